This design comes from an exercise in tuning for small area on the open sky130 flow, not from production work. Where RTL was checked, it was by simulation tests only, not by an equivalence proof against the original. The runs stand in the order in which they began. Some may have run side by side, so a run need not build on the results above it, and the first need not be the original design. The series may have gaps, and a smaller design here may also do less where the tests do not look. Function not checked in runs 4 to 8: the RTL went through the layout flow alone. No activity file was given, so power comes from the tool's default toggle rates.

--- constraint.sdc ---
create_clock -name core_clock -period 20.0 [get_ports {CLOCK_50}]
set_input_delay 4.0000 -clock core_clock [delete_from_list [all_inputs] [get_ports {CLOCK_50}]]
set_output_delay 4.0000 -clock core_clock [all_outputs]
set_load 0.01 [all_outputs]
--- design.v ---
module decode_2t4 (
    input en,
    input wire[1:0] a,
    output reg[3:0] b
);
always @(*) begin
    if(en==0) b <= 4'd0;
    else begin
        case (a)
            2'd0 : b <= 4'b0001;
            2'd1 : b <= 4'b0010;
            2'd2 : b <= 4'b0100;
            2'd3 : b <= 4'b1000;
        endcase
    end
end
endmodule
module decode_3t8 (
    input en,
    input wire[2:0] a,
    output reg[7:0] b
);
always @(*) begin
    if(en==0) b <= 8'd0;
    else begin
    case (a)
        3'd0 : b <= 8'b0000_0001;
        3'd1 : b <= 8'b0000_0010;
        3'd2 : b <= 8'b0000_0100;
        3'd3 : b <= 8'b0000_1000;
        3'd4 : b <= 8'b0001_0000;
        3'd5 : b <= 8'b0010_0000;
        3'd6 : b <= 8'b0100_0000;
        3'd7 : b <= 8'b1000_0000;
    endcase
    end
end
endmodule
module button_state (
    input key,             
    input CLOCK_50,
    input rst,             
    output reg[1:0] state
);
reg en;
reg[15:0] count;     
always @(posedge CLOCK_50) begin
    if(rst)
        en <= 0;
    else if(key == 0)
        en <= 1;
    else en <= 0;
end
always @(posedge CLOCK_50) begin
    if(rst) begin
        count <= 0;
        state <= 2'b00;
    end
    else if(!en) begin
        if(count > 16'd12207) begin      
            state <= 2'b10;
            count <= 0;
        end
        else if(count > 16'd244) begin    
            state <= 2'b01;
            count <= 0;
        end
        else begin
            count <= 0;
            state <= 2'b00;
        end 
    end
    else begin
        count <= count + 1;
        state <= 2'b00;
    end
end
endmodule
module control (
    input CLOCK_50,              
    input rst,                   
    input wire[6:0] keys,        
    output reg[7:0] leds,        
    output reg[3:0] enable       
);
wire[1:0] key0_state;
button_state button_u0(
    .CLOCK_50(CLOCK_50),
    .rst(rst),
    .key(keys[0]),
    .state(key0_state)
);
wire[1:0] key1_state;
button_state button_u1(
    .CLOCK_50(CLOCK_50),
    .rst(rst),
    .key(keys[1]),
    .state(key1_state)
);
wire[1:0] key2_state;
button_state button_u2(
    .CLOCK_50(CLOCK_50),
    .rst(rst),
    .key(keys[2]),
    .state(key2_state)
);
reg[1:0] which;  
wire[3:0] which_en;
decode_2t4 decode_2t4_u1(
    .en(1'b1),
    .a(which),
    .b(which_en)
);
always @(posedge CLOCK_50) begin
    if(rst) begin
        which <= 2'd0;
        enable <= 4'd0;
        end
    else if(key0_state[1]) begin      
        enable <= 4'd0;
        end
    else if(enable == 4'd0) begin
            if(key0_state[0]) begin  
                which <= which - 1;
            end
            else if(key1_state[0]) begin  
                which <= which + 1;
            end
            else if(key2_state[0]) begin  
                enable <= which_en;
            end
        end
    else enable <= enable;
end
reg[13:0] count;  
always @(posedge CLOCK_50) begin
    if(rst) count <= 0;
    else count <= count + 1;
end
always @(*) begin
    leds[7:4] <= 4'd0;       
    if(enable==4'd0) begin
        leds[3:0] <= which_en & {count[12],count[12],count[12],count[12]};
    end
    else leds[3:0] <= which_en;
end
endmodule
module utility_1 (
    input en,
    input wire[6:0] keys,
    output reg[4:0] row,
    output reg[6:0] column
);
always @(*) begin
    if(en)  begin
        column <= 7'b1111111;
        row <= {keys[0],keys[1],keys[2],keys[3],keys[4]};
    end
    else begin
        column <= 0;
        row <= 0;
    end
end
endmodule
module scanlight (
    input en,
    input CLOCK_50,
    input rst,       
    output reg[4:0] row,
    output reg[6:0] column
);
reg[13:0] count; 
wire[7:0] wire_column;
always @(*) begin
    column <= wire_column[6:0];
end
decode_3t8 decode_3t8_column(
    .en(en),
    .a(count[13:11]),
    .b(wire_column)
);
reg[3:0] count_row;  
wire[13:0] count_next = (en == 0) ? 14'd0 : count + 14'd1;
always @(posedge CLOCK_50) begin
    if(rst)
        count_row <= 4'd0;
    else if(count[13] && !count_next[13]) begin
        if(count_row > 4'd4)
            count_row <= 4'd0;
        else count_row <= count_row + 1;
    end
end
wire[7:0] wire_row;
decode_3t8 decode_3t8_row(
    .en(en),
    .a(count_row),
    .b(wire_row)
);
always @(*) begin
    row <= wire_row[4:0];
end
always @(posedge CLOCK_50) begin
    if(rst)
        count <= 0;
    else
        count <= count_next;
end
endmodule
module descan (
    input wire[2:0] num_row,
    input wire[2:0] num_column,
    output reg[34:0] ens
);
always @(*) begin
    if(num_row == 3'd0 && num_column == 3'd0)
        ens <= 35'b0000000_0000000_0000000_0000000_0000001;
    else if(num_row == 3'd0 && num_column == 3'd1)
        ens <= 35'b0000000_0000000_0000000_0000000_0000010;
    else if(num_row == 3'd0 && num_column == 3'd2)
        ens <= 35'b0000000_0000000_0000000_0000000_0000100;
    else if(num_row == 3'd0 && num_column == 3'd3)
        ens <= 35'b0000000_0000000_0000000_0000000_0001000;
    else if(num_row == 3'd0 && num_column == 3'd4)
        ens <= 35'b0000000_0000000_0000000_0000000_0010000;
    else if(num_row == 3'd0 && num_column == 3'd5)
        ens <= 35'b0000000_0000000_0000000_0000000_0100000;
    else if(num_row == 3'd0 && num_column == 3'd6)
        ens <= 35'b0000000_0000000_0000000_0000000_1000000;
    else if(num_row == 3'd1 && num_column == 3'd0)
        ens <= 35'b0000000_0000000_0000000_0000001_0000000;
    else if(num_row == 3'd1 && num_column == 3'd1)
        ens <= 35'b0000000_0000000_0000000_0000010_0000000;
    else if(num_row == 3'd1 && num_column == 3'd2)
        ens <= 35'b0000000_0000000_0000000_0000100_0000000;
    else if(num_row == 3'd1 && num_column == 3'd3)
        ens <= 35'b0000000_0000000_0000000_0001000_0000000;
    else if(num_row == 3'd1 && num_column == 3'd4)
        ens <= 35'b0000000_0000000_0000000_0010000_0000000;
    else if(num_row == 3'd1 && num_column == 3'd5)
        ens <= 35'b0000000_0000000_0000000_0100000_0000000;
    else if(num_row == 3'd1 && num_column == 3'd6)
        ens <= 35'b0000000_0000000_0000000_1000000_0000000;
    else if(num_row == 3'd2 && num_column == 3'd0)
        ens <= 35'b0000000_0000000_0000001_0000000_0000000;
    else if(num_row == 3'd2 && num_column == 3'd1)
        ens <= 35'b0000000_0000000_0000010_0000000_0000000;
    else if(num_row == 3'd2 && num_column == 3'd2)
        ens <= 35'b0000000_0000000_0000100_0000000_0000000;
    else if(num_row == 3'd2 && num_column == 3'd3)
        ens <= 35'b0000000_0000000_0001000_0000000_0000000;
    else if(num_row == 3'd2 && num_column == 3'd4)
        ens <= 35'b0000000_0000000_0010000_0000000_0000000;
    else if(num_row == 3'd2 && num_column == 3'd5)
        ens <= 35'b0000000_0000000_0100000_0000000_0000000;
    else if(num_row == 3'd2 && num_column == 3'd6)
        ens <= 35'b0000000_0000000_1000000_0000000_0000000;
    else if(num_row == 3'd3 && num_column == 3'd0)
        ens <= 35'b0000000_0000001_0000000_0000000_0000000;
    else if(num_row == 3'd3 && num_column == 3'd1)
        ens <= 35'b0000000_0000010_0000000_0000000_0000000;
    else if(num_row == 3'd3 && num_column == 3'd2)
        ens <= 35'b0000000_0000100_0000000_0000000_0000000;
    else if(num_row == 3'd3 && num_column == 3'd3)
        ens <= 35'b0000000_0001000_0000000_0000000_0000000;
    else if(num_row == 3'd3 && num_column == 3'd4)
        ens <= 35'b0000000_0010000_0000000_0000000_0000000;
    else if(num_row == 3'd3 && num_column == 3'd5)
        ens <= 35'b0000000_0100000_0000000_0000000_0000000;
    else if(num_row == 3'd3 && num_column == 3'd6)
        ens <= 35'b0000000_1000000_0000000_0000000_0000000;
    else if(num_row == 3'd4 && num_column == 3'd0)
        ens <= 35'b0000001_0000000_0000000_0000000_0000000;
    else if(num_row == 3'd4 && num_column == 3'd1)
        ens <= 35'b0000010_0000000_0000000_0000000_0000000;
    else if(num_row == 3'd4 && num_column == 3'd2)
        ens <= 35'b0000100_0000000_0000000_0000000_0000000;
    else if(num_row == 3'd4 && num_column == 3'd3)
        ens <= 35'b0001000_0000000_0000000_0000000_0000000;
    else if(num_row == 3'd4 && num_column == 3'd4)
        ens <= 35'b0010000_0000000_0000000_0000000_0000000;
    else if(num_row == 3'd4 && num_column == 3'd5)
        ens <= 35'b0100000_0000000_0000000_0000000_0000000;
    else if(num_row == 3'd4 && num_column == 3'd6)
        ens <= 35'b1000000_0000000_0000000_0000000_0000000;
    else ens <= 0;
end
endmodule
module scan_en (
    input CLOCK_50,
    input rst,       
    input wire[34:0] ens,
    output reg[4:0] row,
    output reg[6:0] column
);
reg[13:0] freq;   
wire[13:0] freq_next = freq + 14'd1;
always @(posedge CLOCK_50) begin
    if(rst) freq <= 0;
    else freq <= freq_next;
end
reg[5:0] count_35;   
always @(posedge CLOCK_50) begin
    if(rst)
        count_35 <= 0;
    else if(!freq[2] && freq_next[2]) begin
        if(count_35 > 6'd33)
            count_35 <= 0;
        else count_35 <= count_35 + 1;
    end
end
always @(*) begin
    case (count_35)
        6'd0 : begin
            row     <= {1'b0,1'b0,1'b0,1'b0,ens[0]};
            column  <= {1'b0,1'b0,1'b0,1'b0,1'b0,1'b0,ens[0]};
        end
        6'd1 : begin
            row     <= {1'b0,1'b0,1'b0,1'b0,ens[1]};
            column  <= {1'b0,1'b0,1'b0,1'b0,1'b0,ens[1],1'b0};
        end
        6'd2 : begin
            row     <= {1'b0,1'b0,1'b0,1'b0,ens[2]};
            column  <= {1'b0,1'b0,1'b0,1'b0,ens[2],1'b0,1'b0};
        end
        6'd3 : begin
            row     <= {1'b0,1'b0,1'b0,1'b0,ens[3]};
            column  <= {1'b0,1'b0,1'b0,ens[3],1'b0,1'b0,1'b0};
        end
        6'd4 : begin
            row     <= {1'b0,1'b0,1'b0,1'b0,ens[4]};
            column  <= {1'b0,1'b0,ens[4],1'b0,1'b0,1'b0,1'b0};
        end
        6'd5 : begin
            row     <= {1'b0,1'b0,1'b0,1'b0,ens[5]};
            column  <= {1'b0,ens[5],1'b0,1'b0,1'b0,1'b0,1'b0};
        end
        6'd6 : begin
            row     <= {1'b0,1'b0,1'b0,1'b0,ens[6]};
            column  <= {ens[6],1'b0,1'b0,1'b0,1'b0,1'b0,1'b0};
        end
        6'd7 : begin
            row     <= {1'b0,1'b0,1'b0,ens[7],1'b0};
            column  <= {1'b0,1'b0,1'b0,1'b0,1'b0,1'b0,ens[7]};
        end
        6'd8 : begin
            row     <= {1'b0,1'b0,1'b0,ens[8],1'b0};
            column  <= {1'b0,1'b0,1'b0,1'b0,1'b0,ens[8],1'b0};
        end
        6'd9 : begin
            row     <= {1'b0,1'b0,1'b0,ens[9],1'b0};
            column  <= {1'b0,1'b0,1'b0,1'b0,ens[9],1'b0,1'b0};
        end
        6'd10 : begin
            row     <= {1'b0,1'b0,1'b0,ens[10],1'b0};
            column  <= {1'b0,1'b0,1'b0,ens[10],1'b0,1'b0,1'b0};
        end
        6'd11 : begin
            row     <= {1'b0,1'b0,1'b0,ens[11],1'b0};
            column  <= {1'b0,1'b0,ens[11],1'b0,1'b0,1'b0,1'b0};
        end
        6'd12 : begin
            row     <= {1'b0,1'b0,1'b0,ens[12],1'b0};
            column  <= {1'b0,ens[12],1'b0,1'b0,1'b0,1'b0,1'b0};
        end
        6'd13 : begin
            row     <= {1'b0,1'b0,1'b0,ens[13],1'b0};
            column  <= {ens[13],1'b0,1'b0,1'b0,1'b0,1'b0,1'b0};
        end
        6'd14 : begin
            row     <= {1'b0,1'b0,ens[14],1'b0,1'b0};
            column  <= {1'b0,1'b0,1'b0,1'b0,1'b0,1'b0,ens[14]};
        end
        6'd15 : begin
            row     <= {1'b0,1'b0,ens[15],1'b0,1'b0};
            column  <= {1'b0,1'b0,1'b0,1'b0,1'b0,ens[15],1'b0};
        end
        6'd16 : begin
            row     <= {1'b0,1'b0,ens[16],1'b0,1'b0};
            column  <= {1'b0,1'b0,1'b0,1'b0,ens[16],1'b0,1'b0};
        end
        6'd17 : begin
            row     <= {1'b0,1'b0,ens[17],1'b0,1'b0};
            column  <= {1'b0,1'b0,1'b0,ens[17],1'b0,1'b0,1'b0};
        end
        6'd18 : begin
            row     <= {1'b0,1'b0,ens[18],1'b0,1'b0};
            column  <= {1'b0,1'b0,ens[18],1'b0,1'b0,1'b0,1'b0};
        end
        6'd19 : begin
            row     <= {1'b0,1'b0,ens[19],1'b0,1'b0};
            column  <= {1'b0,ens[19],1'b0,1'b0,1'b0,1'b0,1'b0};
        end
        6'd20 : begin
            row     <= {1'b0,1'b0,ens[20],1'b0,1'b0};
            column  <= {ens[20],1'b0,1'b0,1'b0,1'b0,1'b0,1'b0};
        end
        6'd21 : begin
            row     <= {1'b0,ens[21],1'b0,1'b0,1'b0};
            column  <= {1'b0,1'b0,1'b0,1'b0,1'b0,1'b0,ens[21]};
        end
        6'd22 : begin
            row     <= {1'b0,ens[22],1'b0,1'b0,1'b0};
            column  <= {1'b0,1'b0,1'b0,1'b0,1'b0,ens[22],1'b0};
        end
        6'd23 : begin
            row     <= {1'b0,ens[23],1'b0,1'b0,1'b0};
            column  <= {1'b0,1'b0,1'b0,1'b0,ens[23],1'b0,1'b0};
        end
        6'd24 : begin
            row     <= {1'b0,ens[24],1'b0,1'b0,1'b0};
            column  <= {1'b0,1'b0,1'b0,ens[24],1'b0,1'b0,1'b0};
        end
        6'd25 : begin
            row     <= {1'b0,ens[25],1'b0,1'b0,1'b0};
            column  <= {1'b0,1'b0,ens[25],1'b0,1'b0,1'b0,1'b0};
        end
        6'd26 : begin
            row     <= {1'b0,ens[26],1'b0,1'b0,1'b0};
            column  <= {1'b0,ens[26],1'b0,1'b0,1'b0,1'b0,1'b0};
        end
        6'd27 : begin
            row     <= {1'b0,ens[27],1'b0,1'b0,1'b0};
            column  <= {ens[27],1'b0,1'b0,1'b0,1'b0,1'b0,1'b0};
        end
        6'd28 : begin
            row     <= {ens[28],1'b0,1'b0,1'b0,1'b0};
            column  <= {1'b0,1'b0,1'b0,1'b0,1'b0,1'b0,ens[28]};
        end
        6'd29 : begin
            row     <= {ens[29],1'b0,1'b0,1'b0,1'b0};
            column  <= {1'b0,1'b0,1'b0,1'b0,1'b0,ens[29],1'b0};
        end
        6'd30 : begin
            row     <= {ens[30],1'b0,1'b0,1'b0,1'b0};
            column  <= {1'b0,1'b0,1'b0,1'b0,ens[30],1'b0,1'b0};
        end
        6'd31 : begin
            row     <= {ens[31],1'b0,1'b0,1'b0,1'b0};
            column  <= {1'b0,1'b0,1'b0,ens[31],1'b0,1'b0,1'b0};
        end
        6'd32 : begin
            row     <= {ens[32],1'b0,1'b0,1'b0,1'b0};
            column  <= {1'b0,1'b0,ens[32],1'b0,1'b0,1'b0,1'b0};
        end
        6'd33 : begin
            row     <= {ens[33],1'b0,1'b0,1'b0,1'b0};
            column  <= {1'b0,ens[33],1'b0,1'b0,1'b0,1'b0,1'b0};
        end
        6'd34 : begin
            row     <= {ens[34],1'b0,1'b0,1'b0,1'b0};
            column  <= {ens[34],1'b0,1'b0,1'b0,1'b0,1'b0,1'b0};
        end
        default : begin      
            row     <= 5'd0;
            column  <= 7'd0;
        end
    endcase
end
endmodule
module display_pic (
    input en,
    input CLOCK_50,
    input rst,       
    input edit,
    input wire[34:0] ens_storage,
    input wire[34:0] ens_cursor,
    output reg[4:0] row,
    output reg[6:0] column
);
wire[4:0] row_wire;
wire[6:0] column_wire;
reg[34:0] input_wire;
always @(*) begin
    row <= row_wire;
    column <= column_wire;
end
scan_en scan_en_u1(
    .CLOCK_50(CLOCK_50),
    .rst(rst),
    .ens(input_wire),
    .row(row_wire),
    .column(column_wire)
);
reg[13:0] count;     
always @(posedge CLOCK_50) begin
    if(rst) count <= 0;
    else count <= count + 1;
end
always @(*) begin
    if(!en) begin
        input_wire <= 0;
    end
    else if(!edit) begin
        input_wire <= ens_storage;
    end
    else begin
        input_wire <= ens_storage | (ens_cursor & {35{count[12]}});
    end
end
endmodule
module select_state (
    input en,            
    input CLOCK_50,
    input rst,           
    input wire[4:1] keys,
    output reg edit,
    output reg[34:0] ens_cursor,
    output reg place
);
wire[1:0] key1_state;
button_state picture_key1(
    .key(keys[1]),
    .CLOCK_50(CLOCK_50),
    .rst(rst),
    .state(key1_state)
);
wire[1:0] key2_state;
button_state picture_key2(
    .key(keys[2]),
    .CLOCK_50(CLOCK_50),
    .rst(rst),
    .state(key2_state)
);
wire[1:0] key3_state;
button_state picture_key3(
    .key(keys[3]),
    .CLOCK_50(CLOCK_50),
    .rst(rst),
    .state(key3_state)
);
wire[1:0] key4_state;
button_state picture_key4(
    .key(keys[4]),
    .CLOCK_50(CLOCK_50),
    .rst(rst),
    .state(key4_state)
);
always @(posedge CLOCK_50) begin
    if(rst) begin
        edit <= 0;
    end
    else if(!en) begin
        edit <= 0;
    end
    else begin
        if(key1_state[1])
            edit <= ~edit;
    end
end
reg[2:0] cursor_c; 
reg[2:0] cursor_r; 
wire[34:0] ens_cursor_wire;
always @(*) begin
    ens_cursor <= ens_cursor_wire;
end
descan descan_u1(
    .num_row(cursor_r),
    .num_column(cursor_c),
    .ens(ens_cursor_wire)
);
reg shift;
always @(posedge CLOCK_50) begin
    if(rst)
        shift <= 0;
    else if(en&&edit&&key1_state[0])
        shift <= ~shift;
end
always @(posedge CLOCK_50) begin
    if(rst) begin
        cursor_r <= 0;
        cursor_c <= 0;
    end
    else if(en&&edit&&shift&&key3_state[0]&&(cursor_r > 3'd3)) begin
        cursor_r <= 0;
    end
    else if(en&&edit&&(!shift)&&key3_state[0]&&(cursor_c == 3'd6)) begin
        cursor_c <= 0;
    end
    else if(en&&edit&&shift&&key2_state[0]&&(cursor_r == 0)) begin
        cursor_r <= 3'd4;
    end
    else if(en&&edit&&(!shift)&&key2_state[0]&&(cursor_c == 0)) begin
        cursor_c <= 3'd6;
    end
    else if(en&&edit&&shift&&key3_state[0]) begin
        cursor_r <= cursor_r + 1;
    end
    else if(en&&edit&&shift&&key2_state[0]) begin
        cursor_r <= cursor_r - 1;
    end
    else if(en&&edit&&(!shift)&&key3_state[0]) begin
        cursor_c <= cursor_c + 1;
    end
    else if(en&&edit&&(!shift)&&key2_state[0]) begin
        cursor_c <= cursor_c - 1;
    end
    else if(en&&edit) begin
        cursor_r <= cursor_r;
        cursor_c <= cursor_c;
    end
    else begin
        cursor_r <= 0;
        cursor_c <= 0;
    end
end
always @(posedge CLOCK_50) begin
    if(rst) begin
        place <= 0;
    end
    else if(en&&edit&&key4_state[0]) begin
        place <= 1;
    end
    else place <= 0;
end
endmodule
module picture_plus (
    input en,
    input CLOCK_50,
    input rst,       
    input wire[4:1] key,  
    output reg led_edit,
    output reg[4:0] row,
    output reg[6:0] column
);
reg[34:0] ens_storage;
wire edit;
wire[34:0] ens_cursor;
wire place;
select_state select_state_u1(
    .en(en),
    .CLOCK_50(CLOCK_50),
    .rst(rst),
    .keys(key),
    .edit(edit),
    .place(place),
    .ens_cursor(ens_cursor)
);
wire[4:0] row_wire;
wire[6:0] column_wire;
always @(*) begin
    row <= row_wire;
    column <= column_wire;
end
display_pic display_pic_u1(
    .en(en),
    .CLOCK_50(CLOCK_50),
    .rst(rst),
    .edit(edit),
    .ens_storage(ens_storage),
    .ens_cursor(ens_cursor),
    .row(row_wire),
    .column(column_wire)
);
always @(posedge CLOCK_50) begin
    if(rst)
        ens_storage <= 35'd0;
    else if(en&&edit&&place) begin
        if(ens_storage==(ens_storage|ens_cursor))
            ens_storage <= ens_storage - ens_cursor;
        else ens_storage <= ens_storage + ens_cursor;
    end
    else ens_storage <= ens_storage;
end
reg[13:0] countToLed;    
always @(posedge CLOCK_50) begin
    if(rst)
        countToLed <= 0;
    else if(en&&edit) 
        countToLed <= countToLed + 1;
    else countToLed <= 0;
end
always @(*) begin
    if(en&&edit)
        led_edit <= countToLed[12];
    else led_edit <= 0;
end
endmodule
module gif (
    input en,
    input CLOCK_50,
    input rst,       
    input wire[6:1] keys,
    output reg[7:4] leds,        
    output reg[4:0] row,
    output reg[6:0] column
);
reg[2:0] choice;
always @(*) begin
    if(en) leds[6:4] <= choice;
    else leds[6:4] <= 0;
end
wire[7:0] pic_en;
decode_3t8 decode_3t8_gifu1(
    .en(en),
    .a(choice),
    .b(pic_en)
);
wire[7:0] led_edit;
wire[4:0] row_wire_0,row_wire_1,row_wire_2,row_wire_3,row_wire_4,row_wire_5,row_wire_6,row_wire_7;
wire[6:0] column_wire_0,column_wire_1,column_wire_2,column_wire_3,column_wire_4,column_wire_5,column_wire_6,column_wire_7;
always @(*) begin
    leds[7] <= | led_edit;
    row <= row_wire_0|row_wire_1|row_wire_2|row_wire_3|row_wire_4|row_wire_5|row_wire_6|row_wire_7;
    column <= column_wire_0|column_wire_1|column_wire_2|column_wire_3|column_wire_4|column_wire_5|column_wire_6|column_wire_7;
end
picture_plus gif_pic_0(
    .en(pic_en[0]),
    .CLOCK_50(CLOCK_50),
    .rst(rst),
    .key(keys[4:1]),
    .led_edit(led_edit[0]),
    .row(row_wire_0),
    .column(column_wire_0)
);
picture_plus gif_pic_1(
    .en(pic_en[1]),
    .CLOCK_50(CLOCK_50),
    .rst(rst),
    .key(keys[4:1]),
    .led_edit(led_edit[1]),
    .row(row_wire_1),
    .column(column_wire_1)
);
picture_plus gif_pic_2(
    .en(pic_en[2]),
    .CLOCK_50(CLOCK_50),
    .rst(rst),
    .key(keys[4:1]),
    .led_edit(led_edit[2]),
    .row(row_wire_2),
    .column(column_wire_2)
);
picture_plus gif_pic_3(
    .en(pic_en[3]),
    .CLOCK_50(CLOCK_50),
    .rst(rst),
    .key(keys[4:1]),
    .led_edit(led_edit[3]),
    .row(row_wire_3),
    .column(column_wire_3)
);
picture_plus gif_pic_4(
    .en(pic_en[4]),
    .CLOCK_50(CLOCK_50),
    .rst(rst),
    .key(keys[4:1]),
    .led_edit(led_edit[4]),
    .row(row_wire_4),
    .column(column_wire_4)
);
picture_plus gif_pic_5(
    .en(pic_en[5]),
    .CLOCK_50(CLOCK_50),
    .rst(rst),
    .key(keys[4:1]),
    .led_edit(led_edit[5]),
    .row(row_wire_5),
    .column(column_wire_5)
);
picture_plus gif_pic_6(
    .en(pic_en[6]),
    .CLOCK_50(CLOCK_50),
    .rst(rst),
    .key(keys[4:1]),
    .led_edit(led_edit[6]),
    .row(row_wire_6),
    .column(column_wire_6)
);
picture_plus gif_pic_7(
    .en(pic_en[7]),
    .CLOCK_50(CLOCK_50),
    .rst(rst),
    .key(keys[4:1]),
    .led_edit(led_edit[7]),
    .row(row_wire_7),
    .column(column_wire_7)
);
wire[1:0] k5_state,k6_state;
button_state gif_button_k5(
    .key(keys[5]),
    .CLOCK_50(CLOCK_50),
    .rst(rst),
    .state(k5_state)
);
button_state gif_button_k6(
    .key(keys[6]),
    .CLOCK_50(CLOCK_50),
    .rst(rst),
    .state(k6_state)
);
reg[13:0] count_gif;     
reg run; 
reg add,sub,clr;
reg drive;
always @(*) begin
    if(run) begin
        drive <= count_gif[10];
    end
    else drive <= add || sub || clr;
end
wire[13:0] count_gif_next = run ? count_gif + 14'd1 : 14'd0;
reg run_next, add_next, sub_next, clr_next;
always @(*) begin
    run_next = run;
    add_next = add;
    sub_next = sub;
    clr_next = clr;
    if(en&&k5_state[1]) begin    
        clr_next = 1;
        run_next = 0;
    end
    else if(en&&k6_state[1]) begin   
        run_next = 1;
    end
    else if(!run&&en&&k6_state[0]) begin  
        add_next = 1;
        sub_next = 0;
        clr_next = 0;
    end
    else if(!run&&en&&k5_state[0]) begin  
        add_next = 0;
        sub_next = 1;
        clr_next = 0;
    end
    else if(run&&en) begin
        run_next = 1;
        add_next = 0;
        sub_next = 0;
        clr_next = 0;
    end
    else begin
        run_next = 0;
        add_next = 0;
        sub_next = 0;
        clr_next = 0;
    end
end
wire drive_next = run_next ? count_gif_next[10] : (add_next || sub_next || clr_next);
always @(posedge CLOCK_50) begin
    if(rst) begin
        count_gif <= 0;
        run <= 0;
        add <= 0;
        sub <= 0;
        clr <= 0;
    end
    else begin
        count_gif <= count_gif_next;
        run <= run_next;
        add <= add_next;
        sub <= sub_next;
        clr <= clr_next;
    end
end
always @(posedge CLOCK_50) begin
    if(rst) begin
        choice <= 0;
    end
    else if(!drive && drive_next) begin
        if(run_next) begin
            choice <= choice + 1;
        end
        else if(clr_next) begin
            choice <= 0;
        end
        else if(add_next) begin
            choice <= choice + 1;
        end
        else if(sub_next) begin
            choice <= choice - 1;
        end
    end
end
endmodule
module Round (
    input CLOCK_50,
    input rst,                   
    input wire[6:0] keys,
    output reg[7:0] leds,
    output reg[4:0] row,
    output reg[6:0] column
);
wire[7:0] led_wire;
wire[3:0] en_wire;
always @(*) begin
    leds <= {led7_pic||led_wire[7]||leds_gif[7],led_wire[6:4]|leds_gif[6:4],led_wire[3:0]};
end
control control_u(
    .CLOCK_50(CLOCK_50),
    .rst(rst),
    .keys(keys),
    .leds(led_wire),
    .enable(en_wire)
);
wire[4:0] row_wire;
wire[6:0] column_wire;
always @(*) begin
    if(en_wire[0]) begin
        row <= row_wire;
        column <= column_wire;
    end
    else if(en_wire[1]) begin
        row <= row_wire_scan;
        column <= column_wire_scan;
    end
    else if(en_wire[2]) begin
        row <= row_wire_pic;
        column <= column_wire_pic;
    end
    else if(en_wire[3]) begin
        row <= row_wire_gif;
        column <= column_wire_gif;
    end
    else begin
        row <= 5'd0;
        column <= 7'd0;
    end
end
utility_1 utility_1_1(
    .en(en_wire[0]),
    .keys(keys),
    .row(row_wire),
    .column(column_wire)
);
wire[4:0] row_wire_scan;
wire[6:0] column_wire_scan;
scanlight scanlight_uti(
    .en(en_wire[1]),
    .CLOCK_50(CLOCK_50),
    .rst(rst),
    .row(row_wire_scan),
    .column(column_wire_scan)
);
wire[4:0] row_wire_pic;
wire[6:0] column_wire_pic;
wire led7_pic;
picture_plus picture_uti(
    .en(en_wire[2]),
    .CLOCK_50(CLOCK_50),
    .rst(rst),
    .key(keys[4:1]),
    .led_edit(led7_pic),
    .row(row_wire_pic),
    .column(column_wire_pic)
);
wire[4:0] row_wire_gif;
wire[6:0] column_wire_gif;
wire[7:4] leds_gif;
gif gif_last(
    .en(en_wire[3]),
    .CLOCK_50(CLOCK_50),
    .rst(rst),
    .keys(keys[6:1]),
    .leds(leds_gif),
    .row(row_wire_gif),
    .column(column_wire_gif)
);
endmodule
--- run.sh ---
#!/bin/bash
# synth_recipe.tcl (not shown) runs the flow's synth.tcl, then flattens the netlist and writes it again
# the make line also repeats each setting of config.mk as NAME=value (left out here)
make -C /OpenROAD-flow-scripts/flow DESIGN_CONFIG=/design/flow/config.mk WORK_HOME=/design/flow/orfs CLKGATE_MAP_FILE= SYNTH_SCRIPT=/design/flow/synth_recipe.tcl finish
--- config.mk ---
export PLATFORM = sky130hd
export DESIGN_NAME = Round
export DESIGN_NICKNAME = Round
export VERILOG_FILES = /design/flow/design.v
export SDC_FILE = /design/flow/constraint.sdc
export NUM_CORES = 8
export LEC_CHECK = 0
export CAP_MARGIN = 20
export CORE_MARGIN = 2
export CORE_UTILIZATION = 40
export SLEW_MARGIN = 20
==> results.cfg, run 1 <==
[outcome]
status = no timing/DRC/antenna violations

[drt]
first_pass_iters = 8
routedWlPerCell_um = 20.7
drc = 0
drt_iter0_markers = 9012
vias = 92896
viasPerCell = 5.81
wl_mm = 331
antenna_left = 0

[timing]
finalSetupViolations = 0
setup_tns_ns = 0
finalHoldViolations = 0
post-route-min-period_ns = 11.22
fin_crit_sh = 0.561
relSlewSlack = 0.189
maxSlewViolCount = 0
grt_setup_unrepaired = no
max_freq_mhz = 89.1
worst_slew_pin_slew_ns = 1.19
skew_ns = 0.103

[clock_network]
worstSkewPairLatency_ns = 0.88
cts-hold-fix-buffers = 0
path_clk_slew_ns = 0.06
cts_root_buffer = clkbuf_16
cts-htree-levels = 4
cts.repair.resized = 0
cts.sinks = 1495
postCtsSetupBuffers = 0
clk_path_buf_depth = 3
cts_buffers = 175
cts_tree = built

[die]
ios = 29
coreArea_sq_mm = 0.241
core.rowCount = 180
die_area_sq_mm = 0.246
start_util = 0.403
dieWidth_um = 496
die_h_um = 496

[worst_setup_path]
cp_top_family = simple AND/OR/NAND/NOR gates
crit_slowest_cell = dfxtp_1
critPathArrivalTime_ns = 7.22
critPathLaunch = gif_last.gif_pic_6.select_state_u1.cursor_c[2]$_SDFFE_PP0P_
cp-end-kind = output port
required_ns = 16.00
crit_chain = inv_1, ha_1, or4_1, a22oi_1, nand2_1, nor2_1, and3_1, a21oi_1, nor3_1, a2111oi_0, o311ai_0, nor2_1, o21ai_0, clkdlybuf4s50_1
r2r_start = gif_last.gif_pic_2.select_state_u1.cursor_r[0]$_SDFFE_PP0P_
worstPathBufferInverterCount = 2
crit_type = register to output port
crit_fanout = 32
critPathLaunchType = register
path_common_cell = nor2_1
cp_slowest_stage_delay_ns = 0.98

[final_layout]
final_layout_size_suffix_gt1_frac = 0.0420
nets = 13273
fill_cells = 24431
stdcell_count = 15997
area_growth_pct = 9.56
postLayoutCellArea_sq_mm = 0.106

[grt]
antenna_found_initial = 21
grt_max_degree = 106
grt_remaining_overflow = 0
grt_pass1_vias = 84661
grt_usage = 0.259
grt_pass1_wl_mm = 508

[logic_synthesis]
synth_area_per_cell_sq_um = 7.52
yosysSeqAreaShare = 0.309
synth_nets = 13518
async_flop_share = 0
synth-seq-cells = 1495
ys_types = 106
synth_area_sq_mm = 0.0970
synthFlopType = dfxtp_1
ys_warn_count = 14
synth_cells = 12903
synth-edff-count = 0

[placement]
hpwl_mm = 250
gp_congestion = 1.07
placed_cell_area_sq_mm = 0.100
io_buffers = 28
placedCellCount = 15666

[flow_run]
drv_cap = 0

[worst_hold_path]
hp-class = register to register
[layout by cell type (no fill, tap or decap), types with 29 or more instances in the layout]
cell / instances
a21oi_1: 1197
nor2b_1: 164
o21ai_0: 566
a2111oi_0: 38
clkbuf_8: 35
o211ai_1: 104
dfxtp_1: 1494
a31oi_1: 111
nor2_1: 1650
o21bai_1: 55
or3_1: 303
xnor2_1: 406
a22oi_1: 39
or2_2: 64
o22ai_1: 69
or4_1: 74
and4_1: 31
nand3b_1: 41
a211oi_1: 107
o221ai_1: 32
nand2b_1: 159
o31ai_1: 42
nor3_1: 430
inv_1: 477
and3_1: 225
a21boi_0: 44
ha_1: 597
nor4_1: 134
buf_4: 102
nand2_1: 1338
xor2_1: 518
o2111ai_1: 30
nand3_1: 610
clkbuf_16: 176
o21a_1: 80
a21o_1: 147
nor3b_1: 55
and2_1: 133
nor4b_1: 29
nand4_1: 206
[routing by layer]
metal,up-vias,track usage,share of wire
met2,3071,0.395,0.42
met4,14,0.118,0.051
met5,-,0,0.00041
met3,713,0.0440,0.072
met1,43634,0.356,0.45
li1,45464,-,-
[layout make-up]
cell class,instances,area [sq um],share of cell area
clock inverters,76,1240,0.0117
inverters,481,1810,0.0170
multi-input cells,10374,63200,0.595
repair buffers,131,1060,0.0100
diodes,16,40.0,0.000377
flip-flops and latches,1495,29900,0.282
well taps,3185,3990,0.0375
clock buffers,239,4990,0.0470
[sequential cells by signal, summed over array words and instances, names as in the netlist, 35 cells and up, named ones only]
signal and cells:
gif_last.gif_pic_5.ens_storage 35, gif_last.gif_pic_0.ens_storage 35, picture_uti.ens_storage 35, gif_last.gif_pic_6.ens_storage 35
gif_last.gif_pic_2.ens_storage 35, gif_last.gif_pic_3.ens_storage 35, gif_last.gif_pic_4.ens_storage 35, gif_last.gif_pic_1.ens_storage 35
gif_last.gif_pic_7.ens_storage 35
[synthesized netlist by cell type, types with 135 or more instances]
cell type,count,area share
a21o_1,147,0.011
a21oi_1,1197,0.062
and3_1,226,0.015
clkbuf_1,484,0.019
dfxtp_1,1495,0.31
ha_1,597,0.077
inv_1,478,0.019
nand2_1,1342,0.052
nand2b_1,159,0.010
nand3_1,610,0.031
nand4_1,206,0.013
nor2_1,1650,0.064
nor2b_1,165,0.011
nor3_1,432,0.022
nor4_1,135,0.0087
o21ai_0,566,0.029
or3_1,303,0.020
xnor2_1,406,0.037
xor2_1,518,0.047
[cell families after synthesis]
logic type,synth area share
AO/OA/AOI/OAI,0.195
XOR/XNOR,0.0835
adder cells (fa/ha/maj),0.0789
buffers and inverters,0.0405
flip-flops,0.309
multiplexers,0.00372
AND/OR/NAND/NOR,0.290
[final timing paths]
check / end / slack, ns / cells past startpoint
max reg2reg: gif_last.gif_pic_2.ens_storage[34]$_SDFFE_PP0P_ / 11.22 / 23
max: column[3] / 8.78 / 14
min: register / 0.41 / 1
min reg2reg: register / 0.41 / 1
[per-stage QoR]
step / hold WS [ns] / setup slack (ns) / util
2_1_floorplan: 0.390 / 11.69 / -
3_3_place_gp: 0.399 / 9.86 / 0.415
3_5_place_dp: 0.404 / 9.88 / 0.415
4_1_cts: 0.414 / 8.90 / 0.441
5_1_grt: 0.429 / 8.50 / 0.441
6_report: 0.412 / 8.78 / 0.441
[worst reg2reg max path, cell delays in order, from the launching register on]
cell and delay (ns):
dfxtp_1 0.36, inv_1 0.13, ha_1 0.46, nor2b_1 0.84, a22oi_1 0.41, nand4_1 0.39, o22ai_1 0.13, nor4_1 0.56
o211ai_1 0.21, nor4_1 0.53, nand2_1 0.71, a21oi_1 0.58, ha_1 0.36, o21ai_0 0.20, nor2_1 0.10, o21ai_0 0.48
o211ai_1 0.40, a2111oi_0 0.69, o31a_1 0.27, o31ai_1 0.12, a31oi_1 0.20, o21ba_2 0.19, mux4_2 0.31, o2111ai_2 0.07
Power of run 1 is not shown: the default activity estimate is doubtful for this run.
==> run 2: changes to the inputs <==
==> design.v (replaced) <==
module button_state (
    input key,             
    input CLOCK_50,
    input rst,             
    output reg[1:0] state
);
reg en;
reg[15:0] count;     
always @(posedge CLOCK_50) begin
    if(rst)
        en <= 0;
    else if(key == 0)
        en <= 1;
    else en <= 0;
end
always @(posedge CLOCK_50) begin
    if(rst) begin
        count <= 0;
        state <= 2'b00;
    end
    else if(!en) begin
        if(count > 16'd12207) begin      
            state <= 2'b10;
            count <= 0;
        end
        else if(count > 16'd244) begin    
            state <= 2'b01;
            count <= 0;
        end
        else begin
            count <= 0;
            state <= 2'b00;
        end 
    end
    else begin
        count <= count + 1;
        state <= 2'b00;
    end
end
endmodule
module Round (
    input CLOCK_50,
    input rst,
    input wire[6:0] keys,
    output reg[7:0] leds,
    output reg[4:0] row,
    output reg[6:0] column
);
wire clk = CLOCK_50;
wire[1:0] s0, s1, s2, s3, s4, s5, s6;
button_state b0(.key(keys[0]), .CLOCK_50(clk), .rst(rst), .state(s0));
button_state b1(.key(keys[1]), .CLOCK_50(clk), .rst(rst), .state(s1));
button_state b2(.key(keys[2]), .CLOCK_50(clk), .rst(rst), .state(s2));
button_state b3(.key(keys[3]), .CLOCK_50(clk), .rst(rst), .state(s3));
button_state b4(.key(keys[4]), .CLOCK_50(clk), .rst(rst), .state(s4));
button_state b5(.key(keys[5]), .CLOCK_50(clk), .rst(rst), .state(s5));
button_state b6(.key(keys[6]), .CLOCK_50(clk), .rst(rst), .state(s6));
reg[12:0] G;
always @(posedge clk) G <= rst ? 13'd0 : G + 13'd1;
reg[1:0] which;
reg act;
always @(posedge clk) begin
    if(rst) begin which <= 0; act <= 0; end
    else if(s0[1]) act <= 0;
    else if(!act) begin
        if(s0[0]) which <= which - 1;
        else if(s1[0]) which <= which + 1;
        else if(s2[0]) act <= 1;
    end
end
wire[3:0] which_en = 4'b0001 << which;
wire en0 = act & (which == 2'd0);
wire en1 = act & (which == 2'd1);
wire en3 = act & (which == 2'd3);
wire A = act & which[1];           
reg[10:0] cg;
reg run, add, sub, clr;
reg[2:0] choice;
wire drive = run ? cg[10] : (add | sub | clr);
wire[10:0] cg_next = run ? cg + 11'd1 : 11'd0;
reg run_n, add_n, sub_n, clr_n;
always @(*) begin
    run_n = run; add_n = add; sub_n = sub; clr_n = clr;
    if(en3 & s5[1]) begin clr_n = 1; run_n = 0; end
    else if(en3 & s6[1]) run_n = 1;
    else if(!run & en3 & s6[0]) begin add_n = 1; sub_n = 0; clr_n = 0; end
    else if(!run & en3 & s5[0]) begin add_n = 0; sub_n = 1; clr_n = 0; end
    else if(run & en3) begin run_n = 1; add_n = 0; sub_n = 0; clr_n = 0; end
    else begin run_n = 0; add_n = 0; sub_n = 0; clr_n = 0; end
end
wire drive_n = run_n ? cg_next[10] : (add_n | sub_n | clr_n);
reg[2:0] choice_n;
always @(*) begin
    choice_n = choice;
    if(!drive & drive_n) begin
        if(run_n) choice_n = choice + 1;
        else if(clr_n) choice_n = 0;
        else if(add_n) choice_n = choice + 1;
        else if(sub_n) choice_n = choice - 1;
    end
end
always @(posedge clk) begin
    if(rst) begin
        cg <= 0; run <= 0; add <= 0; sub <= 0; clr <= 0; choice <= 0;
    end
    else begin
        cg <= cg_next; run <= run_n; add <= add_n; sub <= sub_n; clr <= clr_n;
        choice <= choice_n;
    end
end
wire same = (choice_n == choice);
reg E, P;
reg[2:0] cr, cc;
reg[8:0] sh;
wire[3:0] a = which[0] ? {1'b0, choice} : 4'd8;
wire sha = sh[a];
wire k2s = s2[0], k3s = s3[0];
always @(posedge clk) begin
    if(rst) begin E <= 0; P <= 0; end
    else begin
        E <= (A & same) ? (E ^ s1[1]) : 1'b0;
        P <= A & E & s4[0];
    end
end
always @(posedge clk) begin
    if(rst) sh <= 0;
    else if(A & E & s1[0]) sh[a] <= ~sh[a];
end
always @(posedge clk) begin
    if(rst) begin cr <= 0; cc <= 0; end
    else if(A & E) begin
        if(sha & k3s & (cr > 3'd3)) cr <= 0;
        else if(!sha & k3s & (cc == 3'd6)) cc <= 0;
        else if(sha & k2s & (cr == 3'd0)) cr <= 3'd4;
        else if(!sha & k2s & (cc == 3'd0)) cc <= 3'd6;
        else if(sha & k3s) cr <= cr + 1;
        else if(sha & k2s) cr <= cr - 1;
        else if(!sha & k3s) cc <= cc + 1;
        else if(!sha & k2s) cc <= cc - 1;
    end
    else begin cr <= 0; cc <= 0; end
end
reg[13:0] S;
wire[13:0] S_next = (en1 | (A & E)) ? S + 14'd1 : 14'd0;
always @(posedge clk) S <= rst ? 14'd0 : S_next;
reg[2:0] crow;
always @(posedge clk) begin
    if(rst) crow <= 0;
    else if((which == 2'd1) & S[13] & !S_next[13]) crow <= (crow > 3'd4) ? 3'd0 : crow + 3'd1;
end
reg[2:0] kr, kc;
always @(posedge clk) begin
    if(rst) begin kr <= 0; kc <= 0; end
    else if(G[2:0] == 3'd3) begin
        if(kc == 3'd6) begin
            kc <= 0;
            kr <= (kr == 3'd4) ? 3'd0 : kr + 3'd1;
        end
        else kc <= kc + 3'd1;
    end
end
wire[2:0] j = G[2:0] ^ 3'b100;
reg[279:0] R;
reg[34:0] M;
reg rdone;
reg pend, tm;
reg[2:0] tr, tc, tf;
wire tgl = A & E & P;
wire match_k = (tr == kr) & (tc == kc);
wire[3:0] tc3 = tc + 3'd3 + tf[2];
wire cy = tc3 >= 4'd7;
wire[2:0] tcx = cy ? tc3 - 4'd7 : tc3[2:0];
wire[3:0] tr2 = tr + 3'd2 + cy;
wire[2:0] trx = (tr2 >= 4'd5) ? tr2 - 4'd5 : tr2[2:0];
wire hit0 = pend & match_k & (j == tf);
wire hit140 = pend & (j == (tf ^ 3'b100)) & (trx == kr) & (tcx == kc);
wire hit = hit0 | hit140;
always @(posedge clk) begin
    if(rst) begin rdone <= 0; pend <= 0; end
    else begin
        rdone <= rdone | (G[7] & G[4]);
        if(tgl) pend <= 1;
        else if(hit) pend <= 0;
    end
end
always @(posedge clk) begin
    if(tgl) begin
        tr <= cr; tc <= cc;
        tf <= which[0] ? choice : 3'd0;
        tm <= !which[0];
    end
end
always @(posedge clk) begin
    R <= {rdone & (R[0] ^ (hit0 & !tm)), R[279:141], rdone & (R[140] ^ (hit140 & !tm)), R[139:1]};
    M <= {rdone & (M[0] ^ (hit & tm)), M[34:1]};
end
wire[14:0] rtap = {R[7:0], R[279:273]};
wire[3:0] ridx = {1'b0, choice} + {1'b0, ~j};
wire[7:0] mtap = {M[28], M[29], M[30], M[31], M[32], M[33], M[34], M[0]};
wire dot_v = which[0] ? rtap[ridx] : mtap[j];
wire corr = pend & match_k & (which[0] ? (!tm & (tf == choice)) : tm);
wire[5:0] pcur = cr * 7 + cc;
wire[5:0] k = kr * 7 + kc;
wire dot = A & ((dot_v ^ corr) | (E & (cr == kr) & (cc == kc) & G[12]));
wire[4:0] rowp = dot ? (5'b00001 << kr) : 5'd0;
wire[6:0] colp = dot ? (7'b0000001 << kc) : 7'd0;
always @(*) begin
    leds[7] = A & E & S[12];
    leds[6:4] = en3 ? choice : 3'd0;
    leds[3:0] = act ? which_en : (which_en & {4{G[12]}});
    if(en0) begin
        row = {keys[0], keys[1], keys[2], keys[3], keys[4]};
        column = 7'h7f;
    end
    else if(en1) begin
        row = (crow > 3'd4) ? 5'd0 : (5'b00001 << crow);
        column = (8'b00000001 << S[13:11]);
    end
    else begin
        row = rowp;
        column = colp;
    end
end
endmodule
==> results.cfg, run 2 <==
[outcome]
status = no timing/DRC/antenna violations

[final_layout]
regMostFlops = R
final_common_cell = dfxtp_1
diodes = 0
stdcell_count = 2243
nets = 1722
fill_cells = 3972
area_growth_pct = 14.1
final_cell_mix = dfxtp_1, nor2_1, nand2_1
final_layout_size_suffix_gt1_frac = 0.0572
reg_top3 = R (280), M (35)
largest_reg_flops = 280

[placement]
hpwl_mm = 18.7
io_buffers = 28
placedCellCount = 2155
gp_congestion = 0.833

[die]
coreArea_sq_mm = 0.0428
die_area_sq_mm = 0.0448
start_util = 0.403
ios = 29
die_h_um = 212
dieWidth_um = 212
core.rowCount = 76

[drt]
antenna_left = 0
viasPerCell = 4.87
drt_iter0_markers = 511
routedWlPerCell_um = 12.9
vias = 10918
wl_mm = 28.9
drc = 0
first_pass_iters = 5

[logic_synthesis]
synth_area_per_cell_sq_um = 10.7
yosys.area.top_type = dfxtp_1
synthAdderAreaFrac = 0.0390
netlist_top_cells_area = dfxtp_1, nor2_1, ha_1, xor2_1, xnor2_1
ys_warn_count = 2
synth_compound_area_frac = 0.0701
synthTopCellsByCount = dfxtp_1, nor2_1, nand2_1
synth-edff-count = 10
synth_xor_area_frac = 0.0665
synth-seq-cells = 531
synth_cells = 1617
async_flop_share = 0
synthFlopType = dfxtp_1
yosysMostFrequentCell = dfxtp_1
synth-simple-area-share = 0.164
muxShareOfSynthArea = 0.0154
synth_area_sq_mm = 0.0173
synth_nets = 1678
ys_types = 64
yosys.area.top_type_share = 0.604
synth_top_family_by_area = simple AND/OR/NAND/NOR gates
yosysSeqAreaShare = 0.622

[grt]
grt_pass1_wl_mm = 49.8
grt_usage = 0.132
grt_remaining_overflow = 0
antenna_found_initial = 0
grt_max_degree = 61
grt_pass1_vias = 10510

[worst_setup_path]
cp_top_family = buffers and inverters
crit_fanout = 3
crit_slowest_cell = clkdlybuf4s50_1
worstPathBufferInverterCount = 2
path_common_cell = clkdlybuf4s50_1
critPathLaunchType = input pin
crit_chain = clkdlybuf4s50_1, o211ai_1, o22ai_1, clkdlybuf4s50_1
crit_type = input pin to output port
required_ns = 16.00
cp-end-kind = output port
cp_slowest_stage_delay_ns = 0.58
critPathArrivalTime_ns = 5.43

[clock_network]
cts-hold-fix-buffers = 0
cts_buffers = 49
cts_root_buffer = clkbuf_16
path_clk_slew_ns = 0.06
clk_path_buf_depth = 3
cts_tree = built
cts.sinks = 531
worstSkewPairLatency_ns = 0.58
cts-htree-levels = 2
postCtsSetupBuffers = 0
cts.repair.resized = 0

[power]
p_leak_nw = 7.26
finalPower_w = 0.00199
power_per_cell_area_mw_per_mm2 = 101
max-vdd-ir-drop_mv = 0.0704

[worst_hold_path]
hp-class = register to register

[timing]
fin_crit_sh = 0.472
worst_slew_pin_slew_ns = 0.975
maxSlewViolCount = 0
max_freq_mhz = 106
skew_ns = 0.0152
grt_setup_unrepaired = no
setup_tns_ns = 0
finalSetupViolations = 0
relSlewSlack = 0.350
post-route-min-period_ns = 9.43
finalHoldViolations = 0

[flow_run]
drv_cap = 0
-- run 2: cell types whose count changed in the layout (fill, tap and decap cells not counted), moves of 407 or more --
cell	change
nor2_1	-1460
inv_1	-407
xor2_1	-449
dfxtp_1	-973
a21oi_1	-1126
nand3_1	-546
ha_1	-548
o21ai_0	-508
nand2_1	-1232
-- run 2: per-stage QoR --
stage	instance area (sq um)	hold slack (ns)	util	setup slack (ns)
global placement	18100	0.311	0.423	10.61
finish	19700	0.319	0.460	10.57
detailed placement	18100	0.312	0.423	10.58
global route	19700	0.327	0.460	10.49
CTS	19700	0.325	0.460	10.57
floorplan	17300	0.310	-	11.57
-- run 2: cell type report --
class	count	area, sq um	area share
tap	546	683	0.0347
timing repair buffer	30	290	0.0147
clock buffer	70	1440	0.0729
clock inverter	17	161	0.00820
sequential	531	10700	0.545
inverter	70	263	0.0133
multi-input combinational	979	6130	0.311
-- run 2: cell families (layout without fill, tap and decap cells) --
logic type / Yosys count / in the layout
xor gates and xnor gates: 131 / 131
and+or+nand+nor: 580 / 580
buffers and inverters: 107 / 187
muxes: 20 / 20
adders and majority gates: 52 / 52
AOI/OAI and AO/OA: 196 / 196
DFF: 531 / 531
-- run 2: final timing paths --
path | start | end | slack [ns] | cells past startpoint
max | keys[3] | row[1] | 10.57 | 4
max reg2reg | tf[2]$_SDFFCE_PN0P_ | M[34]$_DFF_P_ | 15.75 | 18
min reg2reg | M[13]$_DFF_P_ | M[12]$_DFF_P_ | 0.32 | 0
min | M[13]$_DFF_P_ | M[12]$_DFF_P_ | 0.32 | 0
-- run 2: routing by layer --
layer,wire [um],track usage
met5,0,0
met4,686,0.0425
met3,1130,0.0254
met2,12700,0.212
met1,14400,0.180
-- run 2: power breakdown --
part	leakage, nW	switching [W]	internal, W	total [W]
registers	4.27	0.00000388	0.00106	0.00107
logic	2.20	0.0000107	0.00000640	0.0000171
clock network	0.786	0.000388	0.000515	0.000903
==> run 3: changes to the inputs <==
--- a/config.mk
+++ b/config.mk
@@ -7,2 +7,3 @@
 export LEC_CHECK = 0
+export ABC_AREA = 1
 export CAP_MARGIN = 20
==> results.cfg, run 3 <==
[outcome]
status = no timing/DRC/antenna violations

[die]
die_h_um = 214
core.rowCount = 76
dieWidth_um = 214
ios = 29
die_area_sq_mm = 0.0457
coreArea_sq_mm = 0.0433
start_util = 0.407

[power]
max-vdd-ir-drop_mv = 0.0760
power_per_cell_area_mw_per_mm2 = 101
finalPower_w = 0.00206
p_leak_nw = 7.77

[timing]
holdWs_ns = 0.318
relSlewSlack = 0.616
skew_ns = 0.0328
max_freq_mhz = 104
finalSetupViolations = 0
fin_crit_sh = 0.481
setup_tns_ns = 0
grt_setup_unrepaired = no
post-route-min-period_ns = 9.63
finalHoldViolations = 0
worst_slew_pin_slew_ns = 0.562
maxSlewViolCount = 0

[worst_setup_path]
reg2reg_slack_ns = 16.28
critPathLaunchType = input pin
required_ns = 16.00
cp-end-kind = output port
crit_type = input pin to output port
critPathArrivalTime_ns = 5.63
crit_fanout = 2

[drt]
antenna_left = 0
viasPerCell = 4.69
drt_iter0_markers = 732
vias = 12254
drc = 0
wl_mm = 31.5
routedWlPerCell_um = 12.1
first_pass_iters = 5

[final_layout]
reg_top3 = R (280), M (35)
final_layout_size_suffix_gt1_frac = 0.0670
regArea_sq_mm = 0.0107
postLayoutCellArea_sq_mm = 0.0203
area_growth_pct = 15.1
fill_cells = 4039
final_common_cell = dfxtp_1
multiInputGateArea_sq_mm = 0.00589
largest_reg_flops = 280
regMostFlops = R
fin_util = 0.469
nets = 2051
diodes = 0
final_cell_mix = dfxtp_1, nand2_1, nor2_1

[flow_run]
drv_cap = 0

[logic_synthesis]
yosys.area.top_type_share = 0.592
yosysSeqAreaShare = 0.609
synth_nets = 1986
ys_types = 55
async_flop_share = 0
synth_area_per_cell_sq_um = 9.15
synthFlopType = dfxtp_1
ys_warn_count = 2
yosysMostFrequentCell = dfxtp_1
synthTopCellsByCount = dfxtp_1, nand2_1, nor2_1
synth_area_sq_mm = 0.0176
synth-edff-count = 10
synth-seq-cells = 531
synth_cells = 1925
netlist_top_cells_area = dfxtp_1, nand2_1, nor2_1, inv_1, a21oi_1
yosys.area.top_type = dfxtp_1

[grt]
grt_pass1_wl_mm = 53.5
grt_remaining_overflow = 0
grt_max_degree = 43
grt_pass1_vias = 11464
antenna_found_initial = 0
grt_usage = 0.143

[clock_network]
clk_path_buf_depth = 3
cts_tree = built
path_clk_slew_ns = 0.07
cts_buffers = 51
cts-htree-levels = 2
cts-hold-fix-buffers = 0
cts_root_buffer = clkbuf_16
worstSkewPairLatency_ns = 0.60
cts.sinks = 531
cts.repair.resized = 0
postCtsSetupBuffers = 0

[placement]
hpwl_mm = 21.4
placed_cell_area_sq_mm = 0.0186
io_buffers = 28
gp_congestion = 0.837

[worst_hold_path]
hp-class = register to register
[run 3: changes by cell type after synthesis, moves of 30 or more]
cell,previous run,this run
a21oi_1,71,129
and3_1,32,2
inv_1,70,230
nand2_1,106,301
nand3_1,64,98
nor2_1,190,237
or3_1,38,1
xnor2_1,62,10
xor2_1,69,17
[run 3: cells by family (layout without fill, tap and decap cells)]
kind of cell / count (synthesis) / after routing / share of synthesized area
AO/OA/AOI/OAI: 284 / 284 / 0.0906
XOR/XNOR: 27 / 27 / 0.0134
adder cells (fa/ha/maj): 52 / 52 / 0.0382
buffers and inverters: 260 / 365 / 0.0567
flip-flops: 531 / 531 / 0.609
AND/OR/NAND/NOR: 771 / 771 / 0.192
[run 3: layout make-up]
type	instances	share of cell area
well taps	585	0.0361
clock buffers	66	0.0683
repair buffers	30	0.0143
inverters	242	0.0450
clock inverters	27	0.0167
multi-input cells	1134	0.290
flip-flops and latches	531	0.529
[run 3: stage by stage]
stage	std cells	setup WS, ns
floorplan	1925	11.77
global placement	2522	10.37
detailed placement	2522	10.40
CTS	2615	10.39
global route	2615	10.39
finish	2615	10.37
[run 3: power by group]
group | leakage [nW] | switching, W | internal (W)
registers | 4.28 | 0.00000286 | 0.00106
logic | 2.65 | 0.0000164 | 0.00000775
clock network | 0.836 | 0.000406 | 0.000559
[run 3: path summary, 6_finish.rpt]
path,from,end,depth (start not counted)
setup / recovery,keys[1],row[3],4
hold / removal,R[91]$_DFF_P_,R[90]$_DFF_P_,0
setup reg to reg,tf[2]$_SDFFCE_PN0P_,R[139]$_DFF_P_,23
hold reg to reg,R[91]$_DFF_P_,R[90]$_DFF_P_,0
[run 3: metal layers]
metal,GRT usage,part of all wire,up-vias
met5,0,0,-
met4,0.0656,0.033,0
met3,0.0267,0.041,70
met2,0.226,0.43,222
met1,0.192,0.49,5577
li1,-,-,6385
[run 3: worst max-delay path: stages]
cell and delay [ns]:
clkdlybuf4s50_1 0.58, nor2_1 0.08, a21oi_1 0.34, clkdlybuf4s50_1 0.63
==> run 4: changes to the inputs <==
--- a/design.v
+++ b/design.v
@@ -4,36 +4,20 @@
     input rst,             
-    output reg[1:0] state
+    output reg[1:0] state  
 );
 reg en;
-reg[15:0] count;     
+reg[15:0] y;           
+reg fs, fl;            
+wire[15:0] x = y ^ 16'haaaa;
+wire z = (x[14:0] == 15'd0);
+wire fb = x[15] ^ x[13] ^ x[8] ^ x[0] ^ z;
+wire wrap = z & x[15];                   
+wire at244 = !y[1] & !y[3] & y[4] & y[6] & !y[15];
+wire at12207 = y[0] & y[1] & y[2] & !y[3] & y[4] & !y[5] & !y[6] & !y[7] & !y[12] & !y[13] & !y[15];
 always @(posedge CLOCK_50) begin
-    if(rst)
-        en <= 0;
-    else if(key == 0)
-        en <= 1;
-    else en <= 0;
-end
-always @(posedge CLOCK_50) begin
-    if(rst) begin
-        count <= 0;
-        state <= 2'b00;
-    end
-    else if(!en) begin
-        if(count > 16'd12207) begin      
-            state <= 2'b10;
-            count <= 0;
-        end
-        else if(count > 16'd244) begin    
-            state <= 2'b01;
-            count <= 0;
-        end
-        else begin
-            count <= 0;
-            state <= 2'b00;
-        end 
-    end
-    else begin
-        count <= count + 1;
-        state <= 2'b00;
-    end
+    en <= !rst & !key;
+    y <= en ? ({x[14:0], fb} ^ 16'haaaa) : 16'haaaa;
+    fs <= !rst & en & !wrap & (fs | at244);
+    fl <= !rst & en & !wrap & (fl | at12207);
+    if(rst) state <= 2'b00;
+    else state <= en ? 2'b00 : {fl, fs & !fl};
 end
--- a/config.mk
+++ b/config.mk
@@ -7,6 +7,8 @@
 export LEC_CHECK = 0
-export ABC_AREA = 1
 export CAP_MARGIN = 20
 export CORE_MARGIN = 2
-export CORE_UTILIZATION = 40
+export CORE_UTILIZATION = 60
+export CTS_BUF_LIST = sky130_fd_sc_hd__clkbuf_8 sky130_fd_sc_hd__clkbuf_16
+export CTS_CLUSTER_DIAMETER = 50
+export CTS_CLUSTER_SIZE = 20
 export SLEW_MARGIN = 20
==> results.cfg, run 4 <==
[timing]
grt_setup_unrepaired = no
worst_slew_pin_slew_ns = 1.04
holdWs_ns = 0.321
setup_tns_ns = 0
max_freq_mhz = 101
finalSetupViolations = 0
relSlewSlack = 0.294
finalHoldViolations = 0
post-route-min-period_ns = 9.86
postLayoutSetupSlackWorst_ns = 10.14
maxSlewViolCount = 0
skew_ns = 0.0275
fin_crit_sh = 0.493

[final_layout]
nets = 1513
postLayoutCellArea_sq_mm = 0.0183
diodes = 0
final_cell_mix = dfxtp_1, nand2_1, nor2_1
reg_top3 = R (280), M (35)
final_layout_size_suffix_gt1_frac = 0.0592
fill_cells = 2020
largest_reg_flops = 280
area_growth_pct = 11.5
regMostFlops = R
final_common_cell = dfxtp_1

[grt]
grt_pass1_wl_mm = 44.1
grt_remaining_overflow = 0
grt_usage = 0.188
grt_max_degree = 76
grt_pass1_vias = 8995
antenna_found_initial = 0

[clock_network]
cts_buffers = 41
clk_path_buf_depth = 3
cts-hold-fix-buffers = 0
cts_tree = built
worstSkewPairLatency_ns = 0.54
cts_root_buffer = clkbuf_16
cts.repair.resized = 0
cts.sinks = 545
postCtsSetupBuffers = 0
cts-htree-levels = 2
path_clk_slew_ns = 0.08

[power]
p_switching_w = 0.000388
p_leak_nw = 6.91
power.internal_w = 0.00155
finalPower_w = 0.00194
pwr-share-clk = 0.423
pwr-share-comb = 0.011
max-vdd-ir-drop_mv = 0.118
power_per_cell_area_mw_per_mm2 = 106
seq_power_share = 0.566
switching_share = 0.200

[placement]
pre_cts_ws_ns = 10.10
hpwl_mm = 16.4
placed_cell_area_sq_mm = 0.0169
io_buffers = 28
gp_congestion = 0.803

[logic_synthesis]
yosys.area.top_type_share = 0.653
synth-edff-count = 10
synthAdderAreaFrac = 0.0304
netlist_top_cells_area = dfxtp_1, nand2_1, ha_1, nor2b_1, nor2_1
synthTopCellsByCount = dfxtp_1, nand2_1, nor2_1
muxShareOfSynthArea = 0.0181
yosysMostFrequentCell = dfxtp_1
synth_area_per_cell_sq_um = 11.4
yosysSeqAreaShare = 0.671
synth_cells = 1439
synth_nets = 1486
yosys.area.top_type = dfxtp_1
ys_warn_count = 2
synth_xor_area_frac = 0.0422
async_flop_share = 0
synth_area_sq_mm = 0.0164
synth-seq-cells = 545
ys_types = 66
synth_top_family_by_area = simple AND/OR/NAND/NOR gates
synthFlopType = dfxtp_1
synth-simple-area-share = 0.155
synth_compound_area_frac = 0.0608

[worst_setup_path]
critPathArrivalTime_ns = 5.86
crit_fanout = 3
cp-end-kind = output port
crit_type = input pin to output port
critPathLaunchType = input pin
required_ns = 16.00

[die]
start_util = 0.610
die_h_um = 169
die_area_sq_mm = 0.0287
core.rowCount = 60
dieWidth_um = 169
ios = 29
coreArea_sq_mm = 0.0269

[flow_run]
drv_cap = 0

[drt]
vias = 9399
wl_met3_um = 894
wl_mm = 26.1
viasPerCell = 5.14
antenna_left = 0
routedWlPerCell_um = 14.3
dr_wl_met2_mm = 11.0
drt_iter0_markers = 485
top_layer_used = met4
first_pass_iters = 5
drc = 0
met1Wirelength_mm = 13.4

[outcome]
status = no timing/DRC/antenna violations

[worst_hold_path]
hp-class = register to register
-- run 4: cell count changes in the layout (fill, tap and decap cells not counted), sizes merged, moves of 15 or more --
cell	delta
a21oi	-92
clkbuf	-17
clkinv	-16
inv	-182
nand2	-178
nand3	-59
nor2	-132
nor2b	+69
nor3	-32
o21ai	-39
xnor2	+37
xor2	+15
-- run 4: cell families after synthesis --
kind of cell / count (synthesis)
AND/OR/NAND/NOR: 501
XOR/XNOR: 79
multiplexers: 21
AO/OA/AOI/OAI: 159
adder cells (fa/ha/maj): 38
buffers and inverters: 96
flip-flops: 545
-- run 4: critical path, cell delays in order --
cell and delay (ns):
clkdlybuf4s50_1 0.50, o21ai_0 0.09, o41ai_1 0.59, clkdlybuf4s50_1 0.67
-- run 4: final timing paths --
path	cells after the start	endpoint	startpoint	slack, ns
worst max-delay path	4	row[1]	keys[3]	10.14
worst min-delay path	0	R[146]$_DFF_P_	R[147]$_DFF_P_	0.32
worst max register to register	19	R[139]$_DFF_P_	tf[2]$_SDFFCE_PN0P_	15.80
worst min register to register	0	R[146]$_DFF_P_	R[147]$_DFF_P_	0.32
-- run 4: cell type report --
type / count / area (sq um) / area share
well taps: 341 / 427 / 0.0233
inverters: 50 / 188 / 0.0103
clock buffers: 49 / 1200 / 0.0658
clock inverters: 15 / 159 / 0.00868
multi-input cells: 798 / 5020 / 0.274
repair buffers: 30 / 290 / 0.0159
flip-flops and latches: 545 / 11000 / 0.602
-- run 4: power groups by stage --
stage,sequential [W],combinational (W),clock (W)
after floorplan,0.00112,0.0000201,0
after global placement,0.00112,0.0000208,0
after detailed placement,0.00112,0.0000211,0
after CTS,0.00110,0.0000212,0.000837
after global routing,0.00110,0.0000234,0.000877
final,0.00110,0.0000211,0.000818
-- run 4: stage by stage --
step | cells | util
floorplan | 1439 | -
global placement | 1764 | 0.630
detailed placement | 1764 | 0.630
CTS | 1828 | 0.681
global route | 1828 | 0.681
finish | 1828 | 0.681
-- run 4: metal layers --
metal / vias up / global-route usage
met1: 4347 / 0.275
met2: 132 / 0.286
li1: 4868 / -
met3: 52 / 0.0275
met5: - / 0
met4: 0 / 0.0650
==> run 5: changes to the inputs <==
--- a/config.mk
+++ b/config.mk
@@ -10,5 +10,2 @@
 export CORE_UTILIZATION = 60
-export CTS_BUF_LIST = sky130_fd_sc_hd__clkbuf_8 sky130_fd_sc_hd__clkbuf_16
-export CTS_CLUSTER_DIAMETER = 50
-export CTS_CLUSTER_SIZE = 20
 export SLEW_MARGIN = 20
==> results.cfg, run 5 <==
[grt]
grt_pass1_vias = 9254
grt_busiest_layer = met2
grt_remaining_overflow = 0
gr-usage-met1 = 0.281
grt_max_degree = 76
grt_usage = 0.196
grtUsageMet3 = 0.0308
antenna_found_initial = 0
met2_usage = 0.306
grt_pass1_wl_mm = 46.0

[flow_run]
drv_cap = 0

[worst_setup_path]
cp_top_family = buffers and inverters
cp-end-kind = output port
path_common_cell = clkdlybuf4s50_1
cp_slowest_stage_delay_ns = 0.68
worstPathBufferInverterCount = 2
crit_type = input pin to output port
required_ns = 16.00
crit_chain = clkdlybuf4s50_1, o21ai_0, o41ai_1, clkdlybuf4s50_1
critPathLaunchType = input pin
crit_slowest_cell = clkdlybuf4s50_1
crit_fanout = 3
critPathArrivalTime_ns = 5.84

[clock_network]
worstSkewPairLatency_ns = 0.57
cts-hold-fix-buffers = 0
path_clk_slew_ns = 0.06
cts_buffers = 49
cts.repair.resized = 0
cts_root_buffer = clkbuf_16
cts-htree-levels = 2
clk_path_buf_depth = 3
cts_tree = built
cts.sinks = 545
postCtsSetupBuffers = 0

[timing]
setup_tns_ns = 0
relSlewSlack = 0.330
worst_slew_pin_slew_ns = 0.992
fin_crit_sh = 0.492
max_freq_mhz = 102
finalHoldViolations = 0
finalSetupViolations = 0
grt_setup_unrepaired = no
post-route-min-period_ns = 9.84
skew_ns = 0.0196
postLayoutSetupSlackWorst_ns = 10.16
maxSlewViolCount = 0

[final_layout]
regMostFlops = R
final_layout_size_suffix_gt1_frac = 0.0694
final_cell_mix = dfxtp_1, nand2_1, nor2_1
largest_reg_flops = 280
postLayoutCellArea_sq_mm = 0.0187
fill_cells = 1956
reg_top3 = R (280), M (35)
final_common_cell = dfxtp_1
area_growth_pct = 13.9
diodes = 0
nets = 1521

[logic_synthesis]
yosysMostFrequentCell = dfxtp_1
synth_xor_area_frac = 0.0422
synth-edff-count = 10
synth_compound_area_frac = 0.0608
async_flop_share = 0
ys_types = 66
synthTopCellsByCount = dfxtp_1, nand2_1, nor2_1
synthFlopType = dfxtp_1
netlist_top_cells_area = dfxtp_1, nand2_1, ha_1, nor2b_1, nor2_1
synth_nets = 1486
synth-simple-area-share = 0.155
synth_top_family_by_area = simple AND/OR/NAND/NOR gates
synthAdderAreaFrac = 0.0304
yosys.area.top_type_share = 0.653
synth_cells = 1439
yosysSeqAreaShare = 0.671
synth_area_per_cell_sq_um = 11.4
synth-seq-cells = 545
ys_warn_count = 2
muxShareOfSynthArea = 0.0181
synth_area_sq_mm = 0.0164
yosys.area.top_type = dfxtp_1

[drt]
first_pass_iters = 5
antenna_left = 0
drc = 0
wl_mm = 26.9
drt_iter0_markers = 435
viasPerCell = 5.15
routedWlPerCell_um = 14.5
vias = 9551

[die]
ios = 29
die_h_um = 169
dieWidth_um = 169
die_area_sq_mm = 0.0287
core.rowCount = 60
coreArea_sq_mm = 0.0269
start_util = 0.610

[power]
max-vdd-ir-drop_mv = 0.0956
p_leak_nw = 7.09
power_per_cell_area_mw_per_mm2 = 112
finalPower_w = 0.00209

[placement]
gp_congestion = 0.803
io_buffers = 28
placed_cell_area_sq_mm = 0.0169
hpwl_mm = 16.4
pre_cts_ws_ns = 10.10

[outcome]
status = no timing/DRC/antenna violations

[worst_hold_path]
hp-class = register to register
## run 5: cell counts after synthesis
No cell type changed its count.
## run 5: metal layers
layer	part of all wire	wire [um]	up-vias
li1	-	-	4904
met1	0.50	13500	4448
met3	0.038	1020	52
met4	0.020	552	0
met2	0.44	11900	147
met5	0	0	-
## run 5: final timing paths
check / slack (ns) / start / cells past startpoint / end
min reg2reg: 0.32 / R[146]$_DFF_P_ / 0 / R[145]$_DFF_P_
min: 0.32 / R[146]$_DFF_P_ / 0 / R[145]$_DFF_P_
max: 10.16 / keys[4] / 4 / row[0]
max reg2reg: 15.73 / tf[2]$_SDFFCE_PN0P_ / 19 / R[139]$_DFF_P_
## run 5: area by class of cell
cell class                      instances  area (sq um)  share of cell area
Timing Repair Buffer                   30           290              0.0155
Inverter                               50           188              0.0100
Clock inverter                         16           233              0.0125
Clock buffer                           74          1520              0.0811
Tap cell                              341           427              0.0228
Multi-Input combinational cell        798          5020               0.269
Sequential cell                       545         11000               0.589
## run 5: report_power, final
group / leakage [nW] / internal (W) / switching [W] / total (W)
combinational: 1.85 / 0.0000102 / 0.0000108 / 0.0000210
clock: 0.851 / 0.000570 / 0.000399 / 0.000969
sequential: 4.39 / 0.00109 / 0.00000622 / 0.00110
## run 5: cell families after synthesis
group                    count (synthesis)
AO/OA/AOI/OAI                          159
XOR/XNOR                                79
adder cells (fa/ha/maj)                 38
buffers and inverters                   96
flip-flops                             545
multiplexers                            21
AND/OR/NAND/NOR                        501
## run 5: per-stage QoR
| step | std cells | utilization | hold WS, ns |
|---|---|---|---|
| after CTS | 1854 | 0.695 | 0.316 |
| after global placement | 1764 | 0.630 | 0.311 |
| after floorplan | 1439 | - | 0.310 |
| after detailed placement | 1764 | 0.630 | 0.312 |
| final | 1854 | 0.695 | 0.322 |
| after global routing | 1854 | 0.695 | 0.320 |
## run 5: worst reg2reg max path, delay by kind of cell, from the launching register on
family                   cells  cell delay [ns]
AO/OA/AOI/OAI                3             0.53
adder cells (fa/ha/maj)      6             1.32
buffers and inverters        3             0.19
flip-flops                   1             0.41
multiplexers                 2             0.42
AND/OR/NAND/NOR              5             1.35
==> run 6: changes to the inputs <==
--- a/config.mk
+++ b/config.mk
@@ -10,2 +10,5 @@
 export CORE_UTILIZATION = 60
+export CTS_BUF_LIST = sky130_fd_sc_hd__clkbuf_16
+export CTS_CLUSTER_DIAMETER = 60
+export CTS_CLUSTER_SIZE = 30
 export SLEW_MARGIN = 20
==> results.cfg, run 6 <==
[timing]
relSlewSlack = 0.284
finalHoldViolations = 0
maxSlewViolCount = 0
post-route-min-period_ns = 9.83
skew_ns = 0.0195
worst_slew_pin_slew_ns = 1.06
max_freq_mhz = 102
grt_setup_unrepaired = no
setup_tns_ns = 0
finalSetupViolations = 0
fin_crit_sh = 0.492

[drt]
first_pass_iters = 5
routedWlPerCell_um = 13.9
viasPerCell = 5.14
antenna_left = 0
wl_mm = 25.3
vias = 9337
drc = 0
drt_iter0_markers = 450

[worst_setup_path]
cp_slowest_stage_delay_ns = 0.67
crit_chain = clkdlybuf4s50_1, o21ai_0, o41ai_1, clkdlybuf4s50_1
r2r_cells = 19
path_common_cell = clkdlybuf4s50_1
crit_type = input pin to output port
critPathLaunchType = input pin
crit_slowest_cell = clkdlybuf4s50_1
cp-end-kind = output port
required_ns = 16.00
crit_fanout = 3
critPathArrivalTime_ns = 5.83

[final_layout]
diodes = 0
multiInputGateArea_sq_mm = 0.00502
largest_reg_flops = 280
nets = 1502
final_cell_mix = dfxtp_1, nand2_1, nor2_1
stdcell_count = 1818
regArea_sq_mm = 0.0110
area_growth_pct = 9.66
regMostFlops = R
final_layout_size_suffix_gt1_frac = 0.0521
final_common_cell = dfxtp_1
fill_cells = 2070
reg_top3 = R (280), M (35)

[clock_network]
clk_path_buf_depth = 3
worstSkewPairLatency_ns = 0.59
postCtsSetupBuffers = 0
cts_tree = built
cts.repair.resized = 0
cts.sinks = 545
cts-htree-levels = 1
cts_buffers = 30
path_clk_slew_ns = 0.10
cts_root_buffer = clkbuf_16
cts-hold-fix-buffers = 0

[logic_synthesis]
synth_area_sq_mm = 0.0164
synth-edff-count = 10
netlist_top_cells_area = dfxtp_1, nand2_1, ha_1, nor2b_1, nor2_1
async_flop_share = 0
ys_warn_count = 2
synth-seq-cells = 545
yosys.area.top_type = dfxtp_1
ys_types = 66
yosysSeqAreaShare = 0.671
yosysMostFrequentCell = dfxtp_1
synth_nets = 1486
synthTopCellsByCount = dfxtp_1, nand2_1, nor2_1
synthFlopType = dfxtp_1
synth_area_per_cell_sq_um = 11.4
yosys.area.top_type_share = 0.653
synth_cells = 1439

[grt]
grt_usage = 0.182
grt_max_degree = 76
grt_pass1_wl_mm = 43.3
grt_remaining_overflow = 0
grt_pass1_vias = 8864
antenna_found_initial = 0

[outcome]
status = no timing/DRC/antenna violations

[worst_hold_path]
holdPathStages = 0
hp-class = register to register

[placement]
hpwl_mm = 16.4
gp_congestion = 0.803
io_buffers = 28
placedCellCount = 1764

[die]
dieWidth_um = 169
die_area_sq_mm = 0.0287
coreArea_sq_mm = 0.0269
die_h_um = 169
core.rowCount = 60
ios = 29
start_util = 0.610

[power]
max-vdd-ir-drop_mv = 0.117
power_per_cell_area_mw_per_mm2 = 100
p_leak_nw = 6.75

[flow_run]
drv_cap = 0
## run 6: worst paths after layout
path | from | end | slack (ns)
worst min register to register | R[157]$_DFF_P_ | R[156]$_DFF_P_ | 0.32
worst min-delay path | R[157]$_DFF_P_ | R[156]$_DFF_P_ | 0.32
worst max-delay path | keys[4] | row[0] | 10.17
worst max register to register | tf[2]$_SDFFCE_PN0P_ | R[139]$_DFF_P_ | 15.75
## run 6: logic make-up after synthesis
| logic type | count (synthesis) | synth area share |
|---|---|---|
| multiplexers | 21 | 0.0181 |
| AND/OR/NAND/NOR | 501 | 0.155 |
| AO/OA/AOI/OAI | 159 | 0.0608 |
| XOR/XNOR | 79 | 0.0422 |
| flip-flops | 545 | 0.671 |
| buffers and inverters | 96 | 0.0228 |
| adder cells (fa/ha/maj) | 38 | 0.0304 |
## run 6: area by class of cell
| type | count | area share |
|---|---|---|
| Clock buffer | 30 | 0.0417 |
| Clock inverter | 24 | 0.0169 |
| Inverter | 50 | 0.0104 |
| Multi-Input combinational cell | 798 | 0.279 |
| Sequential cell | 545 | 0.612 |
| Tap cell | 341 | 0.0237 |
| Timing Repair Buffer | 30 | 0.0161 |
## run 6: metal layers
metal | up-vias | routed length [um] | global-route usage
li1 | 4846 | - | -
met1 | 4324 | 13300 | 0.272
met4 | 0 | 616 | 0.0468
met5 | - | 0 | 0
met2 | 122 | 10600 | 0.278
met3 | 45 | 845 | 0.0268
## run 6: stage by stage
step | power [W] | hold WS (ns) | setup WS (ns) | area (sq um) | utilization
5_1_grt | 0.00187 | 0.324 | 10.11 | 18000 | 0.669
6_report | 0.00180 | 0.323 | 10.17 | 18000 | 0.669
4_1_cts | 0.00182 | 0.326 | 10.10 | 18000 | 0.669
2_1_floorplan | 0.00114 | 0.310 | 11.50 | 16400 | -
3_5_place_dp | 0.00114 | 0.312 | 10.10 | 16900 | 0.630
3_3_place_gp | 0.00114 | 0.311 | 10.09 | 16900 | 0.630
## run 6: critical path, delay by kind of cell
family          cells  cell delay (ns)
compound gates      2             0.64
buf+inv             2             1.18
## run 6: report_power, final
group,internal [W],switching [W],leakage [nW]
Clock,0.000303,0.000382,0.509
Sequential,0.00109,0.00000623,4.39
Combinational,0.0000102,0.0000109,1.85
Total,0.00140,0.000399,6.75
==> run 7: changes to the inputs <==
--- a/config.mk
+++ b/config.mk
@@ -9,6 +9,3 @@
 export CORE_MARGIN = 2
-export CORE_UTILIZATION = 60
-export CTS_BUF_LIST = sky130_fd_sc_hd__clkbuf_16
-export CTS_CLUSTER_DIAMETER = 60
-export CTS_CLUSTER_SIZE = 30
+export CORE_UTILIZATION = 40
 export SLEW_MARGIN = 20
==> results.cfg, run 7 <==
[grt]
grt_usage = 0.125
grt_pass1_wl_mm = 43.9
antenna_found_initial = 0
grt_max_degree = 45
grt_pass1_vias = 9297
grt_remaining_overflow = 0

[die]
die_h_um = 207
die_area_sq_mm = 0.0426
start_util = 0.404
dieWidth_um = 207
core.rowCount = 74
ios = 29
coreArea_sq_mm = 0.0406

[final_layout]
reg_top3 = R (280), M (35)
area_growth_pct = 15.7
final_common_cell = dfxtp_1
regMostFlops = R
fin_util = 0.467
final_layout_size_suffix_gt1_frac = 0.0730
diodes = 0
largest_reg_flops = 280
final_cell_mix = dfxtp_1, nand2_1, nor2_1
nets = 1524
postLayoutCellArea_sq_mm = 0.0190

[timing]
setup_tns_ns = 0
post-route-min-period_ns = 9.51
worst_slew_pin_slew_ns = 1.05
finalSetupViolations = 0
relSlewSlack = 0.294
finalHoldViolations = 0
fin_crit_sh = 0.476
max_freq_mhz = 105
grt_setup_unrepaired = no
skew_ns = 0.0211
maxSlewViolCount = 0

[power]
p_leak_nw = 7.13
switching_share = 0.198
power.internal_w = 0.00170
pwr-share-comb = 0.010
max-vdd-ir-drop_mv = 0.0793
power_per_cell_area_mw_per_mm2 = 112
seq_power_share = 0.518
p_switching_w = 0.000418
pwr-share-clk = 0.472

[logic_synthesis]
ys_types = 66
yosys.area.top_type = dfxtp_1
synthFlopType = dfxtp_1
yosysMostFrequentCell = dfxtp_1
synthTopCellsByCount = dfxtp_1, nand2_1, nor2_1
synth_area_per_cell_sq_um = 11.4
async_flop_share = 0
synth_cells = 1439
synth_nets = 1486
yosys.area.top_type_share = 0.653
synth-edff-count = 10
synth_area_sq_mm = 0.0164
synth-seq-cells = 545
ys_warn_count = 2
yosysSeqAreaShare = 0.671
netlist_top_cells_area = dfxtp_1, nand2_1, ha_1, nor2b_1, nor2_1

[worst_setup_path]
crit_fanout = 3
crit_type = input pin to output port
reg2reg_slack_ns = 15.90
critPathArrivalTime_ns = 5.51
critPathLaunchType = input pin
cp_top_family = buffers and inverters
crit_slowest_cell = clkdlybuf4s50_1
crit_chain = clkdlybuf4s50_1, o21ai_0, o41ai_1, clkdlybuf4s50_1
required_ns = 16.00
cp_slowest_stage_delay_ns = 0.60
worstPathBufferInverterCount = 2
path_common_cell = clkdlybuf4s50_1
cp-end-kind = output port

[drt]
viasPerCell = 4.68
routedWlPerCell_um = 12.5
drt_iter0_markers = 480
drc = 0
vias = 9601
first_pass_iters = 5
antenna_left = 0
wl_mm = 25.7

[clock_network]
cts_tree = built
cts_root_buffer = clkbuf_16
clk_path_buf_depth = 3
cts.sinks = 545
cts-hold-fix-buffers = 0
postCtsSetupBuffers = 0
worstSkewPairLatency_ns = 0.58
path_clk_slew_ns = 0.06
cts.repair.resized = 0
cts-htree-levels = 2
cts_buffers = 52

[placement]
hpwl_mm = 16.7
gp_congestion = 0.778
io_buffers = 28
placed_cell_area_sq_mm = 0.0172

[outcome]
status = no timing/DRC/antenna violations

[worst_hold_path]
hp-class = register to register

[flow_run]
drv_cap = 0
==> run 7: cell counts after synthesis <==
No cell type changed its count.
==> run 7: final timing paths <==
kind,from,end,cells after the start
worst max register to register,tf[2]$_SDFFCE_PN0P_,R[139]$_DFF_P_,19
worst max-delay path,keys[4],row[0],4
worst min register to register,R[246]$_DFF_P_,R[245]$_DFF_P_,0
worst min-delay path,R[246]$_DFF_P_,R[245]$_DFF_P_,0
==> run 7: worst reg2reg max path: cells and delay by family, from the launching register on <==
family,cells,cell delay (ns)
AO/OA/AOI/OAI,3,0.52
buffers and inverters,3,0.19
multiplexers,2,0.40
AND/OR/NAND/NOR,5,1.14
adder cells (fa/ha/maj),6,1.33
flip-flops,1,0.41
==> run 7: per-stage QoR <==
stage | total power [W] | hold slack, ns | std cells | worst slack [ns]
floorplan | 0.00114 | 0.310 | 1439 | 11.50
global placement | 0.00114 | 0.310 | 1955 | 10.55
detailed placement | 0.00114 | 0.312 | 1955 | 10.50
CTS | 0.00214 | 0.325 | 2052 | 10.50
global route | 0.00220 | 0.328 | 2052 | 10.37
finish | 0.00212 | 0.322 | 2052 | 10.49
==> run 7: area by class of cell <==
cell class	instances	area (sq um)
Multi-Input combinational cell	798	5020
Inverter	50	188
Sequential cell	545	11000
Clock buffer	76	1520
Timing Repair Buffer	30	290
Tap cell	532	666
Clock inverter	21	292
Fill cell	3654	21700
==> run 7: layer usage <==
| layer | wire length [um] | GRT usage |
|---|---|---|
| met3 | 942 | 0.0271 |
| met1 | 12800 | 0.170 |
| met2 | 11500 | 0.195 |
| met4 | 577 | 0.0464 |
| met5 | 0 | 0 |
==> run 7: kinds of logic (layout without fill, tap and decap cells) <==
logic type,count (synthesis),after routing,synth area share
adders and majority gates,38,38,0.0304
xor gates and xnor gates,79,79,0.0422
and+or+nand+nor,501,501,0.155
muxes,21,21,0.0181
DFF,545,545,0.671
AOI/OAI and AO/OA,159,159,0.0608
buffers and inverters,96,177,0.0228
==> run 7: power by group through the flow <==
stage / Sequential [W] / Combinational (W) / Clock [W]
6_report: 0.00110 / 0.0000212 / 0.000998
5_1_grt: 0.00110 / 0.0000236 / 0.00107
4_1_cts: 0.00110 / 0.0000215 / 0.00103
3_5_place_dp: 0.00112 / 0.0000213 / 0
3_3_place_gp: 0.00112 / 0.0000211 / 0
2_1_floorplan: 0.00112 / 0.0000201 / 0
==> run 8: changes to the inputs <==
--- a/design.v
+++ b/design.v
@@ -149,14 +149,13 @@
 reg rdone;
-reg pend, tm;
-reg[2:0] tr, tc, tf;
+reg pend;
+reg[2:0] tr, tc;
+reg[3:0] ts;                   
 wire tgl = A & E & P;
-wire match_k = (tr == kr) & (tc == kc);
-wire[3:0] tc3 = tc + 3'd3 + tf[2];
-wire cy = tc3 >= 4'd7;
-wire[2:0] tcx = cy ? tc3 - 4'd7 : tc3[2:0];
-wire[3:0] tr2 = tr + 3'd2 + cy;
-wire[2:0] trx = (tr2 >= 4'd5) ? tr2 - 4'd5 : tr2[2:0];
-wire hit0 = pend & match_k & (j == tf);
-wire hit140 = pend & (j == (tf ^ 3'b100)) & (trx == kr) & (tcx == kc);
-wire hit = hit0 | hit140;
+wire rowm = (tr == kr);
+wire colm = (tc == kc);
+wire[2:0] tr3 = (tr == 3'd0) ? 3'd3 : (tr == 3'd1) ? 3'd4 : (tr == 3'd2) ? 3'd0 :
+                (tr == 3'd3) ? 3'd1 : 3'd2;
+wire eqc = pend & colm & (j == (ts[3] ? 3'd0 : ts[2:0]));
+wire hit0 = eqc & rowm;
+wire hit1 = eqc & (tr3 == kr);
 always @(posedge clk) begin
@@ -164,5 +163,5 @@
     else begin
-        rdone <= rdone | (G[7] & G[4]);
+        rdone <= rdone | (G[7] & G[5] & G[4]);
         if(tgl) pend <= 1;
-        else if(hit) pend <= 0;
+        else if(hit0 | hit1) pend <= 0;
     end
@@ -171,10 +170,9 @@
     if(tgl) begin
-        tr <= cr; tc <= cc;
-        tf <= which[0] ? choice : 3'd0;
-        tm <= !which[0];
-    end
-end
-always @(posedge clk) begin
-    R <= {rdone & (R[0] ^ (hit0 & !tm)), R[279:141], rdone & (R[140] ^ (hit140 & !tm)), R[139:1]};
-    M <= {rdone & (M[0] ^ (hit & tm)), M[34:1]};
+        tr <= cr; tc <= cc; ts <= a;
+    end
+end
+wire wr = !ts[3];
+always @(posedge clk) begin
+    R <= {rdone & (R[0] ^ (hit0 & wr)), R[279:113], rdone & (R[112] ^ (hit1 & wr)), R[111:1]};
+    M <= {rdone & (M[0] ^ (hit0 & !wr)), M[34:8], rdone & (M[7] ^ (hit1 & !wr)), M[6:1]};
 end
@@ -184,5 +182,3 @@
 wire dot_v = which[0] ? rtap[ridx] : mtap[j];
-wire corr = pend & match_k & (which[0] ? (!tm & (tf == choice)) : tm);
-wire[5:0] pcur = cr * 7 + cc;
-wire[5:0] k = kr * 7 + kc;
+wire corr = pend & rowm & colm & (ts == a);
 wire dot = A & ((dot_v ^ corr) | (E & (cr == kr) & (cc == kc) & G[12]));
--- a/config.mk
+++ b/config.mk
@@ -9,3 +9,6 @@
 export CORE_MARGIN = 2
-export CORE_UTILIZATION = 40
+export CORE_UTILIZATION = 60
+export CTS_BUF_LIST = sky130_fd_sc_hd__clkbuf_2 sky130_fd_sc_hd__clkbuf_4
+export CTS_CLUSTER_DIAMETER = 40
+export CTS_CLUSTER_SIZE = 10
 export SLEW_MARGIN = 20
==> results.cfg, run 8 <==
[clock_network]
postCtsSetupBuffers = 0
cts.sinks = 545
cts-hold-fix-buffers = 0
cts_buffers = 67
cts.repair.resized = 0
worstSkewPairLatency_ns = 0.69
path_clk_slew_ns = 0.09
cts_root_buffer = clkbuf_4
clk_path_buf_depth = 3
cts_tree = built
cts-htree-levels = 3

[worst_setup_path]
worstPathBufferInverterCount = 2
crit_fanout = 3
r2r_cells = 12
cp_slowest_stage_delay_ns = 0.61
r2r_end = cr[2]$_SDFFE_PP0P_
cp-end-kind = output port
crit_type = input pin to output port
reg2reg_slack_ns = 16.66
required_ns = 16.00
critPathLaunch = keys[3]
r2r_start = which[0]$_SDFFE_PP0P_
crit_end = row[1]
crit_slowest_cell = clkdlybuf4s50_1
critPathLaunchType = input pin
path_depth = 4
cp_top_family = buffers and inverters
path_common_cell = clkdlybuf4s50_1
crit_chain = clkdlybuf4s50_1, o21ai_0, o41ai_2, clkdlybuf4s50_1
critPathArrivalTime_ns = 5.47

[placement]
pre_cts_ws_ns = 10.54
io_buffers = 28
hpwl_mm = 15.5
gp_congestion = 0.789

[timing]
grt_setup_unrepaired = no
relSlewSlack = 0.444
finalSetupViolations = 0
skew_ns = 0.0696
postLayoutSetupSlackWorst_ns = 10.53
max_freq_mhz = 106
finalHoldViolations = 0
maxSlewViolCount = 0
post-route-min-period_ns = 9.47
worst_slew_pin_slew_ns = 0.835
setup_tns_ns = 0
fin_crit_sh = 0.473

[grt]
grt_remaining_overflow = 0
grt_max_degree = 74
grt_usage = 0.181
grt_pass1_vias = 9062
grt_pass1_wl_mm = 42.5
antenna_found_initial = 1

[final_layout]
area_growth_pct = 7.79
regMostFlops = R
final_layout_size_suffix_gt1_frac = 0.0707
fill_cells = 2199
final_cell_mix = dfxtp_1, nand2_1, nor2_1
final_common_cell = dfxtp_1
fin_util = 0.653
reg_top3 = R (280), M (35)
nets = 1493
largest_reg_flops = 280

[power]
power_per_cell_area_mw_per_mm2 = 96.7
max-vdd-ir-drop_mv = 0.0784
p_leak_nw = 6.52

[logic_synthesis]
ys_warn_count = 2
netlist_top_cells_area = dfxtp_1, nand2_1, nor2_1, xnor2_1, nor2b_1
synth_cells = 1400
synth_nets = 1440
synthFlopType = dfxtp_1
yosys.area.top_type_share = 0.663
yosysSeqAreaShare = 0.682
synth_area_per_cell_sq_um = 11.5
synth-seq-cells = 545
yosysMostFrequentCell = dfxtp_1
ys_types = 68
async_flop_share = 0
yosys.area.top_type = dfxtp_1
synth-edff-count = 10
synth_area_sq_mm = 0.0161
synthTopCellsByCount = dfxtp_1, nand2_1, nor2_1

[drt]
routedWlPerCell_um = 13.5
drt_iter0_markers = 434
wl_mm = 24.5
drc = 0
first_pass_iters = 4
vias = 9184
viasPerCell = 5.07
antenna_left = 0

[die]
start_util = 0.606
die_area_sq_mm = 0.0282
dieWidth_um = 168
ios = 29
die_h_um = 168
coreArea_sq_mm = 0.0267
core.rowCount = 60

[worst_hold_path]
hp-class = register to register

[flow_run]
drv_cap = 0

[outcome]
status = no timing/DRC/antenna violations
run 8: changes by cell type after synthesis, sizes merged, moves of 6 or more:
cell | previous run | this run
nand2 | 129 | 146
inv | 50 | 38
nand3 | 43 | 31
o21ai | 58 | 46
a21oi | 40 | 30
xor2 | 32 | 23
ha | 35 | 28
or3 | 12 | 6
run 8: kinds of logic after synthesis:
logic type                 count (synthesis)  share of synthesized area
muxes                                     18                     0.0164
and+or+nand+nor                          506                      0.158
buffers and inverters                     85                     0.0217
xor gates and xnor gates                  71                     0.0385
AOI/OAI and AO/OA                        144                     0.0580
adders and majority gates                 31                     0.0254
DFF                                      545                      0.682
run 8: stage by stage:
stage	hold slack, ns	power (W)	cells	area [sq um]
after floorplan	0.310	0.00114	1400	16100
after global placement	0.310	0.00115	1725	16700
after detailed placement	0.312	0.00115	1725	16700
after CTS	0.301	0.00171	1811	17400
after global routing	0.317	0.00175	1812	17400
final	0.301	0.00168	1812	17400
run 8: where the power goes:
group | switching (W) | leakage, nW | internal, W
sequential | 0.00000725 | 4.39 | 0.00109
clock | 0.000326 | 0.429 | 0.000235
combinational | 0.0000123 | 1.70 | 0.0000119
run 8: worst min-delay path by stage:
stage                        start              to  cells past startpoint  slack (ns)
floorplan             M[1]$_DFF_P_    M[0]$_DFF_P_                      0        0.31
global placement     R[79]$_DFF_P_   R[78]$_DFF_P_                      0        0.31
detailed placement  R[210]$_DFF_P_  R[209]$_DFF_P_                      0        0.31
CTS                 R[156]$_DFF_P_  R[155]$_DFF_P_                      0        0.30
global route        R[158]$_DFF_P_  R[157]$_DFF_P_                      0        0.32
finish              R[156]$_DFF_P_  R[155]$_DFF_P_                      0        0.30
run 8: final cells by class:
type                    instances  area, sq um  share of cell area
inverters                      39          148             0.00848
repair buffers                 30          290              0.0167
multi-input cells             770         4790               0.275
clock inverters                15          209              0.0120
well taps                     341          427              0.0245
flip-flops and latches        545        11000               0.633
diodes                          1         2.50            0.000144
clock buffers                  71          533              0.0306
run 8: worst register-to-register path, cell delays in order, from the launching register on:
cell	delay (ns)
dfxtp_1	0.72
nand2_4	0.16
clkinv_2	0.16
mux2i_1	0.09
mux4_2	0.51
a21o_1	0.33
inv_1	0.18
nand2_1	0.09
fa_1	0.42
o22ai_1	0.14
a22oi_1	0.08
or3_1	0.32
a21oi_1	0.13
run 8: layer usage:
metal | routed length (um) | global-route usage | vias up
met5 | 0 | 0 | -
met4 | 489 | 0.0645 | 0
met3 | 821 | 0.0369 | 42
met2 | 10400 | 0.275 | 114
met1 | 12800 | 0.258 | 4249
li1 | - | - | 4779

[afterwards: timing with drivers on the ports]
In the flow no input, the clock included, has a driving cell. The finished layouts below were timed again as built, in two steps. Step 1: set_driving_cell puts a clkbuf_16 on CLOCK_50 and a buf_2 on each other input, an assumption about the parent block. Step 2 times the ports against the registers' clock, not the clock port: input delays grow and output delays shrink by t, the midpoint of the rising clock arrivals with the driver on. a / b / c = no drivers / after step 1 / after step 2; a / b = the first two.
run | t, ns | setup slack, ns | latest minus earliest clock arrival (ns)
run 1 | 0.926 | 8.777 / 8.682 / 9.608 | 0.109 / 0.110
run 2 | 0.620 | 10.566 / 10.544 / 10.544 | 0.020 / 0.020
run 3 | 0.635 | 10.372 / 10.344 / 10.344 | 0.033 / 0.033
run 4 | 0.572 | 10.138 / 10.107 / 10.107 | 0.028 / 0.029
run 5 | 0.611 | 10.157 / 10.126 / 10.126 | 0.027 / 0.027
run 6 | 0.627 | 10.167 / 10.135 / 10.135 | 0.022 / 0.023
run 7 | 0.618 | 10.486 / 10.463 / 10.463 | 0.023 / 0.024
run 8 | 0.699 | 10.531 / 10.499 / 10.499 | 0.070 / 0.070
After both steps setup and hold are still met in every run listed.
